This is an optimization exercise on Yosys and OpenROAD, whose aim is small area, not a production implementation. RTL that was checked went through simulation tests only; none was proved equivalent to the original. Runs are listed by start time; runs that overlapped did not see each other's results, and the first one shown may already differ from the original design. Not every run is shown, and edits may drop behaviour that the tests do not exercise. For runs 2 to 5, 7 and 8, only the layout was checked, not whether the RTL still works. In runs 10 to 13, 15 and 16 the design's own scripts or RTL, not TritonCTS, make the clock network. The flow treats the clock pin as an ideal source. Dropping or thinning the clock tree relies on that and would not hold on a real chip.

<file path="flow/design.v">
module debounce(
    input  wire clk,        
    input  wire btn_in,     
    output reg  btn_out     
);
    reg [15:0] shift_reg;
    always @(posedge clk) begin
        shift_reg <= {shift_reg[14:0], btn_in};
        if(shift_reg == 16'hFFFF)
            btn_out <= 1;
        else if(shift_reg == 16'h0000)
            btn_out <= 0;
    end
endmodule
module clock_divider(
    input  wire clk_100MHz,  
    input  wire reset,       
    output reg clk_2Hz,      
    output reg clk_1Hz,      
    output reg clk_fast,     
    output reg clk_blink     
);
    localparam DIV_2HZ   = 2500;
    localparam DIV_1HZ   = 5000;
    localparam DIV_FAST  = 25;
    localparam DIV_BLINK = 3125;
    reg [11:0] counter_2Hz;
    reg [12:0] counter_1Hz;
    reg [4:0]  counter_fast;
    reg [11:0] counter_blink;
    always @(posedge clk_100MHz) begin
      if (reset) begin
        counter_2Hz <= 12'd0;
        clk_2Hz <= 1'b0;
      end else begin
        if (counter_2Hz >= DIV_2HZ - 1) begin
          counter_2Hz <= 12'd0;
          clk_2Hz <= ~clk_2Hz;  
        end else begin
          counter_2Hz <= counter_2Hz + 1;
        end
      end
    end
    always @(posedge clk_100MHz) begin
      if (reset) begin
        counter_1Hz <= 13'd0;
        clk_1Hz <= 1'b0;
      end else begin
        if (counter_1Hz >= DIV_1HZ - 1) begin
          counter_1Hz <= 13'd0;
          clk_1Hz <= ~clk_1Hz;
        end else begin
          counter_1Hz <= counter_1Hz + 1;
        end
      end
    end
    always @(posedge clk_100MHz) begin
      if (reset) begin
        counter_fast <= 5'd0;
        clk_fast <= 1'b0;
      end else begin
        if (counter_fast >= DIV_FAST - 1) begin
          counter_fast <= 5'd0;
          clk_fast <= ~clk_fast;
        end else begin
          counter_fast <= counter_fast + 1;
        end
      end
    end
    always @(posedge clk_100MHz) begin
      if (reset) begin
        counter_blink <= 12'd0;
        clk_blink <= 1'b0;
      end else begin
        if (counter_blink >= DIV_BLINK - 1) begin
          counter_blink <= 12'd0;
          clk_blink <= ~clk_blink;
        end else begin
          counter_blink <= counter_blink + 1;
        end
      end
    end
endmodule
module decade_counter (
    input wire clk,        
    input wire reset,      
    input wire en,         
    output reg [3:0] count,  
    output wire carry      
);
  assign carry = en && (count == 4'd9);
  always @(posedge clk) begin
    if (reset) begin
      count <= 4'd0;
    end else if (en) begin
      if (count == 4'd9) begin
        count <= 4'd0;
      end else begin
        count <= count + 1;
      end
    end
  end
endmodule
module mod6_counter (
    input  wire clk,        
    input  wire reset,      
    input  wire en,         
    output reg [3:0] count,  
    output wire carry       
);
  assign carry = en && (count == 4'd5);
  always @(posedge clk) begin
    if (reset) begin
      count <= 4'd0;
    end else if (en) begin
      if (count == 4'd5) begin
        count <= 4'd0;
      end else begin
        count <= count + 1;
      end
    end
  end
endmodule
module seconds_counter(
    input  wire clk,            
    input  wire reset,          
    input  wire tick,           
    input  wire pause,          
    output wire [3:0] sec_ones,  
    output wire [3:0] sec_tens,  
    output reg  minute_enable   
);
  wire en = tick & ~pause;
  wire ones_carry, tens_carry;
  decade_counter ones_counter (
    .clk   (clk),
    .reset (reset),
    .en    (en),
    .count (sec_ones),
    .carry (ones_carry)
  );
  mod6_counter tens_counter (
    .clk   (clk),
    .reset (reset),
    .en    (ones_carry),
    .count (sec_tens),
    .carry (tens_carry)
  );
  always @(posedge clk) begin
    if (reset)
      minute_enable <= 1'b0;
    else if (tick)
      minute_enable <= tens_carry;
  end
endmodule
module minutes_counter(
    input  wire clk,          
    input  wire reset,        
    input  wire tick,         
    input  wire pause,        
    output wire [3:0] min_ones,  
    output wire [3:0] min_tens   
);
  wire en = tick & ~pause;
  wire ones_carry;
  decade_counter ones_counter (
    .clk(clk),
    .reset(reset),
    .en(en),
    .count(min_ones),
    .carry(ones_carry)
  );
  mod6_counter tens_counter (
    .clk(clk),
    .reset(reset),
    .en(ones_carry),
    .count(min_tens),
    .carry()   
  );
endmodule
module sev_segment(
    input  wire clk,           
    input  wire reset,         
    input  wire tick,          
    input  wire clk_blink,     
    input  wire adjust,        
    input  wire sel,           
    input  wire [15:0] digits,  
    output reg [6:0] seg,      
    output reg [3:0] an        
);
  reg [1:0] digit_sel;
  always @(posedge clk) begin
      if (reset)
          digit_sel <= 2'd0;
      else if (tick)
          digit_sel <= digit_sel + 1;
  end
  reg [3:0] digit;
  always @(*) begin
      case (digit_sel)
          2'd0: digit = digits[15:12];   
          2'd1: digit = digits[11:8];    
          2'd2: digit = digits[7:4];     
          2'd3: digit = digits[3:0];     
          default: digit = 4'd0;
      endcase
  end
  reg blink;
  always @(*) begin
      if (adjust) begin
          if ((sel && (digit_sel == 2 || digit_sel == 3)) ||
              (~sel && (digit_sel == 0 || digit_sel == 1)))
              blink = ~clk_blink;   
          else
              blink = 1'b1;
      end else begin
          blink = 1'b1;
      end
  end
  reg [6:0] seg_temp;
  always @(*) begin
      case (digit)
          4'd0: seg_temp = 7'b1000000;
          4'd1: seg_temp = 7'b1111001;
          4'd2: seg_temp = 7'b0100100;
          4'd3: seg_temp = 7'b0110000;
          4'd4: seg_temp = 7'b0011001;
          4'd5: seg_temp = 7'b0010010;
          4'd6: seg_temp = 7'b0000010;
          4'd7: seg_temp = 7'b1111000;
          4'd8: seg_temp = 7'b0000000;
          4'd9: seg_temp = 7'b0010000;
          default: seg_temp = 7'b1111111;  
      endcase
  end
  always @(*) begin
      if (blink)
          seg = seg_temp;
      else
          seg = 7'b1111111;
  end
  always @(*) begin
      case (digit_sel)
          2'd0: an = 4'b0111;
          2'd1: an = 4'b1011;
          2'd2: an = 4'b1101;
          2'd3: an = 4'b1110;
          default: an = 4'b1111;
      endcase
  end
endmodule
module stopwatch(
    input  wire clk_100MHz,   
    input  wire btn_reset,    
    input  wire btn_pause,    
    input  wire sw_adj,       
    input  wire sw_sel,       
    output wire [6:0] seg,    
    output wire [3:0] an      
);
  wire reset_debounced, pause_debounced;
  debounce db_reset(
      .clk(clk_100MHz),
      .btn_in(btn_reset),
      .btn_out(reset_debounced)
  );
  debounce db_pause(
      .clk(clk_100MHz),
      .btn_in(btn_pause),
      .btn_out(pause_debounced)
  );
  wire adjust_debounced, select_debounced;
  debounce db_asjust(
    .clk(clk_100MHz),
    .btn_in(sw_adj),
    .btn_out(adjust_debounced)
  );
  debounce db_select(
    .clk(clk_100MHz),
    .btn_in(sw_sel),
    .btn_out(select_debounced)
  );
  wire clk_2Hz, clk_1Hz, clk_fast, clk_blink;
  clock_divider clk_div_inst (
      .clk_100MHz(clk_100MHz),
      .reset(reset_debounced),
      .clk_2Hz(clk_2Hz),
      .clk_1Hz(clk_1Hz),
      .clk_fast(clk_fast),
      .clk_blink(clk_blink)
  );
  wire sec_clk, min_clk, minute_enable;
  assign sec_clk = (adjust_debounced && select_debounced) ? clk_2Hz : clk_1Hz;
  assign min_clk = (adjust_debounced && ~select_debounced) ? clk_2Hz : minute_enable;
  reg sec_clk_q, min_clk_q, fast_clk_q;
  always @(posedge clk_100MHz) begin
      sec_clk_q  <= sec_clk;
      min_clk_q  <= min_clk;
      fast_clk_q <= clk_fast;
  end
  wire sec_tick  = sec_clk  & ~sec_clk_q;
  wire min_tick  = min_clk  & ~min_clk_q;
  wire fast_tick = clk_fast & ~fast_clk_q;
  wire sec_pause, min_pause;
  assign sec_pause = adjust_debounced ? (~select_debounced) : pause_debounced;
  assign min_pause = adjust_debounced ? ( select_debounced) : pause_debounced;
  wire [3:0] sec_ones, sec_tens;
  seconds_counter sec_counter_inst (
      .clk(clk_100MHz),
      .reset(reset_debounced),
      .tick(sec_tick),
      .pause(sec_pause),
      .sec_ones(sec_ones),
      .sec_tens(sec_tens),
      .minute_enable(minute_enable)
  );
  wire [3:0] min_ones, min_tens;
  minutes_counter min_counter_inst (
      .clk(clk_100MHz),
      .reset(reset_debounced),
      .tick(min_tick),
      .pause(min_pause),
      .min_ones(min_ones),
      .min_tens(min_tens)
  );
  wire [15:0] digits;
  assign digits = {min_tens, min_ones, sec_tens, sec_ones};
  sev_segment display_inst (
      .clk(clk_100MHz),
      .reset(reset_debounced),
      .tick(fast_tick),
      .clk_blink(clk_blink),
      .adjust(adjust_debounced),
      .sel(select_debounced),
      .digits(digits),
      .seg(seg),
      .an(an)
  );
endmodule
</file>
<file path="flow/run.sh">
#!/bin/bash
# synth_recipe.tcl (not shown) runs the flow's synth.tcl, then flattens the netlist and writes it again
# the make line also repeats each setting of config.mk as NAME=value (left out here)
make -C /OpenROAD-flow-scripts/flow DESIGN_CONFIG=/design/flow/config.mk WORK_HOME=/design/flow/orfs CLKGATE_MAP_FILE= SYNTH_SCRIPT=/design/flow/synth_recipe.tcl finish
</file>
<file path="flow/config.mk">
export PLATFORM = sky130hd
export DESIGN_NAME = stopwatch
export DESIGN_NICKNAME = stopwatch
export VERILOG_FILES = /design/flow/design.v
export SDC_FILE = /design/flow/constraint.sdc
export NUM_CORES = 4
export LEC_CHECK = 0
export CAP_MARGIN = 20
export CORE_MARGIN = 2
export CORE_UTILIZATION = 40
export PLACE_DENSITY = 0.6
export SLEW_MARGIN = 20
</file>
<file path="flow/constraint.sdc">
create_clock -name core_clock -period 10.0 [get_ports {clk_100MHz}]
set_input_delay 2.0000 -clock core_clock [delete_from_list [all_inputs] [get_ports {clk_100MHz}]]
set_output_delay 2.0000 -clock core_clock [all_outputs]
set_load 0.01 [all_outputs]
</file>
==> metrics.yaml, run 1 <==
synth_nets: 520
critPathArrivalTime_ns: 3.13
crit_path_end: "seg[3]"
diodes: 0
cap_violations: 0
rows: 40
drive_above_1_share_pct: 7.61
clock-sinks: 136
crit_start: "display_inst.digit_sel[0]"
dieWidth_um: 116
grt_pass1_vias: 3423
antenna_found_initial: 0
rr_worst_depth: 5
numCtsBuffers: 17
crit_required_ns: 8.00
routedWlPerCell_um: 12.5
final_area_mm2: 0.00590
hold_viol: 0
clock-root-buffer: "clkbuf_16"
synthToLayoutAreaGrowth_pct: 18.3
end_kind: "primary output"
grt_overflow: 0
clk_path_buf_depth: 2
grt_use_total_pct: 14.6
cts_tree: "yes"
viasPerCell: 5.07
synth.distinct_cells: 54
start_util_pct: 41.2
outcome: "finished clean"
path_class: "flop to primary output"
final_util_pct: 48.7
synth-async-reset-ratio_pct: 0
rsz0062_at_grt: "false"
grt_pass1_wl_um: 15500
h-tree-depth: 4
crit_slowest_cell: "or4b_4"
path_cells: "inv_1 > ha_1 > a222oi_1 > mux2i_1 > or4b_4 > nand3_1 > clkdlybuf4s50_1"
setup_viol: 0
synthFlopType: "dfxtp_1"
post_cts_resize_count: 0
gp_congestion: 0.801
clk_latency_ns: 0.42
relSlewSlack_pct: 36.1
reg2reg_from: "clk_div_inst.counter_2Hz[0]"
fin_crit_sh_pct: 51.3
die_h_um: 116
cts_setup_buffers: 0
hold_class: "flop to flop"
whs_path_depth: 0
syn_avg_cell_area_um2: 9.93
slowest_delay_ns: 0.59
clk_pin_slew_ns: 0.06
nNetsFinal: 544
drc: 0
synth_cells: 502
dr.pass1.iters: 6
dpl_cell_area_mm2: 0.00530
max_freq_mhz: 195
fin_skew_ns: 0.00677
synth_warnings: 7
hold_buffers: 0
dp_hpwl_um: 6020
io_pins: 16
core_area_mm2: 0.0121
r2r_end: "clk_div_inst.clk_2Hz"
period_needed_ns: 5.13
synth-seq-cells: 136
ant_nets: 0
synth_area_mm2: 0.00499
grt_max_degree: 42
ff2ff_setup_slack_ns: 8.00
cp_max_fo: 9
vias: 3583
setup_tns_ns: 0
dieArea_mm2: 0.0134
worst_slew_pin_slew_ns: 0.957
final_max_slew_viol_count: 0
ys_seq_area_share_pct: 54.6
port_buffers: 15
startpoint_type: "flop"
wl_um: 8850
synth-edff-count: 0
drtIter0Drc: 186
## area by class of cell
class                      count  area [µm²]
clock buffer                  19         433
clock inverter                13         161
fill                        1169        6210
inverter                      24        90.1
multi-input combinational    331        2120
sequential                   136        2720
tap                          168         210
timing repair buffer          16         158
## cells by family (layout without fill, tap and decap cells)
logic type | Yosys count | after routing | synth area share (%)
flops | 136 | 136 | 54.6
simple gates | 200 | 200 | 21.4
compound gates | 72 | 72 | 9.53
xor+xnor | 40 | 40 | 7.02
mux | 6 | 6 | 1.33
fa+ha+maj | 13 | 13 | 3.26
buf+inv | 35 | 72 | 2.83
## metal layers
metal	vias up	global-route usage (%)	part of all wire (%)
met1	1665	18.9	50
li1	1853	-	-
met3	14	4.71	3.7
met4	0	5.95	1.5
met2	51	22.6	45
met5	-	0	0
## cells in the mapped netlist (2+ instances only)
cell type / instances / area share, %
nand4_1: 25 / 3.1
a41o_1: 2 / 0.40
nor4_1: 20 / 2.5
a211o_1: 2 / 0.35
or4_1: 3 / 0.45
o21ai_0: 17 / 1.7
o21bai_1: 2 / 0.30
nor3b_2: 2 / 0.50
nand3_1: 17 / 1.7
o41ai_1: 4 / 0.70
nand2_1: 24 / 1.8
a31oi_1: 2 / 0.25
and2_1: 2 / 0.25
nor2b_1: 10 / 1.3
nor2_1: 55 / 4.1
buf_2: 2 / 0.20
nor3_1: 15 / 1.5
or3_1: 5 / 0.63
dfxtp_1: 136 / 55
xnor2_1: 20 / 3.5
and3_1: 6 / 0.75
o211ai_1: 6 / 0.90
o2111ai_1: 2 / 0.35
and4_1: 3 / 0.53
a222oi_1: 4 / 0.80
mux2i_1: 3 / 0.60
clkbuf_1: 8 / 0.60
ha_1: 13 / 3.3
a211oi_1: 4 / 0.60
or3b_1: 2 / 0.35
nor3b_1: 3 / 0.45
xor2_1: 20 / 3.5
mux2_2: 2 / 0.45
o21ai_1: 2 / 0.20
inv_1: 23 / 1.7
a21oi_1: 17 / 1.7
or2_2: 2 / 0.25
## worst max-delay path: cells and delay by family (launching register included)
family / cells / cell delay, ns
simple gates: 2 / 0.69
mux: 1 / 0.32
flops: 1 / 0.40
fa+ha+maj: 1 / 0.27
buf+inv: 2 / 0.64
compound gates: 1 / 0.39
## how the worst min path moves through the flow
| stage | start | end | slack (ns) |
|---|---|---|---|
| after floorplan | db_asjust.shift_reg[14] | db_asjust.shift_reg[15] | 0.35 |
| after global placement | db_reset.shift_reg[10] | db_reset.shift_reg[11] | 0.36 |
| after detailed placement | db_asjust.shift_reg[7] | db_asjust.shift_reg[8] | 0.36 |
| after CTS | db_select.shift_reg[6] | db_select.shift_reg[7] | 0.36 |
| after global routing | db_select.shift_reg[6] | db_select.shift_reg[7] | 0.37 |
| final | db_select.shift_reg[6] | db_select.shift_reg[7] | 0.36 |
## cell usage in the layout (no fill, tap or decap), drive strengths merged, types with 5 or more instances in the layout
cell             n
nor4            20
clkbuf          19
inv             31
o211ai           6
o21ai           19
nand4           25
a21oi           17
ha              13
nor2            55
xor2            20
nand2           24
nor3            15
xnor2           20
and3             6
nand3           17
nor2b           10
dfxtp          136
nor3b            5
or3              5
clkdlybuf4s50   15
## through the flow
step / hold slack (ns) / worst slack (ns) / cells
finish: 0.359 / 4.87 / 707
CTS: 0.363 / 4.90 / 707
global placement: 0.356 / 5.49 / 675
detailed placement: 0.357 / 5.37 / 675
global route: 0.370 / 4.72 / 707
floorplan: 0.350 / 5.96 / 502
Power of run 1 is not shown: the default activity estimate is doubtful for this run.
==> run 2, diff against run 1 <==
==> flow/design.v (replaced) <==
module debounce(
    input  wire clk,        
    input  wire btn_in,     
    output reg  btn_out     
);
    reg [4:0] run;
    wire out_next = btn_out ^ run[4];
    wire differs  = btn_in ^ out_next;
    always @(posedge clk) begin
        btn_out <= out_next;
        if (differs)
            run <= {1'b0, run[3:0]} + 5'd1;
        else
            run <= 5'd0;
    end
endmodule
module clock_divider(
    input  wire clk_100MHz,  
    input  wire reset,       
    output wire clk_2Hz,
    output wire clk_1Hz,
    output wire clk_fast,
    output reg  clk_blink,
    output wire fast_tick    
);
    reg [4:0] p1;
    reg [4:0] p2;
    reg [3:0] q;
    reg [2:0] q5;
    wire p1_wrap = p1[4] & p1[3];    
    wire p2_wrap = p2[4] & p2[3];    
    wire q5_wrap = q5[2];            
    always @(posedge clk_100MHz) begin
      if (reset) begin
        p1 <= 5'd0;
        p2 <= 5'd0;
        q  <= 4'd0;
        q5 <= 3'd0;
        clk_blink <= 1'b0;
      end else begin
        p1 <= p1_wrap ? 5'd0 : p1 + 5'd1;
        if (p1_wrap) begin
          p2 <= p2_wrap ? 5'd0 : p2 + 5'd1;
          if (p2_wrap) begin
            q  <= q + 4'd1;
            q5 <= q5_wrap ? 3'd0 : q5 + 3'd1;
            if (q5_wrap)
              clk_blink <= ~clk_blink;
          end
        end
      end
    end
    assign clk_2Hz   = q[2];
    assign clk_1Hz   = q[3];
    assign clk_fast  = p2[0] ^ q[0];
    assign fast_tick = clk_fast & (p1 == 5'd0);
endmodule
module stopwatch(
    input  wire clk_100MHz,
    input  wire btn_reset,
    input  wire btn_pause,
    input  wire sw_adj,
    input  wire sw_sel,
    output reg  [6:0] seg,
    output reg  [3:0] an
);
  wire reset, pause, adjust, select;
  debounce db_reset (.clk(clk_100MHz), .btn_in(btn_reset), .btn_out(reset));
  debounce db_pause (.clk(clk_100MHz), .btn_in(btn_pause), .btn_out(pause));
  debounce db_adjust(.clk(clk_100MHz), .btn_in(sw_adj),    .btn_out(adjust));
  debounce db_select(.clk(clk_100MHz), .btn_in(sw_sel),    .btn_out(select));
  wire clk_2Hz, clk_1Hz, clk_fast, clk_blink, fast_tick;
  clock_divider clk_div_inst (
      .clk_100MHz(clk_100MHz),
      .reset(reset),
      .clk_2Hz(clk_2Hz),
      .clk_1Hz(clk_1Hz),
      .clk_fast(clk_fast),
      .clk_blink(clk_blink),
      .fast_tick(fast_tick)
  );
  reg minute_enable;
  wire sec_clk = (adjust &  select) ? clk_2Hz : clk_1Hz;
  wire min_clk = (adjust & ~select) ? clk_2Hz : minute_enable;
  reg sec_clk_q, min_clk_q;
  always @(posedge clk_100MHz) begin
      sec_clk_q <= sec_clk;
      min_clk_q <= min_clk;
  end
  wire sec_tick = sec_clk & ~sec_clk_q;
  wire min_tick = min_clk & ~min_clk_q;
  wire sec_pause = adjust ? ~select : pause;
  wire min_pause = adjust ?  select : pause;
  wire sec_en = sec_tick & ~sec_pause;
  wire min_en = min_tick & ~min_pause;
  reg [3:0] sec_ones, min_ones;
  reg [2:0] sec_tens, min_tens;
  wire sec_ones_wrap = (sec_ones == 4'd9);
  wire sec_tens_wrap = (sec_tens == 3'd5);
  wire min_ones_wrap = (min_ones == 4'd9);
  wire min_tens_wrap = (min_tens == 3'd5);
  always @(posedge clk_100MHz) begin
      if (reset) begin
          sec_ones <= 4'd0;
          sec_tens <= 3'd0;
          minute_enable <= 1'b0;
      end else begin
          if (sec_en) begin
              sec_ones <= sec_ones_wrap ? 4'd0 : sec_ones + 4'd1;
              if (sec_ones_wrap)
                  sec_tens <= sec_tens_wrap ? 3'd0 : sec_tens + 3'd1;
          end
          if (sec_tick)
              minute_enable <= sec_en & sec_ones_wrap & sec_tens_wrap;
      end
  end
  always @(posedge clk_100MHz) begin
      if (reset) begin
          min_ones <= 4'd0;
          min_tens <= 3'd0;
      end else if (min_en) begin
          min_ones <= min_ones_wrap ? 4'd0 : min_ones + 4'd1;
          if (min_ones_wrap)
              min_tens <= min_tens_wrap ? 3'd0 : min_tens + 3'd1;
      end
  end
  reg [1:0] digit_sel;
  always @(posedge clk_100MHz) begin
      if (reset)
          digit_sel <= 2'd0;
      else if (fast_tick)
          digit_sel <= digit_sel + 2'd1;
  end
  reg [3:0] digit;
  always @(*) begin
      case (digit_sel)
          2'd0: digit = {1'b0, min_tens};
          2'd1: digit = min_ones;
          2'd2: digit = {1'b0, sec_tens};
          default: digit = sec_ones;
      endcase
  end
  wire blank = adjust & (select == digit_sel[1]) & clk_blink;
  reg [6:0] seg_code;
  always @(*) begin
      case (digit)
          4'd0: seg_code = 7'b1000000;
          4'd1: seg_code = 7'b1111001;
          4'd2: seg_code = 7'b0100100;
          4'd3: seg_code = 7'b0110000;
          4'd4: seg_code = 7'b0011001;
          4'd5: seg_code = 7'b0010010;
          4'd6: seg_code = 7'b0000010;
          4'd7: seg_code = 7'b1111000;
          4'd8: seg_code = 7'b0000000;
          4'd9: seg_code = 7'b0010000;
          default: seg_code = 7'b1111111;
      endcase
  end
  always @(*) begin
      seg = blank ? 7'b1111111 : seg_code;
      case (digit_sel)
          2'd0: an = 4'b0111;
          2'd1: an = 4'b1011;
          2'd2: an = 4'b1101;
          default: an = 4'b1110;
      endcase
  end
endmodule
==> run 2 against run 1 <==
Net effect: clock skew grew 0.0014 ns; die area shrank 43%; final cell count shrank 40%; area after synthesis shrank 44%; sequential cell count shrank 75; synthesized cell count shrank 36%; clock-buffer cell count shrank 8; sequential share of layout area shrank 8.2 points; core utilization shrank 1.1 points; non-clock buffer count is the same; hold slack gained 0.085 ns; critical path type unchanged; critical endpoint is now seg[1].
==> metrics.yaml, run 2 <==
hold_viol: 0  # unchanged
ys_seq_area_share_pct: 43.9  # -11 points
synth-edff-count: 0  # unchanged
setup_viol: 0  # unchanged
gp_congestion: 0.855  # +6.8%
antenna_found_initial: 0  # unchanged
cts_tree: "yes"
core_area_mm2: 0.00676  # -44%
yosysMostFrequentCell: "dfxtp_1"
wl_um: 4650  # -47%
end_kind: "primary output"
crit_top_cell: "nand2_1"
synth_cells: 320  # -36%
setup_tns_ns: 0  # unchanged
rsz0062_at_grt: "false"
dr.pass1.iters: 4  # -2
max_freq_mhz: 207  # +6.2%
synth.distinct_cells: 41  # -24%
cap_violations: 0  # unchanged
synth_area_mm2: 0.00278  # -44%
cts_setup_buffers: 0  # unchanged
clk_pin_slew_ns: 0.07  # about the same
critPathArrivalTime_ns: 2.83  # -0.30 ns
drc: 0  # unchanged
syn_avg_cell_area_um2: 8.70  # -12%
grt_max_degree: 37  # -12%
grt_use_total_pct: 13.9  # -0.68 points
dp_hpwl_um: 3290  # -45%
ant_nets: 0  # unchanged
drive_above_1_share_pct: 7.54  # -0.070 points
synth-async-reset-ratio_pct: 0  # unchanged
slowest_delay_ns: 0.53  # -0.06 ns
diodes: 0  # unchanged
worst_slew_pin_slew_ns: 0.523  # -0.434 ns
clk_latency_ns: 0.34  # -0.08 ns
post_cts_resize_count: 0  # unchanged
h-tree-depth: 3  # -1
numCtsBuffers: 9  # -8
relSlewSlack_pct: 65.0  # +29 points
port_buffers: 15  # unchanged
clock-sinks: 61  # -55%
synth.top_cell.area_share_pct: 43.9  # -11 points
clk_path_buf_depth: 2  # unchanged
die_h_um: 87.4  # -24%
final_cell_mix: "dfxtp_1, nor2_1, nand2_1"
final_max_slew_viol_count: 0  # unchanged
crit_slowest_cell: "clkdlybuf4s50_1"
nNetsFinal: 361  # -34%
drtIter0Drc: 112  # -40%
rows: 30  # -25%
dp_cells: 409  # -39%
synth_area_leaders: "dfxtp_1, nor2_1, ha_1"
synth_warnings: 3  # -4
cp_max_fo: 5  # -4
outcome: "finished clean"
synth-seq-cells: 61  # -55%
crit_required_ns: 8.00  # about the same
final_common_cell: "dfxtp_1"
vias: 2106  # -41%
routedWlPerCell_um: 10.9  # -13%
period_needed_ns: 4.83  # -0.298 ns
path_class: "flop to primary output"
synth_nets: 341  # -34%
fin_skew_ns: 0.00819  # +0.00141 ns
io_pins: 16  # unchanged
ys_top_cells_by_count: "dfxtp_1, nor2_1, nand2_1"
synthToLayoutAreaGrowth_pct: 15.6
hold_buffers: 0  # unchanged
grt_pass1_wl_um: 8280  # -47%
hold_class: "flop to flop"
path_cells: "inv_1 > ha_1 > a222oi_1 > mux2i_1 > inv_1 > ha_1 > nand2_1 > nand2_1 > nand2_1 > clkdlybuf4s50_1"
startpoint_type: "flop"
viasPerCell: 4.96  # -2.2%
synthFlopType: "dfxtp_1"
final_cells: 425  # -40%
fin_crit_sh_pct: 48.3  # -3.0 points
clock-root-buffer: "clkbuf_8"
dieWidth_um: 87.4  # -24%
grt_pass1_vias: 1958  # -43%
start_util_pct: 41.2  # about the same
grt_overflow: 0  # unchanged
final_util_pct: 47.6  # -1.1 points
dieArea_mm2: 0.00764  # -43%
yosysTopAreaCell: "dfxtp_1"
## run 2: cell count changes after synthesis, sizes merged, moves of 7 or more
cell,before,now
xor2,20,13
nor2b,10,3
nor4,20,0
nor3,15,8
nand4,25,1
dfxtp,136,61
## run 2: final timing paths
path | slack, ns | from | cells after the start | to
max | 5.17 | digit_sel[1] | 10 | seg[1]
max reg2reg | 8.01 | db_adjust.btn_out | 5 | min_tens[2]
min | 0.44 | db_reset.run[0] | 1 | db_reset.run[0]
min reg2reg | 0.44 | db_reset.run[0] | 1 | db_reset.run[0]
## run 2: critical path: cells and delay by family (launching register included)
kind	cells	cell delay (ns)
AOI/OAI and AO/OA	1	0.44
adders and majority gates	2	0.48
buffers and inverters	3	0.74
DFF	1	0.42
muxes	1	0.22
and+or+nand+nor	3	0.20
## run 2: cell type report
class / instances / area, µm²
fill: 662 / 3540
clock buffer: 11 / 151
timing repair buffer: 16 / 158
tap: 80 / 100
sequential: 61 / 1220
clock inverter: 5 / 58.8
multi-input combinational: 230 / 1450
inverter: 22 / 82.6
## run 2: layer usage
layer	vias to the layer above	wire (µm)	global-route usage [%]
met2	23	2060	21.3
met5	-	0	0
met1	967	2350	17.4
met4	0	72	5.73
li1	1107	-	-
met3	9	170	5.40
## run 2: through the flow
step / hold WS [ns] / area [µm²] / worst slack, ns
after floorplan: 0.418 / 2780 / 6.13
after global placement: 0.433 / 3010 / 5.63
after detailed placement: 0.436 / 3010 / 5.53
after CTS: 0.451 / 3220 / 5.15
after global routing: 0.478 / 3220 / 4.82
final: 0.445 / 3220 / 5.17
## run 2: cells by family after synthesis
logic type,synth area share [%]
mux,2.61
fa+ha+maj,7.19
simple gates,22.0
flops,43.9
xor+xnor,9.44
compound gates,10.7
buf+inv,4.18
Power of run 2 is not shown: the default activity estimate is doubtful for this run.
==> run 3, diff against run 2 <==
--- a/flow/design.v
+++ b/flow/design.v
@@ -143,18 +143,12 @@
   wire blank = adjust & (select == digit_sel[1]) & clk_blink;
-  reg [6:0] seg_code;
-  always @(*) begin
-      case (digit)
-          4'd0: seg_code = 7'b1000000;
-          4'd1: seg_code = 7'b1111001;
-          4'd2: seg_code = 7'b0100100;
-          4'd3: seg_code = 7'b0110000;
-          4'd4: seg_code = 7'b0011001;
-          4'd5: seg_code = 7'b0010010;
-          4'd6: seg_code = 7'b0000010;
-          4'd7: seg_code = 7'b1111000;
-          4'd8: seg_code = 7'b0000000;
-          4'd9: seg_code = 7'b0010000;
-          default: seg_code = 7'b1111111;
-      endcase
-  end
+  wire [3:0] d = digit;
+  wire [6:0] lit;
+  assign lit[0] = d[3] | d[1] | ~(d[2] ^ d[0]);
+  assign lit[1] = ~d[2] | ~(d[1] ^ d[0]);
+  assign lit[2] = d[2] | ~d[1] | d[0];
+  assign lit[3] = d[3] | (~d[2] & ~d[0]) | (d[1] & ~d[0]) | (~d[2] & d[1]) | (d[2] & ~d[1] & d[0]);
+  assign lit[4] = (~d[2] & ~d[0]) | (d[1] & ~d[0]);
+  assign lit[5] = d[3] | (~d[1] & ~d[0]) | (d[2] & ~d[1]) | (d[2] & ~d[0]);
+  assign lit[6] = d[3] | (d[2] ^ d[1]) | (d[1] & ~d[0]);
+  wire [6:0] seg_code = ~lit;
   always @(*) begin
--- a/flow/config.mk
+++ b/flow/config.mk
@@ -10,2 +10,5 @@
 export CORE_UTILIZATION = 40
+export CTS_BUF_LIST = sky130_fd_sc_hd__clkbuf_4 sky130_fd_sc_hd__clkbuf_8
+export CTS_CLUSTER_DIAMETER = 100
+export CTS_CLUSTER_SIZE = 40
 export PLACE_DENSITY = 0.6
==> run 3 against run 2 <==
Net effect: clock skew fell by 0.0016 ns; non-clock buffer count did not move; via count fell by 1.3%; global-route usage barely moved; sequential cell count did not move; highest routed layer unchanged.
==> metrics.yaml, run 3 <==
outcome: "finished clean"
dp_hpwl_um: 3400  # +3.2%
hold_class: "flop to flop"
path_cells: "inv_1 > ha_1 > a222oi_1 > nand2_1 > o21ai_0 > inv_1 > ha_1 > nor3_1 > a31o_2 > clkdlybuf4s50_1"
gp_congestion: 0.871  # +1.8%
viasPerCell: 4.86  # -2.0%
hold_viol: 0  # unchanged
path_class: "flop to primary output"
antenna_found_initial: 0  # unchanged
drc: 0  # unchanged
numCtsBuffers: 9  # unchanged
syn_avg_cell_area_um2: 9.10  # +4.6%
hold_buffers: 0  # unchanged
crit_slowest_cell: "clkdlybuf4s50_1"
synth.distinct_cells: 49  # +20%
clock-sinks: 61  # unchanged
io_pins: 16  # unchanged
relSlewSlack_pct: 67.7  # +2.7 points
grt_pass1_vias: 1847  # -5.7%
fin_crit_sh_pct: 49.4  # +1.1 points
crit_required_ns: 8.00  # about the same
synth-edff-count: 0  # unchanged
port_buffers: 15  # unchanged
start_util_pct: 41.5  # +0.32 points
ant_nets: 0  # unchanged
startpoint_type: "flop"
nNetsFinal: 352  # -2.5%
grt_max_degree: 38  # +2.7%
grt_pass1_wl_um: 8250  # -0.34%
post_cts_resize_count: 0  # unchanged
rows: 30  # unchanged
critPathArrivalTime_ns: 2.94  # +0.11 ns
synth_area_mm2: 0.00282  # +1.3%
synthToLayoutAreaGrowth_pct: 15.1
final_cell_mix: "dfxtp_1, nor2_1, nand2_1"
setup_tns_ns: 0  # unchanged
drive_above_1_share_pct: 8.13  # +0.60 points
synthFlopType: "dfxtp_1"
final_common_cell: "dfxtp_1"
rsz0062_at_grt: "false"
cp_max_fo: 5  # unchanged
synth_warnings: 3  # unchanged
dieArea_mm2: 0.00774  # +1.3%
end_kind: "primary output"
cap_violations: 0  # unchanged
diodes: 0  # unchanged
cts_setup_buffers: 0  # unchanged
ys_top_cells_by_count: "dfxtp_1, nor2_1, nand2_1"
synth_area_leaders: "dfxtp_1, ha_1, nor2_1"
setup_viol: 0  # unchanged
synth_cells: 310  # -3.1%
vias: 2078  # -1.3%
grt_overflow: 0  # unchanged
synth.top_cell.area_share_pct: 43.3  # -0.58 points
routedWlPerCell_um: 11.2  # +2.1%
clk_path_buf_depth: 2  # unchanged
h-tree-depth: 3  # unchanged
wl_um: 4780  # +2.8%
final_max_slew_viol_count: 0  # unchanged
grt_use_total_pct: 13.9  # -0.017 points
dr.pass1.iters: 4  # unchanged
yosysMostFrequentCell: "dfxtp_1"
die_h_um: 88.0  # +0.64%
worst_slew_pin_slew_ns: 0.479  # -0.0431 ns
synth-async-reset-ratio_pct: 0  # unchanged
dieWidth_um: 88.0  # +0.64%
ys_seq_area_share_pct: 43.3  # -0.58 points
clock-root-buffer: "clkbuf_8"
clk_latency_ns: 0.33  # about the same
synth_nets: 333  # -2.3%
cts_tree: "yes"
fin_skew_ns: 0.00656  # -0.00162 ns
yosysTopAreaCell: "dfxtp_1"
drtIter0Drc: 91  # -19%
slowest_delay_ns: 0.52  # about the same
fillCellCount: 659  # -0.45%
clk_pin_slew_ns: 0.06  # about the same
period_needed_ns: 4.94  # +0.114 ns
synth-seq-cells: 61  # unchanged
max_freq_mhz: 202  # -2.3%
core_area_mm2: 0.00679  # +0.56%
## run 3: logic make-up after synthesis
logic type      count (synthesis)  share of synthesized area (%)
buf+inv                        28                           4.04
mux                             6                           2.22
compound gates                 50                           12.0
flops                          61                           43.3
xor+xnor                       29                           9.01
fa+ha+maj                      18                           7.99
simple gates                  118                           21.4
## run 3: through the flow
step	worst slack (ns)	util, %	hold slack (ns)	cells	cell area, µm²
floorplan	5.98	-	0.418	310	2820
global route	4.74	47.8	0.461	428	3250
detailed placement	5.37	45.0	0.439	414	3060
finish	5.06	47.8	0.448	428	3250
global placement	5.48	45.0	0.431	414	3060
CTS	5.00	47.8	0.454	428	3250
## run 3: layer usage
metal	vias to the layer above	wire, µm	GRT usage [%]
met3	4	193	6.41
met5	-	0	0
met1	952	2380	17.1
li1	1091	-	-
met4	0	46	4.20
met2	31	2160	21.8
## run 3: worst paths after layout
path / startpoint / slack (ns) / cells past startpoint / end
min: db_reset.run[4] / 0.45 / 1 / db_reset.btn_out
max: digit_sel[1] / 5.06 / 10 / seg[3]
max reg2reg: db_adjust.btn_out / 8.22 / 4 / min_ones[3]
min reg2reg: db_reset.run[4] / 0.45 / 1 / db_reset.btn_out
## run 3: worst max-delay path, delay by kind of cell (launching register included)
family | cells | cell delay (ns)
adders and majority gates | 2 | 0.48
buffers and inverters | 3 | 0.75
and+or+nand+nor | 2 | 0.27
AOI/OAI and AO/OA | 3 | 0.73
DFF | 1 | 0.40
## run 3: layout make-up
class | instances | area (µm²) | share of cell area (%)
Clock buffer | 12 | 153 | 4.70
Multi-Input combinational cell | 221 | 1490 | 45.7
Inverter | 20 | 75.1 | 2.31
Sequential cell | 61 | 1220 | 37.6
Clock inverter | 2 | 35.0 | 1.08
Tap cell | 96 | 120 | 3.70
Timing Repair Buffer | 16 | 158 | 4.86
Power of run 3 is not shown: the default activity estimate is doubtful for this run.
==> run 4, diff against run 3 <==
==> flow/flow/run.sh (new file) <==
#!/bin/bash
# Own layout flow: the standard synthesis, then an area-oriented re-mapping
# of the combinational logic (registers untouched), then the standard ORFS
# steps with small port buffers and a compact clock tree.
set -euo pipefail
W=$PWD
R=$W/orfs/results/sky130hd/stopwatch/base
LIB=$FLOW_HOME/platforms/sky130hd/lib/sky130_fd_sc_hd__tt_025C_1v80.lib

bash standard.sh synth > $W/log_1_synth_standard.log 2>&1

cp $R/1_2_yosys.v $W/1_2_yosys_standard.v
LIB=$LIB IN=$W/1_2_yosys_standard.v OUT=$W/1_2_yosys_reopt.v ABC_SCRIPT=$W/flow/area.abc \
  yosys -c $W/flow/reopt.tcl > $W/log_1_reopt_yosys.log 2>&1
cp $W/1_2_yosys_reopt.v $R/1_2_yosys.v
touch $R/1_2_yosys.v

CTS="-sink_clustering_enable -repair_clock_nets -dont_use_dummy_load"
CTS="$CTS -sink_clustering_size ${SW_CTS_SIZE:-30} -sink_clustering_max_diameter ${SW_CTS_DIAM:-60}"
CTS="$CTS -buf_list ${SW_CTS_BUF:-sky130_fd_sc_hd__clkbuf_8}"
bash standard.sh "CTS_ARGS=$CTS" \
  "BUFFER_PORTS_ARGS=-buffer_cell sky130_fd_sc_hd__buf_1" \
  finish > $W/log_2_finish.log 2>&1
==> flow/flow/area.abc (new file) <==
strash; balance; rewrite; refactor; balance; rewrite; rewrite -z; balance; refactor -z; rewrite -z; balance; dch -f; amap; topo
==> flow/flow/reopt.tcl (new file) <==
# Re-map the combinational logic of the standard synthesis netlist for area.
# The flip-flop cells (and so their names and types) are kept as they are.
yosys read_liberty -ignore_miss_func $::env(LIB)
yosys read_verilog $::env(IN)
yosys hierarchy -top stopwatch
foreach ff {dfxtp_1 dfxtp_2 dfxtp_4} {
  yosys setattr -mod -set keep_hierarchy 1 sky130_fd_sc_hd__$ff
}
yosys flatten
yosys delete t:\$scopeinfo
yosys opt_clean
yosys abc -liberty $::env(LIB) -script $::env(ABC_SCRIPT) \
  -dont_use *lpflow* -dont_use *probe* -dont_use sky130_fd_sc_hd__clkbuf_* \
  -dont_use *clkinv* -dont_use *dlygate* -dont_use *dlymetal* -dont_use *clkdly*
yosys opt_clean -purge
yosys hilomap -singleton -hicell sky130_fd_sc_hd__conb_1 HI -locell sky130_fd_sc_hd__conb_1 LO
yosys splitnets
yosys opt_clean -purge
yosys stat -liberty $::env(LIB)
yosys select stopwatch
yosys write_verilog -noattr -nohex -nodec -selected $::env(OUT)
==> flow/standard.sh (new file) <==
#!/bin/bash
# synth_recipe.tcl (not shown) runs the flow's synth.tcl, then flattens the netlist and writes it again
# the make line also repeats each setting of config.mk as NAME=value (left out here)
make -C /OpenROAD-flow-scripts/flow DESIGN_CONFIG=/design/flow/config.mk WORK_HOME=/design/flow/orfs CLKGATE_MAP_FILE= SYNTH_SCRIPT=/design/flow/synth_recipe.tcl "${@:-finish}"
--- a/flow/config.mk
+++ b/flow/config.mk
@@ -10,5 +10,2 @@
 export CORE_UTILIZATION = 40
-export CTS_BUF_LIST = sky130_fd_sc_hd__clkbuf_4 sky130_fd_sc_hd__clkbuf_8
-export CTS_CLUSTER_DIAMETER = 100
-export CTS_CLUSTER_SIZE = 40
 export PLACE_DENSITY = 0.6
removed: flow/run.sh
==> run 4 against run 3 <==
Net effect: area after synthesis decreased by 16%; non-clock buffer count down 1; final cell count down 6.3%; register-to-register slack lost 0.46 ns; hold slack lost 0.0073 ns; sequential share of layout area up 8.5 points; clock skew up 0.010 ns; highest routed layer unchanged; synthesized cell count decreased by 2.6%; cell area down 18%; largest cell class is now flip-flops and latches.
==> metrics.yaml, run 4 <==
clk_pin_slew_ns: 0.05  # about the same
wl_um: 4400  # -7.9%
cap_violations: 0  # unchanged
cts_setup_buffers: 0  # unchanged
io_pins: 16  # unchanged
final_common_cell: "dfxtp_1"
rows: 28  # -6.7%
final_cell_mix: "dfxtp_1, nor2_1, nand2_1"
vias: 1992  # -4.1%
dr.pass1.iters: 4  # unchanged
routedWlPerCell_um: 11.0  # -1.7%
min_to: "clk_div_inst.p1[0]"
final_max_slew_viol_count: 0  # unchanged
fin_skew_ns: 0.0169  # +0.0103 ns
clk_path_buf_depth: 2  # unchanged
crit_required_ns: 8.00  # about the same
rsz0062_at_grt: "false"
drc: 0  # unchanged
startpoint_type: "flop"
worst_slew_pin_slew_ns: 0.820  # +0.341 ns
end_kind: "primary output"
rr_worst_depth: 5  # +1
post_cts_resize_count: 0  # unchanged
numCtsBuffers: 9  # unchanged
drive_above_1_share_pct: 2.76  # -5.4 points
fin_crit_sh_pct: 41.2  # -8.2 points
hold_buffers: 0  # unchanged
dp_cells: 392  # -5.3%
dp_hpwl_um: 3110  # -8.4%
relSlewSlack_pct: 45.2  # -22 points
dieArea_mm2: 0.00656  # -15%
start_util_pct: 40.8  # -0.72 points
die_h_um: 81.0  # -7.9%
dp_slack_ns: 6.24  # +0.869 ns
diodes: 0  # unchanged
r2r_end: "db_reset.run[2]"
max_freq_mhz: 243  # +20%
viasPerCell: 4.97  # +2.3%
drtIter0Drc: 116  # +27%
h-tree-depth: 3  # unchanged
grt_max_degree: 21  # -45%
synth_nets: 307  # -7.8%
outcome: "finished clean"
synth_warnings: 3  # unchanged
hold_class: "flop to flop"
path_class: "flop to primary output"
reg2reg_from: "db_reset.btn_out"
synth_cells: 302  # -2.6%
core_area_mm2: 0.00582  # -14%
setup_tns_ns: 0  # unchanged
period_needed_ns: 4.12  # -0.821 ns
synthToLayoutAreaGrowth_pct: 11.6
grt_use_total_pct: 15.3  # +1.5 points
cts_tree: "yes"
final_cells: 401  # -6.3%
port_buffers: 15  # unchanged
whs_path_depth: 1  # unchanged
cp_max_fo: 8  # +3
grt_pass1_wl_um: 7600  # -7.9%
setup_ws_ns: 5.88  # +0.821 ns
dpl_cell_area_mm2: 0.00252  # -18%
critPathArrivalTime_ns: 2.12  # -0.82 ns
ff2ff_setup_slack_ns: 7.76  # -0.46 ns
ant_nets: 0  # unchanged
setup_viol: 0  # unchanged
clock-sinks: 61  # unchanged
antenna_found_initial: 0  # unchanged
dieWidth_um: 81.0  # -7.9%
syn_avg_cell_area_um2: 7.86  # -14%
clock-root-buffer: "clkbuf_8"
grt_pass1_vias: 1786  # -3.3%
grt_overflow: 0  # unchanged
nNetsFinal: 333  # -5.4%
gp_congestion: 0.718  # -18%
hold_viol: 0  # unchanged
clk_latency_ns: 0.34  # about the same
min_from: "clk_div_inst.p1[0]"
final_area_mm2: 0.00265  # -18%
synth_area_mm2: 0.00237  # -16%
run 4: worst max-delay path, cell delays in order (launching register included):
cell and delay (ns):
dfxtp_1 0.44, inv_1 0.15, nand2_1 0.12, nor2_1 0.05, o32ai_1 0.35, inv_1 0.12, o21ai_0 0.12, inv_1 0.06
o31ai_1 0.19, buf_1 0.17
run 4: worst max path at each step:
stage                       startpoint     end  slack [ns]  depth (start not counted)
after floorplan           digit_sel[1]  seg[5]        6.40                          8
after global placement    digit_sel[1]  seg[5]        6.29                          9
after detailed placement  digit_sel[1]  seg[5]        6.24                          9
after CTS                 digit_sel[1]  seg[5]        5.88                          9
after global routing      digit_sel[1]  seg[3]        5.58                         12
final                     digit_sel[1]  seg[5]        5.88                          9
run 4: stage by stage:
step,hold slack (ns),util (%)
6_report,0.441,45.5
5_1_grt,0.467,45.5
3_3_place_gp,0.428,43.4
4_1_cts,0.436,45.5
2_1_floorplan,0.409,-
3_5_place_dp,0.427,43.4
run 4: routing by layer:
| metal | GRT usage, % | wire, µm | share of wire (%) | up-vias |
|---|---|---|---|---|
| met5 | 0 | 0 | 0 | - |
| met4 | 5.93 | 36 | 0.82 | 0 |
| met3 | 7.11 | 201 | 4.6 | 6 |
| met2 | 22.8 | 1900 | 43 | 27 |
| met1 | 19.3 | 2260 | 51 | 876 |
| li1 | - | - | - | 1083 |
run 4: final cells by class:
type                       count  area [µm²]
clock buffer                   9         124
fill                         600        3170
inverter                      35         131
multi-input combinational    206        1020
sequential                    61        1220
tap                           75        93.8
timing repair buffer          15        56.3
Power of run 4 is not shown: the default activity estimate is doubtful for this run.
==> run 5, diff against run 4 <==
--- a/flow/flow/run.sh
+++ b/flow/flow/run.sh
@@ -17,6 +17,4 @@
 
-CTS="-sink_clustering_enable -repair_clock_nets -dont_use_dummy_load"
-CTS="$CTS -sink_clustering_size ${SW_CTS_SIZE:-30} -sink_clustering_max_diameter ${SW_CTS_DIAM:-60}"
-CTS="$CTS -buf_list ${SW_CTS_BUF:-sky130_fd_sc_hd__clkbuf_8}"
-bash standard.sh "CTS_ARGS=$CTS" \
+export SW_CLOCK_BUFFER=${SW_CLOCK_BUFFER:-sky130_fd_sc_hd__clkbuf_16}
+bash standard.sh "PRE_CTS_TCL=$W/flow/cts_hook.tcl" \
   "BUFFER_PORTS_ARGS=-buffer_cell sky130_fd_sc_hd__buf_1" \
==> flow/flow/area.abc (replaced) <==
strash; &get -n; &deepsyn -T 30; &put; dch -f; amap; topo
==> flow/flow/cts_hook.tcl (new file) <==
# Clock distribution for a design this small: one clock buffer, placed at
# the centroid of the flip-flops, drives every flip-flop clock pin. This
# replaces TritonCTS's H-tree (which builds several levels of buffers).
rename clock_tree_synthesis tritoncts_clock_tree_synthesis
proc clock_tree_synthesis { args } {
  set block [ord::get_db_block]
  set sx 0
  set sy 0
  set n 0
  foreach inst [$block getInsts] {
    if { [[$inst getMaster] isSequential] } {
      set bbox [$inst getBBox]
      set sx [expr { $sx + ([$bbox xMin] + [$bbox xMax]) / 2 }]
      set sy [expr { $sy + ([$bbox yMin] + [$bbox yMax]) / 2 }]
      incr n
    }
  }
  set dbu [$block getDbUnitsPerMicron]
  set x [expr { double($sx) / $n / $dbu }]
  set y [expr { double($sy) / $n / $dbu }]
  puts "Clock buffer at ($x, $y) for $n flip-flops"
  insert_buffer -buffer_cell $::env(SW_CLOCK_BUFFER) -net clk_100MHz \
    -location [list $x $y] -buffer_name clkbuf_root -net_name clk_root
  [[$block findNet clk_root] setSigType CLOCK]
  [[$block findNet clk_100MHz] setSigType CLOCK]
  set_propagated_clock [all_clocks]
}
==> run 5 against run 4 <==
Net effect: synthesized cell count down 5.0%; area after synthesis down 2.7%; the run now fails in 4_1_cts.
==> metrics.yaml, run 5 <==
gp_congestion: 0.785  # +9.5%
syn_avg_cell_area_um2: 8.04  # +2.4%
synth_cells: 287  # -5.0%
error_line: "Error: cts.tcl, 36 invalid command name \"NULL\""
dp_hpwl_um: 3010  # -3.2%
start_util_pct: 41.7  # +0.87 points
dp_cells: 374  # -4.6%
synth_nets: 292  # -4.9%
io_pins: 16  # unchanged
dieWidth_um: 80.0  # -1.3%
haltStage: "4_1_cts"
synth_warnings: 3  # unchanged
die_h_um: 80.0  # -1.3%
port_buffers: 15  # unchanged
synth_area_mm2: 0.00231  # -2.7%
outcome: "aborted with a tool error"
rows: 27  # -3.6%
## run 5: through the flow
stage	hold slack, ns	worst slack [ns]	area [µm²]	utilization [%]
after floorplan	0.409	5.99	2310	-
after global placement	0.427	6.11	2450	44.3
after detailed placement	0.429	6.02	2450	44.3
## run 5: worst min path at each step
stage	startpoint	end	slack (ns)	depth (start not counted)
after floorplan	clk_div_inst.p1[0]	clk_div_inst.p1[0]	0.41	1
after global placement	clk_div_inst.p1[0]	clk_div_inst.p1[0]	0.43	1
after detailed placement	clk_div_inst.p1[0]	clk_div_inst.p1[0]	0.43	1
==> run 6, diff against run 5 <==
--- a/flow/design.v
+++ b/flow/design.v
@@ -22,3 +22,3 @@
     output wire clk_fast,
-    output reg  clk_blink,
+    output wire clk_blink,
     output wire fast_tick    
@@ -38,3 +38,2 @@
         q5 <= 3'd0;
-        clk_blink <= 1'b0;
       end else begin
@@ -46,4 +45,2 @@
             q5 <= q5_wrap ? 3'd0 : q5 + 3'd1;
-            if (q5_wrap)
-              clk_blink <= ~clk_blink;
           end
@@ -55,2 +52,3 @@
     assign clk_fast  = p2[0] ^ q[0];
+    assign clk_blink = q[0] ^ q5[0];
     assign fast_tick = clk_fast & (p1 == 5'd0);
--- a/flow/flow/run.sh
+++ b/flow/flow/run.sh
@@ -2,4 +2,5 @@
 # Own layout flow: the standard synthesis, then an area-oriented re-mapping
-# of the combinational logic (registers untouched), then the standard ORFS
-# steps with small port buffers and a compact clock tree.
+# of its combinational logic (the registers are kept as they are), then the
+# standard ORFS steps with minimum-size port buffers and a clock tree of
+# small clock buffers.
 set -euo pipefail
@@ -17,4 +18,5 @@
 
-export SW_CLOCK_BUFFER=${SW_CLOCK_BUFFER:-sky130_fd_sc_hd__clkbuf_16}
-bash standard.sh "PRE_CTS_TCL=$W/flow/cts_hook.tcl" \
+CTS="-sink_clustering_enable -repair_clock_nets -dont_use_dummy_load"
+CTS="$CTS -buf_list sky130_fd_sc_hd__clkbuf_4"
+bash standard.sh "CTS_ARGS=$CTS" \
   "BUFFER_PORTS_ARGS=-buffer_cell sky130_fd_sc_hd__buf_1" \
removed: flow/flow/cts_hook.tcl
==> run 6 against run 5 <==
Net effect: the run now finishes clean; synthesized cell count increased by 0.35%; area after synthesis decreased by 1.6%.
==> metrics.yaml, run 6 <==
dr.pass1.iters: 4
rr_worst_depth: 13
final_cells: 384
fin_crit_sh_pct: 41.8
max_freq_mhz: 239
synthToLayoutAreaGrowth_pct: 9.42
die_h_um: 79.4  # -0.75%
synth_warnings: 3  # unchanged
synth_nets: 293  # +0.34%
wl_um: 4020
drtIter0Drc: 64
diodes: 0
rsz0062_at_grt: "false"
routedWlPerCell_um: 10.5
antenna_found_initial: 0
hold_buffers: 0
drive_above_1_share_pct: 2.88
core_area_mm2: 0.00551
start_util_pct: 41.3  # -0.40 points
final_cell_mix: "nor2_1, dfxtp_1, inv_1"
grt_max_degree: 19
period_needed_ns: 4.18
clock-root-buffer: "clkbuf_4"
drc: 0
setup_viol: 0
gp_congestion: 0.774  # -1.5%
clk_path_buf_depth: 2
grt_pass1_vias: 1645
final_max_slew_viol_count: 0
worst_slew_pin_slew_ns: 0.705
fin_skew_ns: 0.0236
setup_tns_ns: 0
vias: 1834
post_cts_resize_count: 0
dp_cells: 375  # +0.27%
hold_viol: 0
nNetsFinal: 319
cap_violations: 0
viasPerCell: 4.78
clk_pin_slew_ns: 0.10
synth_cells: 288  # +0.35%
dieArea_mm2: 0.00630
clk_latency_ns: 0.38
hold_class: "flop to flop"
startpoint_type: "flop"
crit_slowest_cell: "dfxtp_1"
cts_setup_buffers: 0
ant_nets: 0
port_buffers: 15  # unchanged
grtUsageMet3_pct: 3.73
grt_pass1_wl_um: 7180
grt_use_total_pct: 14.6
synth_area_mm2: 0.00227  # -1.6%
grt_overflow: 0
slowest_delay_ns: 0.40
path_class: "flop to primary output"
relSlewSlack_pct: 52.9
crit_required_ns: 8.00
ff2ff_setup_slack_ns: 7.69
dieWidth_um: 79.4  # -0.75%
critPathArrivalTime_ns: 2.18
h-tree-depth: 3
io_pins: 16  # unchanged
end_kind: "primary output"
clock-sinks: 60
outcome: "finished clean"
met2_usage_pct: 21.4
dp_slack_ns: 6.24  # +0.220 ns
syn_avg_cell_area_um2: 7.89  # -1.9%
final_common_cell: "nor2_1"
cts_tree: "yes"
met1_usage_pct: 19.3
numCtsBuffers: 9
setup_ws_ns: 5.82
rows: 27  # unchanged
dp_hpwl_um: 2960  # -1.9%
cp_max_fo: 5
path_cells: "inv_1 > nand2_1 > o22ai_1 > nor2_1 > o21ai_0 > nand2_1 > inv_1 > nor3_1 > or2_0 > buf_1"
whs_path_depth: 1
busiest_layer: "met2"
-- run 6: final timing paths --
| path | startpoint | to |
|---|---|---|
| worst max-delay path | digit_sel[1] | seg[3] |
| worst min-delay path | clk_div_inst.p1[0] | clk_div_inst.p1[0] |
| worst max register to register | db_adjust.btn_out | min_tens[1] |
| worst min register to register | clk_div_inst.p1[0] | clk_div_inst.p1[0] |
-- run 6: final cells by class --
cell class | instances | area (µm²)
multi-input combinational | 198 | 958
fill | 548 | 3020
sequential | 60 | 1200
timing repair buffer | 15 | 56.3
inverter | 30 | 113
tap | 72 | 90.1
clock buffer | 9 | 67.6
-- run 6: stage by stage --
| stage | utilization (%) | area [µm²] | hold slack [ns] |
|---|---|---|---|
| after floorplan | - | 2270 | 0.409 |
| after global placement | 43.9 | 2420 | 0.425 |
| after detailed placement | 43.9 | 2420 | 0.432 |
| after CTS | 45.1 | 2490 | 0.446 |
| after global routing | 45.1 | 2490 | 0.460 |
| final | 45.1 | 2490 | 0.444 |
-- run 6: critical path: cells and delay by family (launching register included) --
kind	cells	cell delay [ns]
compound gates	2	0.27
buf+inv	3	0.31
flops	1	0.40
simple gates	5	0.84
-- run 6: per-layer routing --
layer  up-vias  wire length, µm
met5         -                0
met4         0               50
li1       1021                -
met1       773             2040
met2        34             1730
met3         6              193
Power of run 6 is not shown: the default activity estimate is doubtful for this run.
==> run 7, diff against run 6 <==
--- a/flow/design.v
+++ b/flow/design.v
@@ -93,12 +93,33 @@
   wire min_en = min_tick & ~min_pause;
+  function [3:0] ones_next(input [3:0] c);
+      begin
+          ones_next[0] = (~c[0]);
+          ones_next[1] = (~c[0] & c[1]) | (c[0] & ~c[1] & ~c[3]);
+          ones_next[2] = (~c[0] & c[2]) | (c[0] & c[1] & ~c[2]) | (~c[1] & c[2]);
+          ones_next[3] = (c[0] & c[1] & c[2]) | (~c[0] & c[3]);
+      end
+  endfunction
+  function [2:0] tens_next(input [2:0] c);
+      begin
+          tens_next[0] = (~c[0]);
+          tens_next[1] = (c[0] & ~c[1] & ~c[2]) | (~c[0] & c[1]);
+          tens_next[2] = (c[0] & c[1]) | (~c[0] & c[2]);
+      end
+  endfunction
+  function ones_last(input [3:0] c);
+      ones_last = (c[0] & c[3]);
+  endfunction
+  function tens_last(input [2:0] c);
+      tens_last = (c[0] & c[2]);
+  endfunction
   reg [3:0] sec_ones, min_ones;
   reg [2:0] sec_tens, min_tens;
-  wire sec_ones_wrap = (sec_ones == 4'd9);
-  wire sec_tens_wrap = (sec_tens == 3'd5);
-  wire min_ones_wrap = (min_ones == 4'd9);
-  wire min_tens_wrap = (min_tens == 3'd5);
+  wire sec_ones_wrap = ones_last(sec_ones);
+  wire sec_tens_wrap = tens_last(sec_tens);
+  wire min_ones_wrap = ones_last(min_ones);
+  wire min_tens_wrap = tens_last(min_tens);
   always @(posedge clk_100MHz) begin
       if (reset) begin
-          sec_ones <= 4'd0;
-          sec_tens <= 3'd0;
+          sec_ones <= 4'b0000;
+          sec_tens <= 3'b000;
           minute_enable <= 1'b0;
@@ -106,5 +127,5 @@
           if (sec_en) begin
-              sec_ones <= sec_ones_wrap ? 4'd0 : sec_ones + 4'd1;
+              sec_ones <= ones_next(sec_ones);
               if (sec_ones_wrap)
-                  sec_tens <= sec_tens_wrap ? 3'd0 : sec_tens + 3'd1;
+                  sec_tens <= tens_next(sec_tens);
           end
@@ -116,8 +137,8 @@
       if (reset) begin
-          min_ones <= 4'd0;
-          min_tens <= 3'd0;
+          min_ones <= 4'b0000;
+          min_tens <= 3'b000;
       end else if (min_en) begin
-          min_ones <= min_ones_wrap ? 4'd0 : min_ones + 4'd1;
+          min_ones <= ones_next(min_ones);
           if (min_ones_wrap)
-              min_tens <= min_tens_wrap ? 3'd0 : min_tens + 3'd1;
+              min_tens <= tens_next(min_tens);
       end
@@ -131,2 +152,3 @@
   end
+  wire blank = adjust & (select == digit_sel[1]) & clk_blink;
   reg [3:0] digit;
@@ -140,12 +162,10 @@
   end
-  wire blank = adjust & (select == digit_sel[1]) & clk_blink;
-  wire [3:0] d = digit;
   wire [6:0] lit;
-  assign lit[0] = d[3] | d[1] | ~(d[2] ^ d[0]);
-  assign lit[1] = ~d[2] | ~(d[1] ^ d[0]);
-  assign lit[2] = d[2] | ~d[1] | d[0];
-  assign lit[3] = d[3] | (~d[2] & ~d[0]) | (d[1] & ~d[0]) | (~d[2] & d[1]) | (d[2] & ~d[1] & d[0]);
-  assign lit[4] = (~d[2] & ~d[0]) | (d[1] & ~d[0]);
-  assign lit[5] = d[3] | (~d[1] & ~d[0]) | (d[2] & ~d[1]) | (d[2] & ~d[0]);
-  assign lit[6] = d[3] | (d[2] ^ d[1]) | (d[1] & ~d[0]);
+  assign lit[0] = (digit[3]) | (digit[0] & digit[2]) | (~digit[0] & ~digit[2]) | (digit[1]);
+  assign lit[1] = (~digit[0] & ~digit[1]) | (~digit[2]) | (digit[0] & digit[1]);
+  assign lit[2] = (~digit[1]) | (digit[2]) | (digit[0]);
+  assign lit[3] = (digit[1] & ~digit[2]) | (~digit[0] & ~digit[2]) | (~digit[0] & digit[1]) | (digit[0] & ~digit[1] & digit[2]) | (digit[3]);
+  assign lit[4] = (~digit[0] & ~digit[2]) | (~digit[0] & digit[1]);
+  assign lit[5] = (~digit[1] & digit[2]) | (~digit[0] & digit[2]) | (~digit[0] & ~digit[1]) | (digit[3]);
+  assign lit[6] = (~digit[0] & digit[2]) | (digit[1] & ~digit[2]) | (~digit[1] & digit[2]) | (digit[3]);
   wire [6:0] seg_code = ~lit;
--- a/flow/flow/run.sh
+++ b/flow/flow/run.sh
@@ -11,8 +11,38 @@
 bash standard.sh synth > $W/log_1_synth_standard.log 2>&1
+cp $R/1_2_yosys.v $W/1_2_yosys_standard.v
 
-cp $R/1_2_yosys.v $W/1_2_yosys_standard.v
-LIB=$LIB IN=$W/1_2_yosys_standard.v OUT=$W/1_2_yosys_reopt.v ABC_SCRIPT=$W/flow/area.abc \
-  yosys -c $W/flow/reopt.tcl > $W/log_1_reopt_yosys.log 2>&1
-cp $W/1_2_yosys_reopt.v $R/1_2_yosys.v
-touch $R/1_2_yosys.v
+# Re-map with ABC: SAT-based AIG optimisation (&deepsyn) with several seeds,
+# each mapped two ways; keep the smallest netlist.
+mkdir -p $W/reopt
+run_one() {
+  local tag=$1 seed=$2 mapper=$3
+  echo "strash; &get -n; &deepsyn -T 20 -S $seed; &put; $mapper; topo" > $W/reopt/$tag.abc
+  LIB=$LIB IN=$W/1_2_yosys_standard.v OUT=$W/reopt/$tag.v ABC_SCRIPT=$W/reopt/$tag.abc \
+    yosys -c $W/flow/reopt.tcl > $W/log_1_reopt_$tag.log 2>&1 || true
+}
+for seeds in "1 2" "3 4"; do
+  for seed in $seeds; do
+    run_one s${seed}_dchf $seed "dch -f; amap" &
+    run_one s${seed}_dch $seed "dch; amap" &
+  done
+  wait
+done
+best=""
+best_area=1e30
+for log in $W/log_1_reopt_*.log; do
+  tag=${log#$W/log_1_reopt_}
+  tag=${tag%.log}
+  area=$(grep "Chip area for top module" $log | tail -1 | awk '{print $NF}')
+  [[ -n "$area" && -s $W/reopt/$tag.v ]] || continue
+  echo "$tag $area" >> $W/reopt/areas.txt
+  if awk -v a=$area -v b=$best_area 'BEGIN{exit !(a < b)}'; then
+    best=$tag
+    best_area=$area
+  fi
+done
+echo "chosen: $best $best_area" >> $W/reopt/areas.txt
+if [[ -n "$best" ]]; then
+  cp $W/reopt/$best.v $R/1_2_yosys.v
+  touch $R/1_2_yosys.v
+fi
 
removed: flow/flow/area.abc
==> run 7 against run 6 <==
Net effect: still clean; hold slack gained 0.0062 ns; cell area down 1.7%; critical path depth fell by 1; sequential share of layout area rose by 0.84 points; fmax increased by 1.8%; core utilization fell by 0.22 points; clock skew increased by 0.00056 ns; final cell count shrank 3.6%; wire length fell by 3.3%.
==> metrics.yaml, run 7 <==
outcome: "finished clean"
synth_warnings: 3  # unchanged
clk_latency_ns: 0.39  # about the same
dieArea_mm2: 0.00619  # -1.8%
fin_skew_ns: 0.0241  # +0.000556 ns
rows: 27  # unchanged
grt_use_total_pct: 14.3  # -0.35 points
path_class: "flop to primary output"
port_buffers: 15  # unchanged
cap_violations: 0  # unchanged
viasPerCell: 4.84  # +1.4%
critPathArrivalTime_ns: 2.11  # -0.07 ns
dp_hpwl_um: 2900  # -2.1%
setup_viol: 0  # unchanged
clk_pin_slew_ns: 0.08  # -0.02 ns
synthToLayoutAreaGrowth_pct: 9.60
busiest_layer: "met2"
drtIter0Drc: 53  # -17%
grt_pass1_wl_um: 6920  # -3.6%
wl_um: 3890  # -3.3%
synth_nets: 279  # -4.8%
diodes: 0  # unchanged
nNetsFinal: 305  # -4.4%
final_max_slew_viol_count: 0  # unchanged
die_h_um: 78.7  # -0.89%
rsz0062_at_grt: "false"
grt_pass1_vias: 1651  # +0.36%
gp_congestion: 0.748  # -3.3%
relSlewSlack_pct: 57.4  # +4.5 points
clock-sinks: 60  # unchanged
antenna_found_initial: 0  # unchanged
cts_tree: "yes"
post_cts_resize_count: 0  # unchanged
fillCellCount: 573  # +4.6%
drc: 0  # unchanged
final_common_cell: "dfxtp_1"
cts_setup_buffers: 0  # unchanged
clock-root-buffer: "clkbuf_4"
grtUsageMet3_pct: 4.02  # +0.29 points
routedWlPerCell_um: 10.5  # +0.40%
syn_avg_cell_area_um2: 8.14  # +3.1%
met1_usage_pct: 17.4  # -1.9 points
ant_nets: 0  # unchanged
h-tree-depth: 3  # unchanged
synth_area_mm2: 0.00223  # -1.9%
grt_overflow: 0  # unchanged
period_needed_ns: 4.11  # -0.0749 ns
end_kind: "primary output"
worst_slew_pin_slew_ns: 0.638  # -0.0678 ns
dr.pass1.iters: 5  # +1
numCtsBuffers: 9  # unchanged
vias: 1792  # -2.3%
final_cell_mix: "dfxtp_1, nor2_1, nand2_1"
fin_crit_sh_pct: 41.1  # -0.75 points
crit_required_ns: 8.00  # about the same
met2_usage_pct: 21.5  # +0.098 points
clk_path_buf_depth: 2  # unchanged
setup_tns_ns: 0  # unchanged
hold_buffers: 0  # unchanged
hold_viol: 0  # unchanged
io_pins: 16  # unchanged
start_util_pct: 41.0  # -0.27 points
cp_max_fo: 5  # unchanged
grt_max_degree: 19  # unchanged
startpoint_type: "flop"
hold_class: "flop to flop"
dieWidth_um: 78.7  # -0.89%
max_freq_mhz: 243  # +1.8%
drive_above_1_share_pct: 3.02  # +0.14 points
synth_cells: 274  # -4.9%
core_area_mm2: 0.00544  # -1.2%
-- run 7: worst paths after layout --
kind	cells after the start	slack [ns]	to	startpoint
worst max register to register	5	7.99	db_reset.run[1]	db_reset.btn_out
worst max-delay path	9	5.89	seg[3]	digit_sel[1]
worst min register to register	2	0.45	db_adjust.run[4]	db_adjust.run[3]
worst min-delay path	2	0.45	db_adjust.run[4]	db_adjust.run[3]
-- run 7: worst max-delay path, cell delays in order (launching register included) --
cell and delay, ns:
dfxtp_1 0.39, inv_1 0.10, nand2_1 0.15, o22a_1 0.15, o221ai_1 0.17, a21oi_1 0.24, a21oi_1 0.11, o21a_1 0.15
o22ai_1 0.11, buf_1 0.17
-- run 7: final cells by class --
class,count,area (µm²),share of cell area [%]
multi-input cells,186,923,37.8
inverters,28,105,4.30
well taps,72,90.1,3.69
clock buffers,9,67.6,2.76
repair buffers,15,56.3,2.30
flip-flops and latches,60,1200,49.2
-- run 7: per-stage QoR --
step	hold WS [ns]	util (%)	area [µm²]	cells	setup slack, ns
finish	0.450	44.9	2440	370	5.89
global route	0.474	44.9	2440	370	5.60
CTS	0.451	44.9	2440	370	5.89
detailed placement	0.440	43.7	2380	361	6.31
global placement	0.434	43.7	2380	361	6.40
floorplan	0.418	-	2230	274	6.48
-- run 7: metal layers --
metal,up-vias,share of wire [%]
li1,988,-
met1,759,52
met2,31,41
met3,14,3.8
met4,0,3.4
met5,-,0
Power of run 7 is not shown: the default activity estimate is doubtful for this run.
==> run 8, diff against run 7 <==
--- a/flow/config.mk
+++ b/flow/config.mk
@@ -9,4 +9,4 @@
 export CORE_MARGIN = 2
-export CORE_UTILIZATION = 40
-export PLACE_DENSITY = 0.6
+export CORE_UTILIZATION = 70
+export PLACE_DENSITY = 0.85
 export SLEW_MARGIN = 20
==> run 8 against run 7 <==
Net effect: first-iteration DRC count grew 110%; area after synthesis is the same; final cell count shrank 7.6%; die area down 41%; non-clock buffer count is the same; fmax increased by 0.34%; sequential cell count is the same; critical path depth unchanged; sequential share of layout area is 0.71 points higher; register-to-register slack worse by 0.08 ns.
==> metrics.yaml, run 8 <==
outcome: "finished clean"
drtIter0Drc: 113  # +110%
grt_overflow: 0  # unchanged
drive_above_1_share_pct: 3.02  # unchanged
core_area_mm2: 0.00305  # -44%
cts_setup_buffers: 0  # unchanged
crit_required_ns: 8.00  # about the same
antenna_found_initial: 0  # unchanged
grt_max_degree: 19  # unchanged
path_class: "flop to primary output"
gp_congestion: 0.813  # +8.7%
critPathArrivalTime_ns: 2.09  # -0.02 ns
dr.pass1.iters: 4  # -1
rsz0062_at_grt: "false"
final_max_slew_viol_count: 0  # unchanged
end_kind: "primary output"
hold_buffers: 0  # unchanged
io_pins: 16  # unchanged
setup_viol: 0  # unchanged
post_cts_resize_count: 0  # unchanged
rows: 20  # -26%
clk_path_buf_depth: 2  # unchanged
cap_violations: 0  # unchanged
grt_pass1_wl_um: 6440  # -6.9%
fin_crit_sh_pct: 40.9  # -0.14 points
crit_start: "digit_sel[1]"
synth_area_mm2: 0.00223  # unchanged
synth_nets: 279  # unchanged
clock-root-buffer: "clkbuf_4"
hold_class: "flop to flop"
dp_slack_ns: 6.36  # +0.0450 ns
grt_use_total_pct: 24.4  # +10 points
clk_latency_ns: 0.39  # about the same
cp_max_fo: 5  # unchanged
ant_nets: 0  # unchanged
h-tree-depth: 3  # unchanged
synth_cells: 274  # unchanged
die_h_um: 60.4  # -23%
vias: 1849  # +3.2%
final_common_cell: "dfxtp_1"
wl_um: 3780  # -2.9%
dieArea_mm2: 0.00365  # -41%
worst_slew_pin_slew_ns: 0.606  # -0.0312 ns
diodes: 0  # unchanged
nNetsFinal: 305  # unchanged
port_buffers: 15  # unchanged
syn_avg_cell_area_um2: 8.14  # unchanged
cts_tree: "yes"
clk_pin_slew_ns: 0.09  # about the same
fin_skew_ns: 0.0143  # -0.00982 ns
reg2reg_from: "db_reset.btn_out"
min_from: "db_reset.run[3]"
setup_ws_ns: 5.91  # +0.0139 ns
clock-sinks: 60  # unchanged
final_cell_mix: "dfxtp_1, nor2_1, nand2_1"
setup_tns_ns: 0  # unchanged
routedWlPerCell_um: 11.0  # +5.1%
max_freq_mhz: 244  # +0.34%
relSlewSlack_pct: 59.5  # +2.1 points
start_util_pct: 73.0  # +32 points
drc: 0  # unchanged
synth_warnings: 3  # unchanged
synthToLayoutAreaGrowth_pct: 8.02
hold_viol: 0  # unchanged
grt_pass1_vias: 1594  # -3.5%
dieWidth_um: 60.4  # -23%
period_needed_ns: 4.09  # -0.0139 ns
numCtsBuffers: 9  # unchanged
dp_hpwl_um: 2750  # -5.1%
viasPerCell: 5.41  # +12%
startpoint_type: "flop"
run 8: cell counts in the layout (fill, tap and decap cells not counted):
Identical to the previous run, type by type.
run 8: cell type report:
cell class | count | area [µm²]
Sequential cell | 60 | 1200
Multi-Input combinational cell | 186 | 923
Fill cell | 219 | 644
Inverter | 28 | 105
Clock buffer | 9 | 67.6
Timing Repair Buffer | 15 | 56.3
Tap cell | 44 | 55.1
run 8: final timing paths:
kind	slack (ns)	endpoint	depth (start not counted)
worst max-delay path	5.91	seg[3]	9
worst min-delay path	0.45	db_reset.run[4]	2
worst max register to register	7.91	db_reset.run[1]	5
worst min register to register	0.45	db_reset.run[4]	2
run 8: through the flow:
stage          area [µm²]  hold slack, ns  instances  utilization [%]
3_5_place_dp         2340           0.439        333             76.7
2_1_floorplan        2230           0.418        274                -
3_3_place_gp         2340           0.430        333             76.7
6_report             2410           0.451        342             78.9
5_1_grt              2410           0.477        342             78.9
4_1_cts              2410           0.453        342             78.9
run 8: per-layer routing:
layer	global-route usage, %	part of all wire, %
met4	10.6	2.2
met1	30.5	49
met5	0	0
met3	10.2	5.3
met2	37.1	43
run 8: critical path, stage by stage (launching register included):
cell and delay [ns]:
dfxtp_1 0.38, inv_1 0.10, nand2_1 0.15, o22a_1 0.14, o221ai_1 0.17, a21oi_1 0.23
a21oi_1 0.11, o21a_1 0.15, o22ai_1 0.11, buf_1 0.17
Power of run 8 is not shown: the default activity estimate is doubtful for this run.
==> run 9, diff against run 8 <==
--- a/flow/design.v
+++ b/flow/design.v
@@ -5,11 +5,11 @@
 );
-    reg [4:0] run;
-    wire out_next = btn_out ^ run[4];
+    reg [3:0] run;
+    reg full;
+    wire out_next = btn_out ^ full;
     wire differs  = btn_in ^ out_next;
+    wire feedback = run[3] ^ ~(run[2] & ~run[1] & ~run[0]);
     always @(posedge clk) begin
         btn_out <= out_next;
-        if (differs)
-            run <= {1'b0, run[3:0]} + 5'd1;
-        else
-            run <= 5'd0;
+        run  <= differs ? {run[2:0], feedback} : 4'b0000;
+        full <= differs & (run == 4'b1000);
     end
--- a/flow/config.mk
+++ b/flow/config.mk
@@ -9,4 +9,4 @@
 export CORE_MARGIN = 2
-export CORE_UTILIZATION = 70
-export PLACE_DENSITY = 0.85
+export CORE_UTILIZATION = 40
+export PLACE_DENSITY = 0.6
 export SLEW_MARGIN = 20
==> run 9 against run 8 <==
Net effect: critical path type unchanged; wire length decreased by 0.34%; die area increased by 68%; clock-buffer cell count unchanged; largest cell class unchanged; highest routed layer unchanged; critical path depth increased by 3; first-iteration DRC count decreased by 37%; worst setup slack got worse by 0.41 ns; still clean; hold slack got worse by 0.037 ns.
==> metrics.yaml, run 9 <==
final_cell_mix: "dfxtp_1, nor2_1, inv_1"
grt_max_degree: 19  # unchanged
slowest_delay_ns: 0.39  # about the same
io_pins: 16  # unchanged
synthToLayoutAreaGrowth_pct: 9.69
dp_slack_ns: 5.94  # -0.421 ns
grt_pass1_wl_um: 6670  # +3.4%
clock-root-buffer: "clkbuf_4"
rr_worst_depth: 4  # -1
numCtsBuffers: 9  # unchanged
drive_above_1_share_pct: 3.04  # +0.020 points
synth_cells: 272  # -0.73%
dr.pass1.iters: 4  # unchanged
cts_tree: "yes"
fin_crit_sh_pct: 45.0  # +4.1 points
post_cts_resize_count: 0  # unchanged
clk_path_buf_depth: 2  # unchanged
syn_avg_cell_area_um2: 8.11  # -0.28%
worst_slew_pin_slew_ns: 0.639  # +0.0328 ns
viasPerCell: 4.82  # -11%
reg2reg_from: "db_reset.btn_out"
fin_skew_ns: 0.0266  # +0.0122 ns
whs_path_depth: 1  # -1
crit_slowest_cell: "dfxtp_1"
cap_violations: 0  # unchanged
crit_family: "simple AND/OR/NAND/NOR gates"
startpoint_type: "flop"
period_needed_ns: 4.50  # +0.409 ns
crit_required_ns: 8.00  # about the same
hold_viol: 0  # unchanged
gp_congestion: 0.798  # -1.9%
synth_warnings: 3  # unchanged
port_buffers: 15  # unchanged
clock-sinks: 60  # unchanged
setup_ws_ns: 5.50  # -0.409 ns
synth_nets: 277  # -0.72%
dp_hpwl_um: 2820  # +2.7%
top_regs: "clk_div_inst.p1 (5), clk_div_inst.p2 (5)"
antenna_found_initial: 0  # unchanged
setup_viol: 0  # unchanged
core_area_mm2: 0.00541  # +77%
min_to: "db_reset.full"
dieWidth_um: 78.3  # +30%
ff2ff_setup_slack_ns: 7.90  # about the same
diodes: 0  # unchanged
outcome: "finished clean"
dieArea_mm2: 0.00613  # +68%
path_buf_inv: 2  # unchanged
critPathArrivalTime_ns: 2.50  # +0.41 ns
crit_start: "digit_sel[1]"
end_kind: "primary output"
path_class: "flop to primary output"
cts_setup_buffers: 0  # unchanged
grt_pass1_vias: 1647  # +3.3%
max_freq_mhz: 222  # -9.1%
drtIter0Drc: 71  # -37%
final_max_slew_viol_count: 0  # unchanged
hold_buffers: 0  # unchanged
clk_latency_ns: 0.39  # about the same
path_cells: "inv_1 > or2_0 > o221ai_1 > nand2b_1 > nand2_1 > o21ai_0 > nand2_1 > o21ai_0 > nor2_1 > nand2_1 > o211ai_1 > buf_1"
nNetsFinal: 303  # -0.66%
final_util_pct: 44.8  # -34 points
cp_max_fo: 5  # unchanged
ant_nets: 0  # unchanged
min_from: "db_reset.run[1]"
h-tree-depth: 3  # unchanged
grt_overflow: 0  # unchanged
dpl_cell_area_mm2: 0.00235  # +0.53%
synth_area_mm2: 0.00221  # -1.0%
drc: 0  # unchanged
start_util_pct: 40.8  # -32 points
setup_tns_ns: 0  # unchanged
grt_use_total_pct: 14.0  # -10 points
clk_pin_slew_ns: 0.08  # about the same
die_h_um: 78.3  # +30%
relSlewSlack_pct: 57.3  # -2.2 points
rsz0062_at_grt: "false"
r2r_end: "db_reset.full"
rows: 27  # +35%
wl_um: 3770  # -0.34%
final_common_cell: "dfxtp_1"
final_area_mm2: 0.00242  # +0.52%
crit_top_cell: "nand2_1"
vias: 1774  # -4.1%
routedWlPerCell_um: 10.2  # -7.4%
hold_class: "flop to flop"
run 9: worst max path at each step:
stage | to | slack [ns] | cells past startpoint
6_report | seg[6] | 5.50 | 12
5_1_grt | seg[6] | 5.12 | 12
4_1_cts | seg[6] | 5.50 | 12
3_5_place_dp | seg[6] | 5.94 | 12
3_3_place_gp | seg[6] | 6.03 | 12
2_1_floorplan | seg[3] | 6.16 | 8
run 9: worst register-to-register path, delay by kind of cell, from the launching register on:
| family | cells | cell delay (ns) |
|---|---|---|
| flops | 1 | 0.74 |
| compound gates | 2 | 0.67 |
| buf+inv | 1 | 0.35 |
| simple gates | 1 | 0.26 |
run 9: layout make-up:
| class | instances | area, µm² |
|---|---|---|
| inverters | 31 | 116 |
| clock buffers | 9 | 67.6 |
| flip-flops and latches | 60 | 1200 |
| multi-input cells | 181 | 890 |
| well taps | 72 | 90.1 |
| fillers | 573 | 2980 |
| repair buffers | 15 | 56.3 |
run 9: metrics by stage:
| step | hold WS (ns) | cells |
|---|---|---|
| after CTS | 0.417 | 368 |
| after global routing | 0.424 | 368 |
| after detailed placement | 0.410 | 359 |
| after floorplan | 0.397 | 272 |
| final | 0.415 | 368 |
| after global placement | 0.410 | 359 |
run 9: layer usage:
| metal | vias to the layer above | wire [µm] | track usage, % |
|---|---|---|---|
| met5 | - | 0 | 0 |
| met4 | 0 | 89 | 7.89 |
| met3 | 8 | 169 | 4.94 |
| met2 | 29 | 1650 | 22.2 |
| met1 | 766 | 1860 | 16.4 |
| li1 | 971 | - | - |
Power of run 9 is not shown: the default activity estimate is doubtful for this run.
==> run 10, diff against run 9 <==
--- a/flow/flow/run.sh
+++ b/flow/flow/run.sh
@@ -48,5 +48,7 @@
 
-CTS="-sink_clustering_enable -repair_clock_nets -dont_use_dummy_load"
-CTS="$CTS -buf_list sky130_fd_sc_hd__clkbuf_4"
-bash standard.sh "CTS_ARGS=$CTS" \
+# Clock tree: flip-flops grouped by position, one clock buffer per group,
+# each driven by the clock port (see cts_hook.tcl).
+export SW_CLOCK_GROUPS=4
+export SW_CLOCK_BUFFER=sky130_fd_sc_hd__clkbuf_8
+bash standard.sh "PRE_CTS_TCL=$W/flow/cts_hook.tcl" \
   "BUFFER_PORTS_ARGS=-buffer_cell sky130_fd_sc_hd__buf_1" \
==> flow/flow/cts_hook.tcl (new file) <==
# Clock distribution for a design this small: the flip-flops are split into
# SW_CLOCK_GROUPS groups by position (k-means), and each group gets one clock
# buffer, at the group's centroid, driven by the clock port. This replaces
# TritonCTS's H-tree, which builds several levels of buffers. With
# SW_CLOCK_ROOT set, one more buffer of that type drives the group buffers.
rename clock_tree_synthesis tritoncts_clock_tree_synthesis
proc clock_tree_synthesis { args } {
  set block [ord::get_db_block]
  set dbu [$block getDbUnitsPerMicron]
  set ffs {}
  foreach inst [$block getInsts] {
    if { [[$inst getMaster] isSequential] } {
      set bbox [$inst getBBox]
      lappend ffs [list [$inst getName] \
        [expr { ([$bbox xMin] + [$bbox xMax]) / 2.0 / $dbu }] \
        [expr { ([$bbox yMin] + [$bbox yMax]) / 2.0 / $dbu }]]
    }
  }
  set k $::env(SW_CLOCK_GROUPS)
  set ffs [lsort -real -index 1 $ffs]
  set n [llength $ffs]
  # Start from k groups of the flip-flops sorted by x.
  set centers {}
  for { set c 0 } { $c < $k } { incr c } {
    set f [lindex $ffs [expr { int(($c + 0.5) * $n / $k) }]]
    lappend centers [list [lindex $f 1] [lindex $f 2]]
  }
  for { set iter 0 } { $iter < 50 } { incr iter } {
    set groups {}
    for { set c 0 } { $c < $k } { incr c } { lappend groups {} }
    foreach f $ffs {
      set best 0
      set bestd 1e30
      for { set c 0 } { $c < $k } { incr c } {
        lassign [lindex $centers $c] cx cy
        set d [expr { abs([lindex $f 1] - $cx) + abs([lindex $f 2] - $cy) }]
        if { $d < $bestd } { set bestd $d; set best $c }
      }
      lset groups $best [concat [lindex $groups $best] [list $f]]
    }
    set centers {}
    foreach g $groups {
      set sx 0.0
      set sy 0.0
      foreach f $g { set sx [expr { $sx + [lindex $f 1] }]; set sy [expr { $sy + [lindex $f 2] }] }
      set m [expr { max(1, [llength $g]) }]
      lappend centers [list [expr { $sx / $m }] [expr { $sy / $m }]]
    }
  }
  set c 0
  foreach g $groups {
    if { [llength $g] == 0 } { continue }
    set pins {}
    foreach f $g { lappend pins [get_pins [lindex $f 0]/CLK] }
    lassign [lindex $centers $c] cx cy
    puts "Clock buffer $c at ($cx, $cy) for [llength $g] flip-flops"
    insert_buffer -buffer_cell $::env(SW_CLOCK_BUFFER) -net clk_100MHz \
      -load_pins $pins -location [list $cx $cy] \
      -buffer_name clkbuf_g$c -net_name clk_g$c
    incr c
  }
  if { [info exists ::env(SW_CLOCK_ROOT)] && $::env(SW_CLOCK_ROOT) ne "" } {
    # One root buffer drives the group buffers, so the port drives one pin.
    set pins {}
    set sx 0.0
    set sy 0.0
    for { set i 0 } { $i < $c } { incr i } {
      lappend pins [get_pins clkbuf_g$i*/A]
      lassign [lindex $centers $i] cx cy
      set sx [expr { $sx + $cx }]
      set sy [expr { $sy + $cy }]
    }
    insert_buffer -buffer_cell $::env(SW_CLOCK_ROOT) -net clk_100MHz \
      -load_pins $pins -location [list [expr { $sx / $c }] [expr { $sy / $c }]] \
      -buffer_name clkbuf_root -net_name clk_root
  }
  set_propagated_clock [all_clocks]
}
--- a/flow/config.mk
+++ b/flow/config.mk
@@ -9,4 +9,4 @@
 export CORE_MARGIN = 2
-export CORE_UTILIZATION = 40
-export PLACE_DENSITY = 0.6
+export CORE_UTILIZATION = 70
+export PLACE_DENSITY = 0.85
 export SLEW_MARGIN = 20
==> run 10 against run 9 <==
Net effect: sequential cell count stayed put; global-route usage is 6.1 points higher; die area is 41% lower; clock skew grew 0.0074 ns; wire length fell by 4.9%; largest cell class unchanged; area after synthesis stayed put; final cell count fell by 9.0%; synthesized cell count stayed put; fmax increased by 5.4%.
==> metrics.yaml, run 10 <==
hold_buffers: 0  # unchanged
hold_class: "flop to flop"
worst_slew_pin_slew_ns: 0.606  # -0.0335 ns
rsz0062_at_grt: "false"
grt_max_degree: 19  # unchanged
outcome: "finished clean"
setup_tns_ns: 0  # unchanged
max_freq_mhz: 234  # +5.4%
top_regs: "clk_div_inst.p1 (5), clk_div_inst.p2 (5)"
dieWidth_um: 60.2  # -23%
fin_crit_sh_pct: 42.7  # -2.3 points
gp_congestion: 0.814  # +2.0%
dp_hpwl_um: 2770  # -2.0%
cp_max_fo: 5  # unchanged
fin_skew_ns: 0.0340  # +0.00743 ns
syn_avg_cell_area_um2: 8.11  # unchanged
crit_slowest_cell: "dfxtp_1"
crit_top_cell: "nand2_1"
synth_area_mm2: 0.00221  # unchanged
hold_viol: 0  # unchanged
crit_family: "simple AND/OR/NAND/NOR gates"
nNetsFinal: 298  # -1.7%
grt_pass1_vias: 1496  # -9.2%
antenna_found_initial: 0  # unchanged
rows: 20  # -26%
port_buffers: 15  # unchanged
period_needed_ns: 4.27  # -0.229 ns
dp_cells: 331  # -7.8%
drc: 0  # unchanged
final_cell_mix: "dfxtp_1, nor2_1, inv_1"
final_common_cell: "dfxtp_1"
slowest_delay_ns: 0.39  # about the same
path_cells: "inv_1 > or2_0 > o221ai_1 > nand2b_1 > nand2_1 > o21ai_0 > nand2_1 > o21ai_0 > nor2_1 > nand2_1 > o211ai_1 > buf_1"
setup_viol: 0  # unchanged
start_util_pct: 72.9  # +32 points
startpoint_type: "flop"
cts_setup_buffers: 0  # unchanged
drive_above_1_share_pct: 1.37  # -1.7 points
dieArea_mm2: 0.00362  # -41%
end_kind: "primary output"
post_cts_resize_count: 0  # unchanged
ant_nets: 0  # unchanged
final_max_slew_viol_count: 0  # unchanged
final_cells: 335  # -9.0%
critPathArrivalTime_ns: 2.27  # -0.23 ns
clk_pin_slew_ns: 0.10  # +0.02 ns
synth_warnings: 3  # unchanged
synth_cells: 272  # unchanged
grt_use_total_pct: 20.1  # +6.1 points
path_buf_inv: 2  # unchanged
diodes: 0  # unchanged
synth_nets: 277  # unchanged
vias: 1782  # +0.45%
die_h_um: 60.2  # -23%
core_area_mm2: 0.00303  # -44%
relSlewSlack_pct: 59.6  # +2.2 points
drtIter0Drc: 115  # +62%
cap_violations: 0  # unchanged
crit_required_ns: 8.00  # about the same
grt_overflow: 0  # unchanged
dr.pass1.iters: 4  # unchanged
wl_um: 3580  # -4.9%
viasPerCell: 5.32  # +10%
io_pins: 16  # unchanged
clk_latency_ns: 0.16  # -0.23 ns
synthToLayoutAreaGrowth_pct: 7.54
routedWlPerCell_um: 10.7  # +4.5%
grt_pass1_wl_um: 5880  # -12%
path_class: "flop to primary output"
## run 10: area by class of cell, clock buffers not listed
cell class                 instances  area [µm²]
sequential                        60        1200
multi-input combinational        181         890
fill                             217         654
inverter                          31         116
timing repair buffer              15        56.3
tap                               44        55.1
## run 10: path summary, 6_finish.rpt
check                   start             to  slack (ns)  cells past startpoint
max              digit_sel[1]         seg[6]        5.73                     12
min           db_reset.run[1]  db_reset.full        0.42                      1
max reg2reg  db_reset.btn_out  db_reset.full        8.00                      4
min reg2reg   db_reset.run[1]  db_reset.full        0.42                      1
## run 10: layer usage
layer	part of all wire (%)	GRT usage (%)	up-vias
met5	0	0	-
met2	46	37.0	27
li1	-	-	955
met3	4.7	2.38	4
met4	1.1	2.86	0
met1	48	25.4	796
## run 10: stage by stage
step                      setup slack, ns  hold WS [ns]  cell area (µm²)  utilization, %
after floorplan                      6.16         0.397             2210               -
after CTS                            5.74         0.425             2370            78.4
after global routing                 5.45         0.437             2370            78.4
after global placement               6.04         0.407             2320            76.6
after detailed placement             5.94         0.408             2320            76.6
final                                5.73         0.424             2370            78.4
Power of run 10 is not shown: the default activity estimate is doubtful for this run.
==> run 11, diff against run 10 <==
--- a/flow/design.v
+++ b/flow/design.v
@@ -5,4 +5,5 @@
 );
-    reg [3:0] run;
+    reg [3:0] run_q;        
     reg full;
+    wire [3:0] run = run_q ^ 4'b0100;
     wire out_next = btn_out ^ full;
@@ -10,6 +11,7 @@
     wire feedback = run[3] ^ ~(run[2] & ~run[1] & ~run[0]);
+    wire [3:0] run_next = differs ? {run[2:0], feedback} : 4'b0000;
     always @(posedge clk) begin
         btn_out <= out_next;
-        run  <= differs ? {run[2:0], feedback} : 4'b0000;
-        full <= differs & (run == 4'b1000);
+        run_q <= run_next ^ 4'b0100;
+        full  <= differs & (run == 4'b1000);
     end
==> run 11 against run 10 <==
Net effect: register-to-register slack worse by 0.12 ns; via count fell by 2.0%; die area fell by 0.63%; critical path depth shrank 4; wire length is 7.3% higher; first-iteration DRC count increased by 39%; area after synthesis decreased by 0.68%.
==> metrics.yaml, run 11 <==
io_pins: 16  # unchanged
nNetsFinal: 286  # -4.0%
final_max_slew_viol_count: 0  # unchanged
synth_cells: 260  # -4.4%
setup_tns_ns: 0  # unchanged
synth_area_mm2: 0.00219  # -0.68%
hold_class: "flop to flop"
crit_required_ns: 8.00  # about the same
synth_warnings: 3  # unchanged
hold_buffers: 0  # unchanged
top_regs: "clk_div_inst.p1 (5), clk_div_inst.p2 (5)"
clk_latency_ns: 0.17  # about the same
drc: 0  # unchanged
synthToLayoutAreaGrowth_pct: 7.59  # about the same
final_cell_mix: "dfxtp_1, nor2_1, nand2_1"
diodes: 0  # unchanged
min_to: "db_reset.full"
start_util_pct: 72.4  # -0.50 points
startpoint_type: "flop"
fillCellCount: 231  # +6.5%
final_common_cell: "dfxtp_1"
drive_above_1_share_pct: 1.43  # +0.059 points
whs_path_depth: 1  # unchanged
setup_viol: 0  # unchanged
period_needed_ns: 3.99  # -0.281 ns
grt_pass1_vias: 1566  # +4.7%
crit_family: "compound AO/OA/AOI/OAI gates"
grt_overflow: 0  # unchanged
syn_avg_cell_area_um2: 8.43  # +3.9%
path_class: "flop to primary output"
hold_viol: 0  # unchanged
end_kind: "primary output"
path_cells: "inv_1 > nand2_1 > o221ai_1 > nor2_1 > o31ai_1 > nor2_1 > o21ai_0 > buf_1"
grt_use_total_pct: 22.6  # +2.6 points
relSlewSlack_pct: 56.3  # -3.3 points
grtUsageMet3_pct: 2.60  # +0.22 points
dr.pass1.iters: 4  # unchanged
post_cts_resize_count: 0  # unchanged
cap_violations: 0  # unchanged
max_freq_mhz: 250  # +7.0%
fin_crit_sh_pct: 39.9  # -2.8 points
cts_setup_buffers: 0  # unchanged
ff2ff_setup_slack_ns: 7.88  # -0.12 ns
viasPerCell: 5.41  # +1.6%
routedWlPerCell_um: 11.9  # +11%
core_area_mm2: 0.00303  # unchanged
synth_nets: 265  # -4.3%
crit_top_cell: "nor2_1"
worst_slew_pin_slew_ns: 0.655  # +0.0493 ns
r2r_end: "db_reset.full"
fin_skew_ns: 0.0386  # +0.00463 ns
gp_congestion: 0.932  # +15%
wl_um: 3840  # +7.3%
critPathArrivalTime_ns: 1.99  # -0.28 ns
ant_nets: 0  # unchanged
clk_pin_slew_ns: 0.12  # +0.02 ns
rsz0062_at_grt: "false"
reg2reg_from: "db_reset.btn_out"
busiest_layer: "met2"
path_buf_inv: 2  # unchanged
met2_usage_pct: 41.3  # +4.3 points
dp_hpwl_um: 2710  # -2.3%
crit_slowest_cell: "o221ai_1"
slowest_delay_ns: 0.38  # about the same
grt_pass1_wl_um: 6530  # +11%
drtIter0Drc: 160  # +39%
die_h_um: 60.0  # -0.32%
grt_max_degree: 23  # +4
dieArea_mm2: 0.00360  # -0.63%
dieWidth_um: 60.0  # -0.32%
met1_usage_pct: 28.9  # +3.4 points
vias: 1746  # -2.0%
min_from: "db_reset.run_q[0]"
antenna_found_initial: 0  # unchanged
cp_max_fo: 5  # unchanged
outcome: "finished clean"
port_buffers: 15  # unchanged
rr_worst_depth: 4  # unchanged
rows: 20  # unchanged
==> run 11: cell type report, clock buffers not listed <==
type / count / area (µm²) / share of cell area (%)
Sequential cell: 60 / 1200 / 50.9
Tap cell: 44 / 55.1 / 2.33
Timing Repair Buffer: 15 / 56.3 / 2.39
Inverter: 25 / 93.8 / 3.98
Multi-Input combinational cell: 175 / 897 / 38.0
==> run 11: stage by stage <==
stage	cells	util [%]	hold slack [ns]	area (µm²)	worst slack (ns)
after global routing	323	77.9	0.416	2360	5.73
after CTS	323	77.9	0.394	2360	6.02
final	323	77.9	0.393	2360	6.01
after detailed placement	319	76.1	0.396	2300	6.19
after floorplan	260	-	0.379	2190	6.31
after global placement	319	76.1	0.393	2300	6.24
==> run 11: per-layer routing <==
layer	wire, µm	up-vias	share of wire [%]
li1	-	937	-
met1	1800	773	47
met2	1860	32	48
met3	154	4	4.0
met4	34	0	0.88
met5	0	-	0
==> run 11: worst max path at each step <==
| stage | start | slack (ns) | cells after the start | to |
|---|---|---|---|---|
| after detailed placement | digit_sel[1] | 6.19 | 8 | seg[5] |
| after global routing | db_adjust.btn_out | 5.73 | 9 | seg[5] |
| after CTS | digit_sel[1] | 6.02 | 8 | seg[5] |
| after floorplan | digit_sel[1] | 6.31 | 8 | seg[5] |
| final | digit_sel[1] | 6.01 | 8 | seg[5] |
| after global placement | digit_sel[1] | 6.24 | 7 | seg[3] |
Power of run 11 is not shown: the default activity estimate is doubtful for this run.
==> run 12, diff against run 11 <==
--- a/flow/flow/run.sh
+++ b/flow/flow/run.sh
@@ -48,6 +48,10 @@
 
-# Clock tree: flip-flops grouped by position, one clock buffer per group,
-# each driven by the clock port (see cts_hook.tcl).
+# Clock tree: flip-flops split by position into 4 groups of equal size, one
+# clock buffer per group, each driven by the clock port; each buffer is the
+# smallest of SW_CLOCK_SIZES that keeps its flip-flops' clock slew under
+# SW_CLOCK_SLEW_NS (see cts_hook.tcl).
 export SW_CLOCK_GROUPS=4
 export SW_CLOCK_BUFFER=sky130_fd_sc_hd__clkbuf_8
+export SW_CLOCK_SIZES="sky130_fd_sc_hd__clkbuf_8 sky130_fd_sc_hd__clkbuf_16"
+export SW_CLOCK_SLEW_NS=0.1
 bash standard.sh "PRE_CTS_TCL=$W/flow/cts_hook.tcl" \
--- a/flow/flow/cts_hook.tcl
+++ b/flow/flow/cts_hook.tcl
@@ -1,4 +1,5 @@
 # Clock distribution for a design this small: the flip-flops are split into
-# SW_CLOCK_GROUPS groups by position (k-means), and each group gets one clock
-# buffer, at the group's centroid, driven by the clock port. This replaces
+# SW_CLOCK_GROUPS groups of equal size by position (balanced k-means), and
+# each group gets one clock buffer, at the group's centroid, driven by the
+# clock port. This replaces
 # TritonCTS's H-tree, which builds several levels of buffers. With
@@ -30,11 +31,22 @@
     for { set c 0 } { $c < $k } { incr c } { lappend groups {} }
+    # Balanced assignment: nearest pairs first, at most ceil(n/k) per group.
+    set cap [expr { ($n + $k - 1) / $k }]
+    set pairs {}
+    set i 0
     foreach f $ffs {
-      set best 0
-      set bestd 1e30
       for { set c 0 } { $c < $k } { incr c } {
         lassign [lindex $centers $c] cx cy
-        set d [expr { abs([lindex $f 1] - $cx) + abs([lindex $f 2] - $cy) }]
-        if { $d < $bestd } { set bestd $d; set best $c }
+        lappend pairs [list [expr { abs([lindex $f 1] - $cx) + abs([lindex $f 2] - $cy) }] $i $c]
       }
-      lset groups $best [concat [lindex $groups $best] [list $f]]
+      incr i
+    }
+    set placed {}
+    set count {}
+    for { set c 0 } { $c < $k } { incr c } { lappend count 0 }
+    foreach p [lsort -real -index 0 $pairs] {
+      lassign $p d i c
+      if { [dict exists $placed $i] || [lindex $count $c] >= $cap } { continue }
+      dict set placed $i $c
+      lset count $c [expr { [lindex $count $c] + 1 }]
+      lset groups $c [concat [lindex $groups $c] [list [lindex $ffs $i]]]
     }
@@ -61,2 +73,23 @@
   }
+  # Size each group's buffer: the smallest of SW_CLOCK_SIZES whose worst
+  # flip-flop clock-pin slew (placement parasitics) stays under
+  # SW_CLOCK_SLEW_NS, else the largest.
+  if { [info exists ::env(SW_CLOCK_SIZES)] } {
+    set_propagated_clock [all_clocks]
+    set sizes $::env(SW_CLOCK_SIZES)
+    for { set i 0 } { $i < $c } { incr i } {
+      set inst [lindex [get_cells clkbuf_g$i*] 0]
+      foreach size $sizes {
+        replace_cell $inst $size
+        estimate_parasitics -placement
+        set worst 0
+        foreach f [lindex $groups $i] {
+          set s [get_property [get_pins [lindex $f 0]/CLK] slew_max]
+          if { $s > $worst } { set worst $s }
+        }
+        puts "Clock group $i: $size, worst slew $worst"
+        if { $worst <= $::env(SW_CLOCK_SLEW_NS) } { break }
+      }
+    }
+  }
   if { [info exists ::env(SW_CLOCK_ROOT)] && $::env(SW_CLOCK_ROOT) ne "" } {
==> run 12 against run 11 <==
Net effect: core utilization unchanged; hold slack improved by 0.0095 ns; clock skew decreased by 0.028 ns; synthesized cell count unchanged; critical endpoint unchanged; die area unchanged; via count about the same; final cell count unchanged; register-to-register slack improved by 0.11 ns.
==> metrics.yaml, run 12 <==
outcome: "finished clean"
viasPerCell: 5.40  # about the same
vias: 1745  # -0.057%
relSlewSlack_pct: 60.8  # +4.5 points
ff2ff_setup_slack_ns: 7.99  # +0.11 ns
post_cts_resize_count: 0  # unchanged
synth_cells: 260  # unchanged
clk_pin_slew_ns: 0.10  # -0.02 ns
rows: 20  # unchanged
critPathArrivalTime_ns: 2.01  # +0.02 ns
port_buffers: 15  # unchanged
synth_nets: 265  # unchanged
dr.pass1.iters: 4  # unchanged
dieArea_mm2: 0.00360  # unchanged
crit_required_ns: 8.00  # about the same
diodes: 0  # unchanged
drive_above_1_share_pct: 1.43  # unchanged
holdWs_ns: 0.403  # +0.00951 ns
synthToLayoutAreaGrowth_pct: 7.59  # unchanged
cp_max_fo: 5  # unchanged
start_util_pct: 72.4  # unchanged
syn_avg_cell_area_um2: 8.43  # unchanged
hold_class: "flop to flop"
drc: 0  # unchanged
io_pins: 16  # unchanged
wl_um: 3670  # -4.6%
fillCellCount: 234  # +1.3%
setup_tns_ns: 0  # unchanged
synth_warnings: 3  # unchanged
grt_max_degree: 18  # -22%
grt_pass1_vias: 1543  # -1.5%
antenna_found_initial: 0  # unchanged
die_h_um: 60.0  # unchanged
cap_violations: 0  # unchanged
top_regs: "clk_div_inst.p1 (5), clk_div_inst.p2 (5)"
dp_cells: 319  # unchanged
hold_buffers: 0  # unchanged
fin_skew_ns: 0.0109  # -0.0277 ns
final_cells: 323  # unchanged
core_area_mm2: 0.00303  # unchanged
ant_nets: 0  # unchanged
path_class: "flop to primary output"
cts_setup_buffers: 0  # unchanged
end_kind: "primary output"
startpoint_type: "flop"
setup_viol: 0  # unchanged
drtIter0Drc: 122  # -24%
grt_use_total_pct: 22.0  # -0.67 points
final_common_cell: "dfxtp_1"
fin_crit_sh_pct: 40.1  # +0.18 points
dieWidth_um: 60.0  # unchanged
synth_area_mm2: 0.00219  # unchanged
grt_overflow: 0  # unchanged
final_max_slew_viol_count: 0  # unchanged
max_freq_mhz: 249  # -0.44%
hold_viol: 0  # unchanged
period_needed_ns: 4.01  # +0.0177 ns
worst_slew_pin_slew_ns: 0.588  # -0.0671 ns
nNetsFinal: 286  # unchanged
clk_latency_ns: 0.15  # -0.02 ns
grt_pass1_wl_um: 6390  # -2.1%
final_cell_mix: "dfxtp_1, nor2_1, nand2_1"
dp_hpwl_um: 2710  # unchanged
gp_congestion: 0.932  # unchanged
routedWlPerCell_um: 11.3  # -4.6%
rsz0062_at_grt: "false"
## run 12: layer usage
metal	up-vias	GRT usage, %	routed length (µm)
li1	936	-	-
met4	0	3.81	16
met1	777	28.6	1780
met5	-	0	0
met2	30	39.4	1720
met3	2	2.38	142
## run 12: path summary, 6_finish.rpt
| path | cells past startpoint | to | startpoint |
|---|---|---|---|
| setup reg to reg | 4 | db_reset.full | db_reset.btn_out |
| hold / removal | 1 | db_adjust.run_q[3] | db_adjust.run_q[2] |
| hold reg to reg | 1 | db_adjust.run_q[3] | db_adjust.run_q[2] |
| setup / recovery | 8 | seg[5] | digit_sel[1] |
## run 12: final cells by class, clock buffers not listed
cell class	instances	area, µm²	share of cell area, %
Multi-Input combinational cell	175	897	38.0
Tap cell	44	55.1	2.33
Inverter	25	93.8	3.98
Sequential cell	60	1200	50.9
Timing Repair Buffer	15	56.3	2.39
## run 12: worst max-delay path, cell delays in order (launching register included)
cell	delay, ns
dfxtp_1	0.36
inv_1	0.12
nand2_1	0.13
o221ai_1	0.38
nor2_1	0.13
o31ai_1	0.30
nor2_1	0.11
o21ai_0	0.18
buf_1	0.17
## run 12: per-stage QoR
| stage | util, % | worst slack (ns) | area (µm²) |
|---|---|---|---|
| after global placement | 76.1 | 6.24 | 2300 |
| after CTS | 77.9 | 6.00 | 2360 |
| final | 77.9 | 5.99 | 2360 |
| after global routing | 77.9 | 5.72 | 2360 |
| after detailed placement | 76.1 | 6.19 | 2300 |
| after floorplan | - | 6.31 | 2190 |
Power of run 12 is not shown: the default activity estimate is doubtful for this run.
==> run 13, diff against run 12 <==
--- a/flow/flow/run.sh
+++ b/flow/flow/run.sh
@@ -14,3 +14,3 @@
 # Re-map with ABC: SAT-based AIG optimisation (&deepsyn) with several seeds,
-# each mapped two ways; keep the smallest netlist.
+# then choices and area mapping; keep the smallest netlist.
 mkdir -p $W/reopt
@@ -22,5 +22,4 @@
 }
-for seeds in "1 2" "3 4"; do
+for seeds in "1 2 3 4" "5 6 7 8" "9 10 11 12"; do
   for seed in $seeds; do
-    run_one s${seed}_dchf $seed "dch -f; amap" &
     run_one s${seed}_dch $seed "dch; amap" &
@@ -29,4 +28,8 @@
 done
-best=""
-best_area=1e30
+for seed in 1 2 3 4; do
+  run_one s${seed}_dchf $seed "dch -f; amap" &
+done
+wait
+# Take the smallest netlist that yosys proves equivalent to the standard one
+# (same registers, equivalent logic between them); else keep the standard.
 for log in $W/log_1_reopt_*.log; do
@@ -34,15 +37,19 @@
   tag=${tag%.log}
-  area=$(grep "Chip area for top module" $log | tail -1 | awk '{print $NF}')
-  [[ -n "$area" && -s $W/reopt/$tag.v ]] || continue
-  echo "$tag $area" >> $W/reopt/areas.txt
-  if awk -v a=$area -v b=$best_area 'BEGIN{exit !(a < b)}'; then
-    best=$tag
-    best_area=$area
+  area=$( (grep "Chip area for top module" $log || true) | tail -1 | awk '{print $NF}')
+  if [[ -n "$area" && -s $W/reopt/$tag.v ]]; then
+    echo "$tag $area" >> $W/reopt/areas.txt
   fi
 done
-echo "chosen: $best $best_area" >> $W/reopt/areas.txt
-if [[ -n "$best" ]]; then
-  cp $W/reopt/$best.v $R/1_2_yosys.v
-  touch $R/1_2_yosys.v
-fi
+touch $W/reopt/areas.txt
+chosen=standard
+for tag in $(sort -g -k2 $W/reopt/areas.txt | awk '{print $1}'); do
+  if LIB=$LIB GOLD=$W/1_2_yosys_standard.v GATE=$W/reopt/$tag.v \
+      yosys -c $W/flow/equiv.tcl > $W/log_1_equiv_$tag.log 2>&1; then
+    chosen=$tag
+    cp $W/reopt/$tag.v $R/1_2_yosys.v
+    touch $R/1_2_yosys.v
+    break
+  fi
+done
+echo "chosen: $chosen" >> $W/reopt/areas.txt
 
==> flow/flow/equiv.tcl (new file) <==
# Check that the re-mapped netlist ($::env(GATE)) does what the standard
# synthesis netlist ($::env(GOLD)) does: same registers (by name), and
# equivalent logic between them.
yosys read_liberty -ignore_miss_func $::env(LIB)
yosys read_verilog $::env(GOLD)
yosys rename stopwatch gold
yosys read_verilog $::env(GATE)
yosys rename stopwatch gate
yosys hierarchy -check
yosys flatten
yosys delete t:\$scopeinfo
yosys opt_clean
yosys equiv_make gold gate equiv
yosys hierarchy -top equiv
yosys equiv_simple -seq 1
yosys equiv_induct
yosys equiv_status -assert
==> run 13 against run 12 <==
Net effect: still clean on timing, DRC and antenna; critical path depth is the same; area after synthesis unchanged; register-to-register slack hardly changed; hold slack stayed put; sequential cell count did not move; sequential share of layout area is the same; clock skew stayed put; synthesized cell count unchanged; core utilization unchanged; final cell count unchanged; die area unchanged; critical endpoint unchanged; largest cell class unchanged.
==> metrics.yaml, run 13 <==
dp_cells: 319  # unchanged
drc: 0  # unchanged
core_area_mm2: 0.00303  # unchanged
final_max_slew_viol_count: 0  # unchanged
gp_congestion: 0.932  # unchanged
drive_above_1_share_pct: 1.43  # unchanged
wl_um: 3670  # unchanged
rsz0062_at_grt: "false"
hold_class: "flop to flop"
setup_viol: 0  # unchanged
final_cell_mix: "dfxtp_1, nor2_1, nand2_1"
synth_warnings: 3  # unchanged
viasPerCell: 5.40  # unchanged
dr.pass1.iters: 4  # unchanged
grt_overflow: 0  # unchanged
period_needed_ns: 4.01  # unchanged
synthToLayoutAreaGrowth_pct: 7.59  # unchanged
drtIter0Drc: 122  # unchanged
nNetsFinal: 286  # unchanged
grt_use_total_pct: 22.0  # unchanged
path_class: "flop to primary output"
clk_pin_slew_ns: 0.10  # about the same
hold_viol: 0  # unchanged
startpoint_type: "flop"
io_pins: 16  # unchanged
dp_hpwl_um: 2710  # unchanged
crit_slowest_cell: "o221ai_1"
path_buf_inv: 2  # unchanged
clk_latency_ns: 0.15  # about the same
die_h_um: 60.0  # unchanged
holdWs_ns: 0.403  # unchanged
rows: 20  # unchanged
critPathArrivalTime_ns: 2.01  # about the same
outcome: "finished clean"
dieWidth_um: 60.0  # unchanged
cp_max_fo: 5  # unchanged
fin_crit_sh_pct: 40.1  # unchanged
crit_start: "digit_sel[1]"
start_util_pct: 72.4  # unchanged
reg2reg_from: "db_reset.btn_out"
top_regs: "clk_div_inst.p1 (5), clk_div_inst.p2 (5)"
end_kind: "primary output"
max_freq_mhz: 249  # unchanged
synth_area_mm2: 0.00219  # unchanged
hold_buffers: 0  # unchanged
setup_tns_ns: 0  # unchanged
path_cells: "inv_1 > nand2_1 > o221ai_1 > nor2_1 > o31ai_1 > nor2_1 > o21ai_0 > buf_1"
final_common_cell: "dfxtp_1"
slowest_delay_ns: 0.38  # about the same
final_cells: 323  # unchanged
antenna_found_initial: 0  # unchanged
crit_required_ns: 8.00  # about the same
grt_max_degree: 18  # unchanged
routedWlPerCell_um: 11.3  # unchanged
cts_setup_buffers: 0  # unchanged
grt_pass1_wl_um: 6390  # unchanged
crit_family: "compound AO/OA/AOI/OAI gates"
synth_nets: 265  # unchanged
post_cts_resize_count: 0  # unchanged
relSlewSlack_pct: 60.8  # unchanged
worst_slew_pin_slew_ns: 0.588  # unchanged
ant_nets: 0  # unchanged
crit_top_cell: "nor2_1"
dieArea_mm2: 0.00360  # unchanged
min_from: "db_adjust.run_q[2]"
syn_avg_cell_area_um2: 8.43  # unchanged
cap_violations: 0  # unchanged
vias: 1745  # unchanged
synth_cells: 260  # unchanged
diodes: 0  # unchanged
grt_pass1_vias: 1543  # unchanged
fin_skew_ns: 0.0109  # unchanged
port_buffers: 15  # unchanged
run 13: area by class of cell, clock buffers not listed:
class	count	area, µm²
Sequential cell	60	1200
Multi-Input combinational cell	175	897
Fill cell	234	669
Inverter	25	93.8
Timing Repair Buffer	15	56.3
Tap cell	44	55.1
run 13: worst paths after layout:
path	endpoint	slack, ns	cells after the start
worst max-delay path	seg[5]	5.99	8
worst min-delay path	db_adjust.run_q[3]	0.40	1
worst max register to register	db_reset.full	7.99	4
worst min register to register	db_adjust.run_q[3]	0.40	1
run 13: metal layers:
metal	vias up	GRT usage (%)	routed length (µm)
met1	777	28.6	1780
met5	-	0	0
met3	2	2.38	142
met4	0	3.81	16
li1	936	-	-
met2	30	39.4	1720
run 13: per-stage QoR:
step	worst slack [ns]	cell area, µm²	util (%)
2_1_floorplan	6.31	2190	-
3_5_place_dp	6.19	2300	76.1
6_report	5.99	2360	77.9
4_1_cts	6.00	2360	77.9
3_3_place_gp	6.24	2300	76.1
5_1_grt	5.72	2360	77.9
Power of run 13 is not shown: the default activity estimate is doubtful for this run.
==> run 14, diff against run 13 <==
--- a/flow/flow/run.sh
+++ b/flow/flow/run.sh
@@ -61,3 +61,3 @@
 export SW_CLOCK_BUFFER=sky130_fd_sc_hd__clkbuf_8
-export SW_CLOCK_SIZES="sky130_fd_sc_hd__clkbuf_8 sky130_fd_sc_hd__clkbuf_16"
+export SW_CLOCK_SIZES="sky130_fd_sc_hd__clkbuf_4 sky130_fd_sc_hd__clkbuf_8 sky130_fd_sc_hd__clkbuf_16"
 export SW_CLOCK_SLEW_NS=0.1
--- a/flow/config.mk
+++ b/flow/config.mk
@@ -9,4 +9,4 @@
 export CORE_MARGIN = 2
-export CORE_UTILIZATION = 70
-export PLACE_DENSITY = 0.85
+export CORE_UTILIZATION = 85
+export PLACE_DENSITY = 0.92
 export SLEW_MARGIN = 20
==> run 14 against run 13 <==
Net effect: the flow now stops in 3_1_place_gp_skip_io; area after synthesis did not move; synthesized cell count unchanged.
==> metrics.yaml, run 14 <==
synth_warnings: 3  # unchanged
synth_cells: 260  # unchanged
synth_area_mm2: 0.00219  # unchanged
synth_nets: 265  # unchanged
syn_avg_cell_area_um2: 8.43  # unchanged
start_util_pct: 89.3  # +17 points
error_line: "[ERROR GPL-0301] Utilization 101.167 % exceeds 100%."
outcome: "aborted with a tool error"
dieWidth_um: 54.8  # -8.6%
die_h_um: 54.8  # -8.6%
haltStage: "3_1_place_gp_skip_io"
rows: 18  # -10%
==> run 15, diff against run 14 <==
--- a/flow/config.mk
+++ b/flow/config.mk
@@ -9,4 +9,4 @@
 export CORE_MARGIN = 2
-export CORE_UTILIZATION = 85
-export PLACE_DENSITY = 0.92
+export CORE_UTILIZATION = 75
+export PLACE_DENSITY = 0.9
 export SLEW_MARGIN = 20
==> run 15 against run 14 <==
Net effect: now clean on timing, DRC and antenna; synthesized cell count unchanged; area after synthesis did not move.
==> metrics.yaml, run 15 <==
synthToLayoutAreaGrowth_pct: 6.85
ant_nets: 0
crit_slowest_cell: "or3_1"
final_cell_mix: "dfxtp_1, nor2_1, nand2_1"
grt_use_total_pct: 23.0
crit_required_ns: 8.00
slowest_delay_ns: 0.42
path_cells: "inv_1 > nand2_1 > o221ai_1 > nor2_1 > or3_1 > o22ai_1 > buf_1"
antenna_found_initial: 0
clk_pin_slew_ns: 0.09
crit_family: "simple AND/OR/NAND/NOR gates"
post_cts_resize_count: 0
dp_hpwl_um: 2730
port_buffers: 15
gp_congestion: 0.861
worst_slew_pin_slew_ns: 0.593
cts_setup_buffers: 0
vias: 1751
path_buf_inv: 2
rows: 19  # +1
grt_pass1_wl_um: 6400
grt_max_degree: 18
synth_warnings: 3  # unchanged
drtIter0Drc: 70
synth_nets: 265  # unchanged
grt_pass1_vias: 1637
dpl_cell_area_mm2: 0.00229
period_needed_ns: 3.98
outcome: "finished clean"
core_area_mm2: 0.00276
clk_latency_ns: 0.15
startpoint_type: "flop"
path_class: "flop to primary output"
io_pins: 16
drive_above_1_share_pct: 1.43
top_regs: "clk_div_inst.p1 (5), clk_div_inst.p2 (5)"
die_h_um: 58.1  # +6.0%
routedWlPerCell_um: 11.8
setup_viol: 0
max_freq_mhz: 251
dieWidth_um: 58.1  # +6.0%
cap_violations: 0
hold_viol: 0
holdWs_ns: 0.406
end_kind: "primary output"
final_util_pct: 84.9
critPathArrivalTime_ns: 1.98
cp_max_fo: 5
syn_avg_cell_area_um2: 8.43  # unchanged
final_max_slew_viol_count: 0
setup_tns_ns: 0
rsz0062_at_grt: "false"
grt_overflow: 0
start_util_pct: 79.5  # -9.8 points
dieArea_mm2: 0.00337
diodes: 0
hold_buffers: 0
drc: 0
nNetsFinal: 286
final_area_mm2: 0.00234
viasPerCell: 5.65
fin_skew_ns: 0.00715
hold_class: "flop to flop"
fin_crit_sh_pct: 39.8
relSlewSlack_pct: 60.4
wl_um: 3650
synth_cells: 260  # unchanged
final_common_cell: "dfxtp_1"
dr.pass1.iters: 4
synth_area_mm2: 0.00219  # unchanged
-- run 15: metal layers --
layer	up-vias	share of wire, %	GRT usage [%]
li1	942	-	-
met1	780	47	29.3
met2	24	49	44.0
met3	5	3.7	1.56
met4	0	0.82	1.99
met5	-	0	0
-- run 15: per-stage QoR --
step                      cells  setup slack (ns)
after floorplan             260              6.31
after global placement      306              6.25
after detailed placement    306              6.22
after CTS                   310              6.04
after global routing        310              5.83
final                       310              6.02
-- run 15: worst paths after layout --
check	startpoint	to	slack, ns	depth (start not counted)
worst min register to register	db_pause.run_q[2]	db_pause.run_q[3]	0.41	1
worst max-delay path	digit_sel[1]	seg[3]	6.02	7
worst max register to register	db_reset.btn_out	db_reset.full	7.96	4
worst min-delay path	db_pause.run_q[2]	db_pause.run_q[3]	0.41	1
-- run 15: cell type report, clock buffers not listed --
type	count	area, µm²
multi-input cells	175	897
well taps	31	38.8
flip-flops and latches	60	1200
fillers	170	415
inverters	25	93.8
repair buffers	15	56.3
Power of run 15 is not shown: the default activity estimate is doubtful for this run.
==> run 16, diff against run 15 <==
--- a/flow/design.v
+++ b/flow/design.v
@@ -23,5 +23,4 @@
     output wire clk_1Hz,
-    output wire clk_fast,
     output wire clk_blink,
-    output wire fast_tick    
+    output wire [1:0] digit_sel   
 );
@@ -53,5 +52,5 @@
     assign clk_1Hz   = q[3];
-    assign clk_fast  = p2[0] ^ q[0];
     assign clk_blink = q[0] ^ q5[0];
-    assign fast_tick = clk_fast & (p1 == 5'd0);
+    wire [2:0] scan = p2[2:0] + q[2:0] + {2'b00, |p1};
+    assign digit_sel = scan[2:1];
 endmodule
@@ -71,3 +70,4 @@
   debounce db_select(.clk(clk_100MHz), .btn_in(sw_sel),    .btn_out(select));
-  wire clk_2Hz, clk_1Hz, clk_fast, clk_blink, fast_tick;
+  wire clk_2Hz, clk_1Hz, clk_blink;
+  wire [1:0] digit_sel;
   clock_divider clk_div_inst (
@@ -77,5 +77,4 @@
       .clk_1Hz(clk_1Hz),
-      .clk_fast(clk_fast),
       .clk_blink(clk_blink),
-      .fast_tick(fast_tick)
+      .digit_sel(digit_sel)
   );
@@ -147,9 +146,2 @@
   end
-  reg [1:0] digit_sel;
-  always @(posedge clk_100MHz) begin
-      if (reset)
-          digit_sel <= 2'd0;
-      else if (fast_tick)
-          digit_sel <= digit_sel + 2'd1;
-  end
   wire blank = adjust & (select == digit_sel[1]) & clk_blink;
--- a/flow/flow/run.sh
+++ b/flow/flow/run.sh
@@ -61,3 +61,3 @@
 export SW_CLOCK_BUFFER=sky130_fd_sc_hd__clkbuf_8
-export SW_CLOCK_SIZES="sky130_fd_sc_hd__clkbuf_4 sky130_fd_sc_hd__clkbuf_8 sky130_fd_sc_hd__clkbuf_16"
+export SW_CLOCK_SIZES="sky130_fd_sc_hd__clkbuf_8 sky130_fd_sc_hd__clkbuf_16"
 export SW_CLOCK_SLEW_NS=0.1
--- a/flow/config.mk
+++ b/flow/config.mk
@@ -9,4 +9,4 @@
 export CORE_MARGIN = 2
-export CORE_UTILIZATION = 75
-export PLACE_DENSITY = 0.9
+export CORE_UTILIZATION = 70
+export PLACE_DENSITY = 0.85
 export SLEW_MARGIN = 20
==> run 16 against run 15 <==
Net effect: still clean on timing, DRC and antenna; clock skew down 0.0013 ns; worst setup slack worse by 1.5 ns; register-to-register slack about the same; synthesized cell count is 1.5% higher; first-iteration DRC count rose by 30%; area after synthesis fell by 1.4%; cell area fell by 1.2%; hold slack better by 0.00081 ns; largest cell class unchanged; highest routed layer unchanged.
==> metrics.yaml, run 16 <==
clk_latency_ns: 0.15  # about the same
cts_setup_buffers: 0  # unchanged
port_buffers: 15  # unchanged
synth_nets: 269  # +1.5%
syn_avg_cell_area_um2: 8.19  # -2.9%
final_max_slew_viol_count: 0  # unchanged
viasPerCell: 5.61  # -0.61%
fin_crit_sh_pct: 54.4  # +15 points
whs_path_depth: 1  # unchanged
dr.pass1.iters: 4  # unchanged
hold_buffers: 0  # unchanged
hold_class: "flop to flop"
grt_max_degree: 18  # unchanged
rr_worst_depth: 4  # unchanged
worst_slew_pin_slew_ns: 0.617  # +0.0241 ns
end_kind: "primary output"
synth_cells: 264  # +1.5%
rows: 20  # +1
setup_tns_ns: 0  # unchanged
nNetsFinal: 290  # +1.4%
max_freq_mhz: 184  # -27%
startpoint_type: "flop"
wl_um: 3750  # +2.6%
vias: 1774  # +1.3%
grt_use_total_pct: 20.9  # -2.0 points
rsz0062_at_grt: "false"
io_pins: 16  # unchanged
dp_slack_ns: 4.76  # -1.45 ns
synth_area_mm2: 0.00216  # -1.4%
period_needed_ns: 5.44  # +1.46 ns
dieArea_mm2: 0.00355  # +5.3%
grt_overflow: 0  # unchanged
cp_max_fo: 5  # unchanged
relSlewSlack_pct: 58.8  # -1.6 points
clk_pin_slew_ns: 0.08  # about the same
synthToLayoutAreaGrowth_pct: 7.06
setup_ws_ns: 4.56  # -1.46 ns
ant_nets: 0  # unchanged
drive_above_1_share_pct: 1.41  # -0.020 points
fin_skew_ns: 0.00583  # -0.00132 ns
path_class: "flop to primary output"
critPathArrivalTime_ns: 3.44  # +1.46 ns
gp_congestion: 0.845  # -1.9%
outcome: "finished clean"
cap_violations: 0  # unchanged
hold_viol: 0  # unchanged
crit_required_ns: 8.00  # about the same
diodes: 0  # unchanged
dp_hpwl_um: 2740  # +0.31%
routedWlPerCell_um: 11.9  # +0.65%
synth_warnings: 3  # unchanged
die_h_um: 59.6  # +2.6%
grt_pass1_wl_um: 5940  # -7.2%
core_area_mm2: 0.00300  # +8.9%
final_common_cell: "dfxtp_1"
post_cts_resize_count: 0  # unchanged
drc: 0  # unchanged
drtIter0Drc: 91  # +30%
dieWidth_um: 59.6  # +2.6%
setup_viol: 0  # unchanged
antenna_found_initial: 0  # unchanged
holdWs_ns: 0.407  # +0.000812 ns
grt_pass1_vias: 1448  # -12%
final_cell_mix: "dfxtp_1, nor2_1, o21ai_0"
top_regs: "clk_div_inst.p1 (5), clk_div_inst.p2 (5)"
start_util_pct: 72.0  # -7.5 points
## run 16: changes by cell type in the layout (fill, tap and decap cells not counted), sizes merged, moves of 3 or more
cell and delta:
o21ai +9, a211oi +3, nor3 -3, nor2 +3
## run 16: critical path: stages (launching register included)
cell and delay (ns):
dfxtp_1 0.33, nor2_1 0.11, o21ai_0 0.09, or4_1 0.39, o21ai_0 0.11, nand2_1 0.09, o21ai_0 0.11, nor2_1 0.07
a21oi_1 0.29, inv_1 0.10, or2_0 0.27, o22ai_1 0.18, nor2_1 0.10, nor2_1 0.17, inv_1 0.08, o22ai_1 0.17
or2_0 0.15, o21ai_0 0.10, o31a_1 0.28, buf_1 0.12
## run 16: final cells by class, clock buffers not listed
type	count	area [µm²]
inverter	24	90.1
fill	236	688
timing repair buffer	15	56.3
tap	33	41.3
multi-input combinational	182	911
sequential	58	1160
## run 16: worst paths after layout
check | from | end | slack [ns]
max reg2reg | db_reset.btn_out | db_reset.full | 7.96
min | db_select.run_q[2] | db_select.run_q[3] | 0.41
min reg2reg | db_select.run_q[2] | db_select.run_q[3] | 0.41
max | clk_div_inst.p1[0] | seg[6] | 4.56
## run 16: layer usage
layer	up-vias	wire length (µm)	track usage [%]
met5	-	0	0
met3	3	173	1.97
li1	945	-	-
met4	0	32	2.54
met1	788	1800	28.2
met2	38	1750	37.5
## run 16: stage by stage
step / utilization [%] / cells / area [µm²]
2_1_floorplan: - / 264 / 2160
3_5_place_dp: 75.3 / 312 / 2260
6_report: 77.1 / 316 / 2310
4_1_cts: 77.1 / 316 / 2310
3_3_place_gp: 75.3 / 312 / 2260
5_1_grt: 77.1 / 316 / 2310
Power of run 16 is not shown: the default activity estimate is doubtful for this run.

separate check: timing with driven ports:
No port has a modelled driver above. Below, the same layouts with a new extraction and two added sets of constraints. Step 1, drivers: a clkbuf_16 drives clk_100MHz and a buf_2 each remaining input, both assumed. Step 2 moves the port delays by t, midway between the first and last clock arrival at a register: inputs arrive t later, outputs are due t later. That takes back most of the time a late clock gives input paths. Slacks: no drivers / after step 1 / after step 2; pairs: no drivers / after step 1.
run	t, ns	setup WS [ns]	worst hold slack (ns)	worst register clock-pin slew, ns	pins driven straight from the clock port
run 1	0.452	4.874 / 4.835 / 5.287	0.359 / 0.359 / 0.359	0.06 / 0.06	1
run 2	0.359	5.172 / 5.147 / 5.507	0.445 / 0.445 / 0.445	0.07 / 0.07	1
run 3	0.351	5.058 / 5.031 / 5.382	0.448 / 0.448 / 0.448	0.06 / 0.06	1
run 4	0.360	5.879 / 5.852 / 6.213	0.441 / 0.441 / 0.441	0.07 / 0.07	1
run 6	0.398	5.818 / 5.791 / 6.189	0.444 / 0.444 / 0.444	0.10 / 0.10	1
run 7	0.396	5.893 / 5.869 / 6.265	0.450 / 0.450 / 0.450	0.10 / 0.10	1
run 8	0.411	5.907 / 5.883 / 6.294	0.451 / 0.451 / 0.451	0.09 / 0.09	1
run 9	0.405	5.498 / 5.474 / 5.879	0.415 / 0.415 / 0.415	0.10 / 0.10	1
run 10	0.195	5.727 / 5.671 / 5.866	0.424 / 0.424 / 0.424	0.10 / 0.10	4
run 11	0.204	6.007 / 5.955 / 6.159	0.393 / 0.393 / 0.393	0.12 / 0.12	4
run 12	0.195	5.990 / 5.942 / 6.137	0.403 / 0.403 / 0.403	0.10 / 0.10	4
run 13	0.195	5.990 / 5.942 / 6.137	0.403 / 0.403 / 0.403	0.10 / 0.10	4
run 15	0.198	6.017 / 5.966 / 6.164	0.406 / 0.406 / 0.406	0.09 / 0.09	4
run 16	0.197	4.557 / 4.504 / 4.701	0.407 / 0.407 / 0.407	0.09 / 0.09	4
After both steps setup and hold are still met in every run listed.
